What follows belongs to an exercise in optimizing a design on an open flow for a short achievable clock period and few clock cycles; a production flow would make more cautious choices. Only simulation tests tie the RTL to the original design; equivalence was not proved. The runs stand in the order in which they began. Some may have run side by side, so a run need not build on the results above it, and the first need not be the original design. Not every run is shown, and edits may drop behaviour that the tests do not exercise. Power figures rest on the tool's default switching activity, not on a simulated workload.

==> design.v <==
module micro68k
(
  input clk,
  input reset_n,
  output reg [15:0] mem_address,
  output reg [15:0] mem_write,
  output reg [1:0] mem_write_mask,
  output reg mem_write_enable,
  input [15:0] mem_read,
  output halted,
  output error
);
reg mem_bus_enable;
reg [31:0] data [7:0];
reg [31:0] address [7:0];
reg [15:0] pc;
reg [15:0] pc_current;
reg [15:0] instruction;
reg [31:0] arg1;
reg [2:0] arg1_reg;
reg [31:0] temp;
reg [5:0] ea_code;
wire [2:0] op_reg;
wire [2:0] op_mode;
wire [2:0] ea_mode;
wire [2:0] ea_reg;
assign op_reg = instruction[11:9];
assign op_mode = instruction[8:6];
assign ea_mode = ea_code[5:3];
assign ea_reg  = ea_code[2:0];
reg is_address;
reg is_immediate;
reg [2:0] size;
reg direction;
reg is_lea;
reg do_branch;
reg [5:0] shift_count;
reg [2:0] shift_type;
wire[1:0] shift_size;
assign shift_size = instruction[7:6];
wire xn_type;
wire [3:0] xn_reg;
wire xn_size;
wire [2:0] xn_scale;
wire signed [7:0] xn_disp;
assign xn_type = temp[15];
assign xn_reg = temp[14:12];
assign xn_size = temp[11];
assign xn_scale = temp[10:9];
assign xn_disp = temp[7:0];
reg [2:0] dest_reg;
reg [3:0] alu_op;
reg [31:0] dest_value;
reg [32:0] result;
reg [31:0] alu_mask;
reg alu_reverse_sign;
reg [5:0] state;
reg [5:0] state_after_fetch_data;
reg [5:0] state_after_ea;
reg mem_count;
reg mem_last;
reg [31:0] ea;
reg [31:0] ea_value;
reg [31:0] ea_wb;
reg [15:0]flags;
parameter FLAG_EXTEND   = 4;
parameter FLAG_NEGATIVE = 3;
parameter FLAG_ZERO     = 2;
parameter FLAG_OVERFLOW = 1;
parameter FLAG_CARRY    = 0;
parameter STATE_RESET =        0;
parameter STATE_DELAY_LOOP =   1;
parameter STATE_FETCH_OP_0 =   2;
parameter STATE_FETCH_OP_1 =   3;
parameter STATE_START_DECODE = 4;
parameter STATE_FETCH_DATA_0 = 5;
parameter STATE_FETCH_DATA_1 = 6;
parameter STATE_FETCH_EA_0 =   7;
parameter STATE_FETCH_EA_1 =   8;
parameter STATE_WRITE_EA_0 =   9;
parameter STATE_WRITE_EA_1 =   10;
parameter STATE_COMPUTE_EA_0 = 11;
parameter STATE_COMPUTE_EA_1 = 12;
parameter STATE_COMPUTE_EA_2 = 13;
parameter STATE_ALU_IMM_0 =    14;
parameter STATE_ALU_IMM_1 =    15;
parameter STATE_ALU_CCR =      16;
parameter STATE_ALU_0 =        17;
parameter STATE_ALU_1 =        18;
parameter STATE_ALU_2 =        19;
parameter STATE_ALU_3 =        20;
parameter STATE_ALU_4 =        21;
parameter STATE_ALU_WB =       22;
parameter STATE_ALU_WB_MEM =   23;
parameter STATE_MOVE_0 =       24;
parameter STATE_MOVE_1 =       25;
parameter STATE_EXT =          26;
parameter STATE_SHIFT_0 =      27;
parameter STATE_SHIFT_1 =      28;
parameter STATE_SHIFT_2 =      29;
parameter STATE_BRANCH_0 =     30;
parameter STATE_BRANCH_1 =     31;
parameter STATE_PUSH_TEMP_0 =  32;
parameter STATE_PUSH_TEMP_1 =  33;
parameter STATE_POP_PC_0 =     34;
parameter STATE_POP_PC_1 =     35;
parameter STATE_SWAP =         36;
parameter STATE_BIT_UPDATE   = 37;
parameter STATE_ALU_QUICK_0  = 38;
parameter STATE_DEBUG_0 =      50;
parameter STATE_DEBUG_1 =      51;
parameter STATE_HALTED =       57;  
parameter STATE_ERROR =        58;  
parameter STATE_EEPROM_START = 59;
parameter STATE_EEPROM_READ =  60;
parameter STATE_EEPROM_WAIT =  61;
parameter STATE_EEPROM_WRITE = 62;
parameter STATE_EEPROM_DONE =  63;
parameter ALU_OR  = 0;
parameter ALU_AND = 1;
parameter ALU_SUB = 2;
parameter ALU_ADD = 3;
parameter ALU_BIT = 4;
parameter ALU_EOR = 5;
parameter ALU_CMP = 6;
parameter ALU_MOV = 7;
parameter ALU_JMP = 8;
parameter ALU_JSR = 9;
parameter ALU_LEA = 10;
parameter ALU_CLR = 11;
parameter ALU_NEG = 12;
parameter ALU_SR  = 13;
task set_flags8_nocf(input [8:0] value);
  begin
    flags[FLAG_NEGATIVE] <= value[7];
    flags[FLAG_ZERO]     <= value[7:0] == 0;
    flags[FLAG_OVERFLOW] <= 0;
    flags[FLAG_CARRY]    <= 0;
  end
endtask
task set_flags16_nocf(input [16:0] value);
  begin
    flags[FLAG_NEGATIVE] <= value[15];
    flags[FLAG_ZERO]     <= value[15:0] == 0;
    flags[FLAG_OVERFLOW] <= 0;
    flags[FLAG_CARRY]    <= 0;
  end
endtask
task set_flags32_nocf(input [32:0] value);
  begin
    flags[FLAG_NEGATIVE] <= value[31];
    flags[FLAG_ZERO]     <= value[31:0] == 0;
    flags[FLAG_OVERFLOW] <= 0;
    flags[FLAG_CARRY]    <= 0;
  end
endtask
task set_flags8(input [8:0] value, input [7:0] old, input [31:0] src, input alu_reverse_sign);
  begin
    flags[FLAG_NEGATIVE] <= value[7];
    flags[FLAG_ZERO]     <= value[7:0] == 0;
    flags[FLAG_OVERFLOW] <= old[7] == (src[7] ^ alu_reverse_sign) && value[7] != old[7];
    flags[FLAG_CARRY]    <= value[8];
  end
endtask
task set_flags16(input [16:0] value, input [15:0] old, input [31:0] src, input alu_reverse_sign);
  begin
    flags[FLAG_NEGATIVE] <= value[15];
    flags[FLAG_ZERO]     <= value[15:0] == 0;
    flags[FLAG_OVERFLOW] <= old[15] == (src[15] ^ alu_reverse_sign) && value[15] != old[15];
    flags[FLAG_CARRY]    <= value[16];
  end
endtask
task set_flags32(input [32:0] value, input [31:0] old, input [31:0] src, input alu_reverse_sign);
  begin
    flags[FLAG_NEGATIVE] <= value[31];
    flags[FLAG_ZERO]     <= value[31:0] == 0;
    flags[FLAG_OVERFLOW] <= old[31] == (src[31] ^ alu_reverse_sign) && value[31] != old[31];
    flags[FLAG_CARRY]    <= value[32];
  end
endtask
always @(posedge clk) begin
  if (!reset_n) begin
    state <= STATE_RESET;
    mem_address <= 0;
    mem_write <= 0;
    mem_write_mask <= 0;
    mem_bus_enable <= 0;
    mem_write_enable <= 0;
    pc <= 0;
    pc_current <= 0;
    is_address <= 0;
    is_immediate <= 0;
    size <= 0;
    direction <= 0;
    alu_op <= 0;
    state_after_fetch_data <= 0;
    state_after_ea <= 0;
    mem_count <= 0;
    mem_last <= 0;
  end else
    case (state)
      STATE_RESET:
        begin
          mem_address <= 0;
          mem_write_enable <= 0;
          mem_write <= 0;
          instruction <= 0;
          flags <= 0;
          arg1 <= 0;
          arg1_reg <= 0;
          pc <= 16'h4000;
          state <= STATE_FETCH_OP_0;
          address[7] <= 16'h1000;
        end
      STATE_FETCH_OP_0:
        begin
          is_lea <= 0;
          is_address <= 0;
          is_immediate <= 0;
          alu_mask <= 32'hffffffff;
          do_branch <= 0;
          direction <= 0;
          mem_count <= 0;
          mem_bus_enable <= 1;
          mem_address <= pc;
          pc <= pc + 2;
          state <= STATE_FETCH_OP_1;
        end
      STATE_FETCH_OP_1:
        begin
          pc_current <= pc;
          mem_bus_enable <= 0;
          instruction <= mem_read;
          state <= STATE_START_DECODE;
        end
      STATE_START_DECODE:
        case (instruction[15:14])
          2'b00:
            case (instruction[13:12])
              2'b00:
                if (instruction[8] == 0) begin
                  alu_op <= instruction[11:9];
                  state <= STATE_ALU_IMM_0;
                end else begin
                  alu_op <= ALU_BIT;
                  state <= STATE_ALU_0;
                end
              default:
                begin
                  alu_op <= ALU_MOV;
                  state <= STATE_ALU_0;
                end
            endcase
          2'b01:
            case (instruction[13:12])
              2'b00:
                if (instruction[8] == 1) begin
                  is_lea <= 1;
                  alu_op <= ALU_LEA;
                  state <= STATE_ALU_0;
                end else begin
                  case (instruction[11:9])
                    3'b000:
                      begin
                        alu_op <= ALU_SR;
                        state <= STATE_ALU_0;
                      end
                    3'b001:
                      begin
                        if (instruction[7:6] == 2'b11)
                          alu_op <= ALU_SR;
                        else
                          alu_op <= ALU_CLR;
                        state <= STATE_ALU_0;
                      end
                    3'b010:
                      begin
                        if (instruction[7:6] == 2'b11)
                          alu_op <= ALU_SR;
                        else
                          alu_op <= ALU_NEG;
                        state <= STATE_ALU_0;
                      end
                    3'b011:
                      begin
                        alu_op <= ALU_SR;
                        state <= STATE_ALU_0;
                      end
                    3'b100:
                      begin
                        arg1 <= data[instruction[2:0]];
                        if (instruction[7:6] == 2'b01)
                          state <= STATE_SWAP;
                        else
                          state <= STATE_EXT;
                      end
                    3'b111:
                      case (instruction[7:6])
                        2'b01:
                          if (instruction[5:4] == 2'b00)
                            if (instruction[3:0] == 1)
                              state <= STATE_ERROR;
                            else
                              state <= STATE_HALTED;
                          else
                            case (instruction[3:0])
                              4'b0101: state <= STATE_POP_PC_0;
                              default: state <= STATE_FETCH_OP_0;
                            endcase
                        2'b10:
                          begin
                            is_lea <= 1;
                            alu_op <= ALU_JSR;
                            state <= STATE_ALU_0;
                          end
                        2'b11:
                          begin
                            is_lea <= 1;
                            alu_op <= ALU_JMP;
                            state <= STATE_ALU_0;
                          end
                      endcase
                  endcase
                end
              2'b01:
                begin
                  if (instruction[8] == 0)
                    alu_op <= ALU_ADD;
                  else
                    alu_op <= ALU_SUB;
                  state <= STATE_ALU_QUICK_0;
                end
              2'b10:
                begin
                  state <= STATE_BRANCH_0;
                end
              2'b11:
                begin
                  data[op_reg] <= {{24{instruction[7]}}, instruction[7:0]};
                  state <= STATE_FETCH_OP_0;
                end
              default: state <= STATE_ERROR;
            endcase
          2'b10:
            case (instruction[13:12])
              2'b00:
                begin
                  alu_op <= ALU_OR;
                  state <= STATE_ALU_0;
                end
              2'b01:
                begin
                  alu_op <= ALU_SUB;
                  state <= STATE_ALU_0;
                end
              2'b11:
                begin
                  if (op_mode[2] == 1) begin
                    alu_op <= ALU_EOR;
                  end else begin
                    alu_op <= ALU_CMP;
                  end
                  state <= STATE_ALU_0;
                end
              default: state <= STATE_HALTED;
            endcase
          2'b11:
            case (instruction[13:12])
              4'b00:
                begin
                  alu_op <= ALU_AND;
                  state <= STATE_ALU_0;
                end
              2'b01:
                begin
                  alu_op <= ALU_ADD;
                  state <= STATE_ALU_0;
                end
              4'b10:
                begin
                  state <= STATE_SHIFT_0;
                end
            endcase
        endcase
      STATE_FETCH_DATA_0:
        begin
          mem_bus_enable <= 1;
          mem_address <= pc;
          state <= STATE_FETCH_DATA_1;
        end
      STATE_FETCH_DATA_1:
        begin
          mem_bus_enable <= 0;
          mem_count <= mem_count + 1;
          pc <= pc + 2;
          if (mem_last == 1)
            case (mem_count)
              0: temp[31:16] <= mem_read;
              1: temp[15:0]  <= mem_read;
            endcase
          else
            begin
              temp[31:0] <= 0;
              temp[15:0] <= mem_read;
            end
          if (mem_count == mem_last)
            state <= state_after_fetch_data;
          else
            state <= STATE_FETCH_DATA_0;
        end
      STATE_FETCH_EA_0:
        begin
          mem_bus_enable <= 1;
          mem_address <= { ea[15:1], 1'b0 };
          state <= STATE_FETCH_EA_1;
        end
      STATE_FETCH_EA_1:
        begin
          mem_bus_enable <= 0;
          mem_count <= mem_count + 1;
          ea <= ea + 2;
          if (mem_last == 1)
            case (mem_count)
              0: temp[31:16] <= mem_read;
              1: temp[15:0]  <= mem_read;
            endcase
          else
            begin
              temp[31:16] <= 0;
              if (size == 2) begin
                temp[15:0] <= mem_read;
              end else begin
                temp[15:8] <= 0;
                if (ea[0] == 0)
                  temp[7:0] <= mem_read[7:0];
                else
                  temp[7:0] <= mem_read[15:8];
              end
            end
          if (mem_count == mem_last)
            state <= state_after_ea;
          else
            state <= STATE_FETCH_EA_0;
        end
      STATE_WRITE_EA_0:
        begin
          mem_bus_enable <= 1;
          mem_write_enable <= 1;
          mem_address <= { ea_wb[15:1], 1'b0 };
          if (mem_last == 1) begin
            mem_write_mask <= 2'b00;
            case (mem_count)
              0: mem_write <= temp[31:16];
              1: mem_write <= temp[15:0];
            endcase
          end else begin
            if (size == 2) begin
              mem_write_mask <= 2'b00;
              mem_write <= temp[15:0];
            end else begin
              if (ea_wb[0] == 0) begin
                mem_write_mask <= 2'b01;
                mem_write[7:0] <= temp[7:0];
              end else begin
                mem_write_mask <= 2'b10;
                mem_write[15:8] <= temp[7:0];
              end
            end
          end
          state <= STATE_WRITE_EA_1;
        end
      STATE_WRITE_EA_1:
        begin
          mem_bus_enable <= 0;
          mem_write_enable <= 0;
          ea_wb <= ea_wb + 2;
          if (mem_count == mem_last)
            state <= state_after_ea;
          else
            state <= STATE_WRITE_EA_0;
          mem_count <= mem_count + 1;
        end
      STATE_COMPUTE_EA_0:
        begin
          mem_count <= 0;
          case (ea_mode)
            3'b010:
              begin
                ea <= address[ea_reg];
                state <= state_after_ea;
              end
            3'b011:
              begin
                ea <= address[ea_reg];
                address[ea_reg] <= address[ea_reg] + size;
                state <= state_after_ea;
              end
            3'b100:
              begin
                ea <= address[ea_reg] - size;
                address[ea_reg] <= address[ea_reg] - size;
                state <= state_after_ea;
              end
            3'b101:
              begin
                mem_last <= 0;
                state_after_fetch_data <= STATE_COMPUTE_EA_1;
                state <= STATE_FETCH_DATA_0;
              end
            3'b110:
              begin
                mem_last <= 0;
                state_after_fetch_data <= STATE_COMPUTE_EA_1;
                state <= STATE_FETCH_DATA_0;
              end
            3'b111:
              begin
                mem_last <= ea_reg == 3'b001 ? 1 : 0;
                state_after_fetch_data <= STATE_COMPUTE_EA_1;
                state <= STATE_FETCH_DATA_0;
              end
            default:
              state <= STATE_ERROR;
          endcase
        end
      STATE_COMPUTE_EA_1:
        begin
          case (ea_mode)
            3'b101:
              begin
                ea <= address[ea_reg] + $signed(temp[15:0]);
              end
            3'b110:
              begin
                if (xn_size == 0)
                  if (xn_type == 0)
                    ea <= address[ea_reg] + xn_disp + (data[xn_reg][15:0] << xn_scale);
                  else
                    ea <= address[ea_reg] + xn_disp + (address[xn_reg][15:0] << xn_scale);
                else
                  if (xn_type == 0)
                    ea <= address[ea_reg] + xn_disp + (data[xn_reg] << xn_scale);
                  else
                    ea <= address[ea_reg] + xn_disp + (address[xn_reg] << xn_scale);
              end
            3'b111:
              begin
                mem_count <= 0;
                case (ea_reg)
                  3'b000:
                    begin
                      ea <= temp;
                    end
                  3'b001:
                    begin
                      ea <= temp;
                    end
                  3'b010:
                    begin
                      ea <= pc_current + $signed(temp[15:0]);
                    end
                  3'b011:
                    begin
                      if (xn_size == 0)
                        if (xn_type == 0)
                          ea <= pc_current + xn_disp + (data[xn_reg][15:0] << xn_scale);
                        else
                          ea <= pc_current + xn_disp + (address[xn_reg][15:0] << xn_scale);
                      else
                        if (xn_type == 0)
                          ea <= pc_current + xn_disp + (data[xn_reg] << xn_scale);
                        else
                          ea <= pc_current + xn_disp + (address[xn_reg] << xn_scale);
                    end
                endcase
              end
          endcase
          state <= state_after_ea;
        end
      STATE_ALU_IMM_0:
        begin
          mem_count <= 0;
          is_immediate <= 1;
          direction <= 1;
          if (alu_op == ALU_BIT) begin
            mem_last <= 0;
            size <= ea_mode == 0 ? 4 : 1;
          end else begin
            mem_last <= instruction[7:6] == 2 ? 1 : 0;
            case (instruction[7:6])
              2'b00: size <= 1;
              2'b01: size <= 2;
              2'b10: size <= 4;
            endcase
          end
          state_after_fetch_data <= STATE_ALU_IMM_1;
          state <= STATE_FETCH_DATA_0;
        end
      STATE_ALU_IMM_1:
        begin
          arg1 <= temp;
          ea_code <= instruction[5:0];
          if (instruction[5:0] == 6'b111100)
            state <= STATE_ALU_CCR;
          else
            state <= STATE_ALU_1;
        end
      STATE_ALU_QUICK_0:
        begin
          is_immediate <= 1;
          direction <= 1;
          arg1 <= op_reg == 0 ? 8 : op_reg;
          ea_code <= instruction[5:0];
          mem_count <= 0;
          mem_last <= instruction[7:6] == 2 ? 1 : 0;
          case (instruction[7:6])
            2'b00: size <= 1;
            2'b01: size <= 2;
            2'b10: size <= 4;
          endcase
          state <= STATE_ALU_1;
        end
      STATE_ALU_CCR:
        begin
          case (alu_op)
            ALU_OR:  flags[4:0] <= arg1 | flags[4:0];
            ALU_AND: flags[4:0] <= arg1 & flags[4:0];
            ALU_ADD: flags[4:0] <= arg1 + flags[4:0];
            ALU_EOR: flags[4:0] <= arg1 ^ flags[4:0];
          endcase
          state <= STATE_FETCH_OP_0;
        end
      STATE_ALU_0:
        begin
          if (alu_op == ALU_MOV) begin
            direction <= 0;
            mem_last <= instruction[13:12] == 2'b10 ? 1 : 0;
            case (instruction[13:12])
              2'b01: size <= 1;
              2'b11: size <= 2;
              2'b10: size <= 4;
            endcase
          end else if (alu_op == ALU_BIT) begin
            direction <= 1;
            size <= ea_mode == 0 ? 4 : 1;
            is_immediate <= 1;
            mem_last <= 0;
          end else if (alu_op == ALU_SR) begin
            direction <= ~instruction[10];
            size <= 2;
          end else if (op_mode[1:0] == 2'b11) begin
            direction <= 0;
            mem_last <= op_mode[2];
            is_address <= 1;
            size <= op_mode[2] == 0 ? 2 : 4;
          end else begin
            direction <= op_mode[2];
            mem_last <= op_mode[1];
            case (op_mode[1:0])
              0: size <= 1;
              1: size <= 2;
              2: size <= 4;
            endcase
          end
          arg1 <= data[op_reg];
          arg1_reg <= op_reg;
          ea_code <= instruction[5:0];
          state_after_ea <= STATE_ALU_2;
          state <= STATE_ALU_1;
        end
      STATE_ALU_1:
        begin
          case (ea_mode)
            3'b000:
              begin
                temp <= data[ea_reg];
                state <= STATE_ALU_3;
              end
            3'b001:
              begin
                temp <= address[ea_reg];
                state <= STATE_ALU_3;
              end
            3'b111:
              begin
                if (ea_reg == 3'b100) begin
                  mem_count <= 0;
                  mem_last <= size == 4 ? 1 : 0;
                  state_after_fetch_data <= STATE_ALU_3;
                  state <= STATE_FETCH_DATA_0;
                end else begin
                  state_after_ea <= STATE_ALU_2;
                  state <= STATE_COMPUTE_EA_0;
                end
              end
            default:
              begin
                state_after_ea <= STATE_ALU_2;
                state <= STATE_COMPUTE_EA_0;
              end
          endcase
          case (size)
            1: alu_mask <= 8'hff;
            2: alu_mask <= 16'hffff;
            4: alu_mask <= 32'hffffffff;
          endcase
        end
      STATE_ALU_2:
        begin
          mem_count <= 0;
          mem_last <= size == 4 ? 1 : 0;
          ea_wb <= ea;
          if (is_lea == 1) begin
            if (alu_op == ALU_JMP || alu_op == ALU_JSR)
              pc <= ea;
            else
              address[op_reg] <= ea;
            if (alu_op == ALU_JSR) begin
              temp <= pc;
              state <= STATE_PUSH_TEMP_0;
            end else begin
              state <= STATE_FETCH_OP_0;
            end
          end else begin
            state <= STATE_FETCH_EA_0;
          end
          if (alu_op == ALU_MOV) begin
            ea_code[2:0] <= instruction[11:9];
            ea_code[5:3] <= instruction[8:6];
            state_after_ea <= STATE_MOVE_0;
          end else begin
            state_after_ea <= STATE_ALU_3;
          end
        end
      STATE_ALU_3:
        begin
          if (is_immediate) begin
            dest_value <= temp & alu_mask;
            dest_reg = ea_reg;
          end else if (direction == 0) begin
            if (alu_op != ALU_BIT) arg1 <= temp;
            dest_reg = op_reg;
            dest_value <= data[op_reg] & alu_mask;
          end else begin
            dest_value <= temp & alu_mask;
            temp <= data[op_reg];
          end
          if (alu_op == ALU_MOV) begin
            ea_code[2:0] <= instruction[11:9];
            ea_code[5:3] <= instruction[8:6];
            state <= STATE_MOVE_0;
          end else begin
            state <= STATE_ALU_4;
          end
        end
      STATE_ALU_4:
        begin
          case (alu_op)
            ALU_OR:  result <= dest_value | arg1;
            ALU_AND: result <= dest_value & arg1;
            ALU_SUB: result <= dest_value - arg1;
            ALU_CMP: result <= dest_value - arg1;
            ALU_ADD: result <= dest_value + arg1;
            ALU_EOR: result <= dest_value ^ arg1;
            ALU_CLR: result <= 0;
            ALU_NEG: result <= 0 - arg1;
            ALU_SR:  result <= flags;
            ALU_BIT: begin flags[FLAG_ZERO] <= ~dest_value[arg1]; result <= dest_value; end
          endcase
          alu_reverse_sign <= alu_op == ALU_SUB || alu_op == ALU_CMP;
          if (alu_op == ALU_BIT) begin
            state <= STATE_BIT_UPDATE;
          end else if (alu_op == ALU_NEG) begin
            dest_reg = ea_reg;
            direction <= 1;
            state <= STATE_ALU_WB;
          end else if (alu_op == ALU_SR && direction == 0) begin
            flags <= temp;
            state <= STATE_FETCH_OP_0;
          end else begin
            state <= STATE_ALU_WB;
          end
        end
      STATE_ALU_WB:
        begin
          if (alu_op != ALU_BIT && alu_op != ALU_SR)
            case (size)
              1:
                begin
                  set_flags8(result, dest_value, arg1, alu_reverse_sign);
                  temp[7:0] <= result[7:0];
                end
              2:
                begin
                  set_flags16(result, dest_value, arg1, alu_reverse_sign);
                  temp[15:0] <= result[15:0];
                end
              4:
                begin
                  set_flags32(result, dest_value, arg1, alu_reverse_sign);
                  temp[31:0] <= result[31:0];
                end
            endcase
          if (alu_op == ALU_CMP) begin
            state <= STATE_FETCH_OP_0;
          end else if (is_address == 1) begin
            if (size == 2)
              address[op_reg][15:0] <= result[15:0];
            else
              address[op_reg] <= result;
            state <= STATE_FETCH_OP_0;
          end else if (direction == 0) begin
            case (size)
              1: data[op_reg][7:0] <= result[7:0];
              2: data[op_reg][15:0] <= result[15:0];
              4: data[op_reg] <= result;
            endcase
            state <= STATE_FETCH_OP_0;
          end else begin
            case (ea_mode)
              3'b000:
                begin
                  case (size)
                    1: data[ea_reg][7:0] <= result[7:0];
                    2: data[ea_reg][15:0] <= result[15:0];
                    4: data[ea_reg] <= result;
                  endcase
                  state <= STATE_FETCH_OP_0;
                end
              3'b001:
                begin
                  case (size)
                    1: address[ea_reg][7:0] <= result[7:0];
                    2: address[ea_reg][15:0] <= result[15:0];
                    4: address[ea_reg] <= result;
                  endcase
                  state <= STATE_FETCH_OP_0;
                end
              default:
                begin
                  state <= STATE_ALU_WB_MEM;
                end
            endcase
          end
        end
      STATE_ALU_WB_MEM:
        begin
          mem_count <= 0;
          mem_last <= size == 4 ? 1 : 0;
          temp <= result;
          state_after_ea <= STATE_FETCH_OP_0;
          state <= STATE_WRITE_EA_0;
        end
      STATE_MOVE_0:
        begin
          arg1 <= temp;
          case (ea_mode)
            3'b000:
              begin
                case (size)
                  1:
                    begin
                      data[ea_reg][7:0] <= temp[7:0];
                      flags[FLAG_NEGATIVE] <= temp[7];
                      flags[FLAG_ZERO] <= temp[7:0] == 0 ? 1 : 0;
                    end
                  2:
                    begin
                      data[ea_reg][15:0] <= temp[15:0];
                      flags[FLAG_NEGATIVE] <= temp[15];
                      flags[FLAG_ZERO] <= temp[15:0] == 0 ? 1 : 0;
                    end
                  4:
                    begin
                      data[ea_reg] <= temp;
                      flags[FLAG_NEGATIVE] <= temp[31];
                      flags[FLAG_ZERO] <= temp[31:0] == 0 ? 1 : 0;
                    end
                endcase
                flags[FLAG_OVERFLOW] <= 0;
                flags[FLAG_CARRY] <= 0;
                state <= STATE_FETCH_OP_0;
              end
            3'b001:
              begin
                case (size)
                  2: address[ea_reg] <= {{16{temp[15]}}, temp[15:0]};
                  4: address[ea_reg] <= temp;
                endcase
                state <= STATE_FETCH_OP_0;
              end
            default:
              begin
                state_after_ea <= STATE_MOVE_1;
                state <= STATE_COMPUTE_EA_0;
              end
          endcase
        end
      STATE_MOVE_1:
        begin
          ea_wb <= ea;
          case (instruction[13:12])
            2'b01:
              begin
                set_flags8_nocf(arg1);
                temp[7:0] <= arg1[7:0];
              end
            2'b11:
              begin
                set_flags16_nocf(arg1);
                temp[15:0] <= arg1[15:0];
              end
            2'b10:
              begin
                set_flags32_nocf(arg1);
                temp[31:0] <= arg1[31:0];
              end
          endcase
          mem_count <= 0;
          mem_last <= size == 4 ? 1 : 0;
          state_after_ea <= STATE_FETCH_OP_0;
          state <= STATE_WRITE_EA_0;
        end
      STATE_EXT:
        begin
          if (op_mode == 2) begin
            data[instruction[2:0]][15:0] <= {{8{arg1[7]}}, arg1[7:0]};
            flags[FLAG_NEGATIVE] <= arg1[7];
            flags[FLAG_ZERO]     <= arg1[7:0] == 0;
          end else begin
            data[instruction[2:0]] <= {{16{arg1[15]}}, arg1[15:0]};
            flags[FLAG_NEGATIVE] <= arg1[15];
            flags[FLAG_ZERO]     <= arg1[15:0] == 0;
          end
          flags[FLAG_OVERFLOW] <= 0;
          flags[FLAG_CARRY] <= 0;
          state <= STATE_FETCH_OP_0;
        end
      STATE_SHIFT_0:
        begin
          if (instruction[5] == 0)
            shift_count <= instruction[11:9] == 0 ? 8 : instruction[11:9];
          else
            shift_count <= data[instruction[11:9]];
          shift_type = { instruction[8], instruction[4:3] };
          state <= STATE_SHIFT_1;
        end
      STATE_SHIFT_1:
        begin
          case (shift_type)
            3'b000: result <= $signed(data[instruction[2:0]]) >> shift_count;
            3'b001: result <= data[instruction[2:0]] >> shift_count;
            3'b011:
              case (shift_size)
                2'b00:
                  begin
                    result <=
                      (data[instruction[2:0]][7:0] >> shift_count) |
                      (data[instruction[2:0]][7:0] << (8 - shift_count));
                  end
                2'b01:
                  begin
                    result <=
                      (data[instruction[2:0]][15:0] >> shift_count) |
                      (data[instruction[2:0]][15:0] << (16 - shift_count));
                  end
                2'b10:
                  begin
                    result <=
                      (data[instruction[2:0]] >> shift_count) |
                      (data[instruction[2:0]] << (32 - shift_count));
                  end
              endcase
            3'b100: result <= $signed(data[instruction[2:0]]) << shift_count;
            3'b101: result <= data[instruction[2:0]] << shift_count;
            3'b111:
              case (shift_size)
                2'b00:
                  begin
                    result <=
                      (data[instruction[2:0]][7:0] << shift_count) |
                      (data[instruction[2:0]][7:0] >> (8 - shift_count));
                  end
                2'b01:
                  begin
                    result <=
                      (data[instruction[2:0]][15:0] << shift_count) |
                      (data[instruction[2:0]][15:0] >> (16 - shift_count));
                  end
                2'b10:
                  begin
                    result <=
                      (data[instruction[2:0]] << shift_count) |
                      (data[instruction[2:0]] >> (32 - shift_count));
                  end
              endcase
          endcase
          state <= STATE_SHIFT_2;
        end
      STATE_SHIFT_2:
        begin
          case (shift_size)
            2'b00:
              begin
                data[instruction[2:0]][7:0] <= result[7:0];
                flags[FLAG_ZERO] <= result[7:0] == 0;
                flags[FLAG_NEGATIVE] <= result[7];
                if (shift_type[2] == 0)
                  flags[FLAG_CARRY] <= data[instruction[2:0]][shift_count - 1];
                else
                  flags[FLAG_CARRY] <= data[instruction[2:0]][8 - shift_count];
              end
            2'b01:
              begin
                data[instruction[2:0]][15:0] <= result[15:0];
                flags[FLAG_ZERO] <= result[15:0] == 0;
                flags[FLAG_NEGATIVE] <= result[15];
                if (shift_type[2] == 0)
                  flags[FLAG_CARRY] <= data[instruction[2:0]][shift_count - 1];
                else
                  flags[FLAG_CARRY] <= data[instruction[2:0]][16 - shift_count];
              end
            2'b10:
              begin
                data[instruction[2:0]] <= result;
                flags[FLAG_ZERO] <= result == 0;
                flags[FLAG_NEGATIVE] <= result[31];
                if (shift_type[2] == 0)
                  flags[FLAG_CARRY] <= data[instruction[2:0]][shift_count - 1];
                else
                  flags[FLAG_CARRY] <= data[instruction[2:0]][32 - shift_count];
              end
          endcase
          flags[FLAG_OVERFLOW] <= 0;
          state <= STATE_FETCH_OP_0;
        end
      STATE_BRANCH_0:
        begin
          if (instruction[7:0] == 0) begin
            mem_count <= 0;
            mem_last <= 0;
            state_after_fetch_data <= STATE_BRANCH_1;
            state <= STATE_FETCH_DATA_0;
          end else begin
            temp <= { {8{instruction[7]}}, instruction[7:0] };
            state <= STATE_BRANCH_1;
          end
          case (instruction[11:9])
            3'b000:
              begin
                do_branch <= 1;
              end
            3'b001:
              begin
                if ((~flags[FLAG_CARRY] && ~flags[FLAG_ZERO]) ^ instruction[8])
                  do_branch <= 1;
              end
            3'b010:
              begin
                if (~flags[FLAG_CARRY] ^ instruction[8])
                  do_branch <= 1;
              end
            3'b011:
              begin
                if (~flags[FLAG_ZERO] ^ instruction[8])
                  do_branch <= 1;
              end
            3'b100:
              begin
                if (~flags[FLAG_OVERFLOW] ^ instruction[8])
                  do_branch <= 1;
              end
            3'b101:
              begin
                if (~flags[FLAG_NEGATIVE] ^ instruction[8])
                  do_branch <= 1;
              end
            3'b110:
              begin
                if (((flags[FLAG_NEGATIVE] &&  flags[FLAG_OVERFLOW]) ||
                    (~flags[FLAG_NEGATIVE] && ~flags[FLAG_OVERFLOW]))
                     ^ instruction[8])
                  do_branch <= 1;
              end
            3'b111:
              begin
                if (((flags[FLAG_NEGATIVE] &&
                      flags[FLAG_OVERFLOW] &&
                     ~flags[FLAG_ZERO]) ||
                    (~flags[FLAG_NEGATIVE] &&
                     ~flags[FLAG_OVERFLOW] &&
                     ~flags[FLAG_ZERO])) ^ instruction[8])
                  do_branch <= 1;
              end
          endcase
          arg1 <= pc;
        end
      STATE_BRANCH_1:
        begin
          if (do_branch)
            pc <= $signed(arg1[15:0]) + $signed(temp[15:0]);
          temp <= pc;
          if (instruction[11:8] == 4'b0001) begin
            mem_count <= 0;
            state <= STATE_PUSH_TEMP_0;
          end else begin
            state <= STATE_FETCH_OP_0;
          end
        end
      STATE_PUSH_TEMP_0:
        begin
          mem_bus_enable <= 1;
          mem_write_enable <= 1;
          mem_address <= address[7] - 2;
          mem_write_mask <= 2'b00;
          case (mem_count)
            0: mem_write <= temp[15:0];
            1: mem_write <= temp[31:16];
          endcase
          state <= STATE_PUSH_TEMP_1;
        end
      STATE_PUSH_TEMP_1:
        begin
          mem_bus_enable <= 0;
          mem_write_enable <= 0;
          if (mem_count == 1)
            state <= STATE_FETCH_OP_0;
          else
            state <= STATE_PUSH_TEMP_0;
          address[7] <= mem_address;
          mem_count <= mem_count + 1;
        end
      STATE_POP_PC_0:
        begin
          mem_bus_enable <= 1;
          mem_address <= address[7];
          state <= STATE_POP_PC_1;
        end
      STATE_POP_PC_1:
        begin
          case (mem_count)
            1: pc[15:0]  <= mem_read;
          endcase
          address[7] <= mem_address + 2;
          mem_count <= mem_count + 1;
          mem_bus_enable <= 0;
          if (mem_count == 1)
            state <= STATE_FETCH_OP_0;
          else
            state <= STATE_POP_PC_0;
        end
      STATE_SWAP:
        begin
          data[instruction[2:0]][31:16] <= arg1[15:0];
          data[instruction[2:0]][15:0]  <= arg1[31:16];
          state <= STATE_FETCH_OP_0;
        end
      STATE_BIT_UPDATE:
        begin
          case (instruction[7:6])
            2'b01: result[arg1] <= result[arg1] ^ 1;
            2'b10: result[arg1] <= 0;
            2'b11: result[arg1] <= 1;
          endcase
          if (instruction[7:6] == 0)
            state <= STATE_FETCH_OP_0;
          else
            state <= STATE_ALU_WB;
        end
      STATE_HALTED:
        begin
          state <= STATE_HALTED;
        end
      STATE_ERROR:
        begin
          state <= STATE_ERROR;
        end
    endcase
end
assign halted = state == STATE_HALTED;
assign error  = state == STATE_ERROR;
endmodule
==> run.sh <==
#!/bin/bash
# synth_recipe.tcl (not shown) runs the flow's synth.tcl, then flattens the netlist and writes it again
# the make line also repeats each setting of config.mk as NAME=value (left out here)
make -C /OpenROAD-flow-scripts/flow DESIGN_CONFIG=/design/flow/config.mk WORK_HOME=/design/flow/orfs CLKGATE_MAP_FILE= SYNTH_SCRIPT=/design/flow/synth_recipe.tcl finish
==> config.mk <==
export PLATFORM = sky130hd
export DESIGN_NAME = micro68k
export DESIGN_NICKNAME = micro68k
export VERILOG_FILES = /design/flow/design.v
export SDC_FILE = /design/flow/constraint.sdc
export NUM_CORES = 4
export LEC_CHECK = 0
export CAP_MARGIN = 20
export CELL_PAD_IN_SITES_DETAIL_PLACEMENT = 1
export CORE_MARGIN = 2
export CORE_UTILIZATION = 35
export SLEW_MARGIN = 20
==> constraint.sdc <==
create_clock -name core_clock -period 12.0 [get_ports {clk}]
set_input_delay 2.4000 -clock core_clock [delete_from_list [all_inputs] [get_ports {clk}]]
set_output_delay 2.4000 -clock core_clock [all_outputs]
set_load 0.01 [all_outputs]
==> summary.log, run 1 <==
qor: worst_setup_path.cp-start-kind flip-flop
qor: routing.post_detailed_route_via_to_cell_ratio 7.51
qor: status.outcome timing/DRC/antenna clean
qor: yosys.postSynthRegisterBits 847
qor: floorplanning.design.die.area 0.241 mm2
qor: yosys.synthesis.area 0.0831 mm2
qor: sta.post-route-min-period 7.89 ns
qor: clocking.cts_root_buffer clkbuf_16
qor: yosys.ranking_of_synthesized_cells_by_instance_count 973 x nand2_1, 836 x nor2_1, 741 x edfxtp_1, 662 x a21oi_1, 651 x o21ai_0
qor: routing.wl_met1 201000 um
qor: worst_setup_path.worst_path_max_delay_cell o41ai_1
qor: sta.timing_worst_slew_pin_value 1.43 ns
qor: floorplanning.number_of_core_rows 178
qor: global_route.antenna_found_initial 44
qor: power_and_ir_drop.power.share.switching 54.4%
qor: finish.syn2layout_area_growth 10.9%
qor: clocking.clkTransAtPathRegs 0.07 ns
qor: sta.relSlewSlack 4.22%
qor: sta.finalSetupTns 0 ns
qor: routing.ant_nets 0
qor: sta.number_of_max_slew_violations_in_the_final_report 0
qor: yosys.synth-warning-count 1
qor: placement.dpl_cell_area 0.0885 mm2
qor: global_route.grt.overflow.total 0
qor: clocking.cts_hold_buf 0
qor: clocking.post-cts-setup-buffers 0
qor: routing.routed-wl-met2 217000 um
qor: power_and_ir_drop.power_report.internal_total 9.21 mW
qor: clocking.clock_tree.buffer_depth 3
qor: yosys.mappedNetlistNets 9531
qor: worst_setup_path.critical_path.max_fanout 44
qor: finish.multiInputGateArea 0.0557 mm2
qor: yosys.post_synth_inst_count 9238
qor: routing.wl_per_cell 44.2 um
qor: worst_setup_path.critPathRequiredTime 12.52 ns
qor: floorplanning.die-height 491 um
qor: worst_setup_path.cp_top_family compound AO/OA/AOI/OAI gates
qor: yosys.synth_enable_flop_cells 741
qor: floorplanning.floorplan.core_area 0.236 mm2
qor: worst_setup_path.critPathArrivalTime 8.41 ns
qor: yosys.leading_cell_type_by_number_of_instances_after_synthesis nand2_1
qor: routing.firstDrtPassIters 14
qor: clocking.numClockSinks 847
qor: yosys.synth.area.top_cells edfxtp_1 27%, mux4_2 12%, mux2i_1 5.0%
qor: placement.buffer_ports.inserted 54
qor: clocking.htree_num_levels 3
qor: worst_setup_path.crit_type reg -> reg
qor: sta.setup_viol 0
qor: yosys.netlist.top_cell.by_area edfxtp_1
qor: yosys.ys_seq_area_share 29.3%
qor: power_and_ir_drop.combPwrFrac 62.6%
qor: global_route.global_route_wire_length_before_repair 744000 um
qor: yosys.postSynthAreaPerCell 9.00 um2
qor: finish.drive_gt1_share 14.7%
qor: clocking.insertion_delay 0.83 ns
qor: power_and_ir_drop.power_frac_seq 21.1%
qor: yosys.top_cell_type_s_share_of_synthesized_area 26.8%
qor: power_and_ir_drop.peakVddDrop 0.000154 V
qor: global_route.globalRouteTotalUtil 43.5%
qor: finish.finalInstanceArea 0.0921 mm2
qor: sta.clock-skew-final 0.0918 ns
qor: routing.routed_wl 547000 um
qor: power_and_ir_drop.switchingPower 11.0 mW
qor: yosys.async_reset_ff_share 0%
qor: floorplanning.dieWidth 491 um
qor: global_route.maximum_number_of_pins_on_one_net_before_global_route_repair 107
qor: routing.routed.top_layer met5
qor: floorplanning.io-pin-count 55
qor: placement.place.detailed.hpwl 412000 um
qor: global_route.grt_pass1_vias 88800
qor: finish.biggestRegsByFlops address (256), data (256), result (33)
qor: clocking.tritoncts_clock_tree yes
qor: routing.dr_total_vias 92800
qor: finish.fill_cells 27000
qor: yosys.synthDistinctLibCells 103
qor: routing.drt_iter0_markers 17500
qor: worst_setup_path.max_stage_delay 0.74 ns
qor: clocking.cts_made_buffers 102
qor: sta.final_hold_violation_count 0
qor: finish.final_util 39.1%
qor: sta.max_freq 127 MHz
qor: placement.gp_routability_congestion 1.12
qor: yosys.ys_dominant_reg_cell edfxtp_1
qor: power_and_ir_drop.portion_of_total_power_attributed_to_the_clock_network 16.3%
qor: sta.rsz0062_at_grt no
qor: floorplanning.floorplan.initialDensity 35.3%
qor: clocking.post_cts_resized 0
qor: sta.post-route-period-util 65.8%
qor: routing.drc 0
qor: worst_setup_path.endpoint_kind flip-flop
qor: worst_setup_path.path_buf_inv 3
qor: min_path.worstHoldPathType reg -> reg
qor: routing.routed_wire_length_on_met3 82300 um
qor: power_and_ir_drop.power.static_leakage 32.1 nW
qor: finish.regArea 0.0244 mm2
qor: run.drv_cap 0
qor: power_and_ir_drop.power-per-cell-area 220 mW/mm2
qor: finish.finalNetCount 9397
==> worst paths after layout <==
path,startpoint,to,slack [ns],depth (start not counted)
setup reg to reg,flip-flop,ea[30],4.11,28
setup / recovery,flip-flop,ea[30],4.11,28
hold reg to reg,pc_current[0],pc_current[0],0.50,2
hold / removal,pc_current[0],pc_current[0],0.50,2
==> power groups by stage <==
| stage | registers, mW | logic, mW | clock network [mW] |
|---|---|---|---|
| 2_1_floorplan | 3.84 | 6.98 | 0 |
| 3_3_place_gp | 4.25 | 11.6 | 0 |
| 3_5_place_dp | 4.27 | 11.7 | 0 |
| 4_1_cts | 4.21 | 11.8 | 3.29 |
| 5_1_grt | 4.26 | 12.7 | 3.38 |
| 6_report | 4.27 | 12.7 | 3.30 |
==> layout make-up <==
class	instances	share of cell area (%)
clock buffers	129	2.98
inverters	181	0.739
flip-flops and latches	847	26.5
multi-input cells	7476	60.4
well taps	3150	4.28
clock inverters	58	0.723
diodes	25	0.0679
repair buffers	496	4.27
==> placed cells by master, fill, tap and decap left out, drive strengths merged, types with 37 or more instances in the layout <==
cell type,instances
nand2,973
nor2,838
edfxtp,741
o21ai,665
a21oi,662
buf,441
mux4,436
mux2i,413
ha,263
nand3,262
xnor2,232
nor3,201
inv,179
a22oi,168
o211ai,146
xor2,143
o22ai,135
clkbuf,131
a211oi,128
a31oi,117
mux2,114
a222oi,107
nand4,106
dfxtp,106
o221ai,105
a21o,98
and3,96
and2,87
a221oi,84
nand2b,74
nor4,62
nor2b,60
clkdlybuf4s50,53
or3,51
o31ai,51
clkinv,50
o21a,39
o211a,39
or2,39
o2111ai,37
==> through the flow <==
step / cells / hold WS [ns] / power (mW) / setup WS, ns
3_5_place_dp: 12100 / 0.483 / 16.0 / 4.30
2_1_floorplan: 9238 / 0.435 / 10.8 / 5.04
5_1_grt: 12300 / 0.521 / 20.4 / 3.63
3_3_place_gp: 12100 / 0.454 / 15.8 / 4.18
6_report: 12400 / 0.498 / 20.2 / 4.11
4_1_cts: 12300 / 0.496 / 19.3 / 4.22
==> cells by family after synthesis <==
family	count (synthesis)	share of synthesized area [%]
AOI/OAI and AO/OA	2941	23.6
xor gates and xnor gates	375	3.95
adders and majority gates	275	4.25
buffers and inverters	915	4.39
DFF	847	29.3
muxes	963	18.3
and+or+nand+nor	2922	16.1
==> worst min-delay path, cell delays in order (launching register included) <==
cell and delay (ns):
dfxtp_1 0.32, nand2_1 0.06, a21oi_1 0.07
==> routing by layer <==
layer	vias to the layer above	track usage, %
li1	35800	-
met1	46600	55.1
met2	8184	60.4
met3	2150	17.4
met4	46	29.0
met5	-	0.317
Testbench counts, summed over its fixed seeds: cycles 526,006.
==> run 2, diff against run 1 <==
==> design.v (replaced) <==
module micro68k
(
  input clk,
  input reset_n,
  output reg [15:0] mem_address,
  output reg [15:0] mem_write,
  output reg [1:0] mem_write_mask,
  output reg mem_write_enable,
  input [15:0] mem_read,
  output halted,
  output error
);
localparam S_FETCH  = 4'd0;
localparam S_DEC    = 4'd1;
localparam S_FD     = 4'd2;    
localparam S_RD     = 4'd3;    
localparam S_WR     = 4'd4;    
localparam S_CE0    = 4'd5;
localparam S_CE1    = 4'd6;
localparam S_EX     = 4'd7;    
localparam S_MOVE0  = 4'd8;
localparam S_SHIFT2 = 4'd9;
localparam S_BR1    = 4'd10;
localparam S_PUSH   = 4'd11;
localparam S_HALT   = 4'd12;
localparam S_ERR    = 4'd13;
localparam FD_ALU3 = 2'd0;
localparam FD_IMM1 = 2'd1;
localparam FD_CE1  = 2'd2;
localparam FD_BR1  = 2'd3;
localparam EA_ALU2  = 3'd0;
localparam EA_MOVE0 = 3'd1;
localparam EA_MOVE1 = 3'd2;
localparam EA_ALU3  = 3'd3;
localparam EA_FETCH = 3'd4;
localparam ALU_OR  = 0;
localparam ALU_AND = 1;
localparam ALU_SUB = 2;
localparam ALU_ADD = 3;
localparam ALU_BIT = 4;
localparam ALU_EOR = 5;
localparam ALU_CMP = 6;
localparam ALU_MOV = 7;
localparam ALU_JMP = 8;
localparam ALU_JSR = 9;
localparam ALU_LEA = 10;
localparam ALU_CLR = 11;
localparam ALU_NEG = 12;
localparam ALU_SR  = 13;
localparam FLAG_EXTEND   = 4;
localparam FLAG_NEGATIVE = 3;
localparam FLAG_ZERO     = 2;
localparam FLAG_OVERFLOW = 1;
localparam FLAG_CARRY    = 0;
reg [255:0] dregs, dregs_n;      
reg [255:0] aregs, aregs_n;      
reg [15:0] pc, pc_n;
reg [15:0] pc_current, pc_current_n;
reg [15:0] instruction, instruction_n;
reg [15:0] flags, flags_n;
reg [31:0] temp, temp_n;
reg [31:0] arg1, arg1_n;
reg [31:0] dest_value, dest_value_n;
reg [32:0] result, result_n;
reg [31:0] alu_mask, alu_mask_n;
reg [3:0] alu_op, alu_op_n;
reg [2:0] size, size_n;
reg direction, direction_n;
reg is_address, is_address_n;
reg is_immediate, is_immediate_n;
reg is_lea, is_lea_n;
reg do_branch, do_branch_n;
reg alu_reverse_sign, alu_reverse_sign_n;
reg [31:0] ea, ea_n;
reg [31:0] ea_wb, ea_wb_n;
reg [5:0] ea_code, ea_code_n;
reg [5:0] shift_count, shift_count_n;
reg [2:0] shift_type, shift_type_n;
reg mem_count, mem_count_n;
reg mem_last, mem_last_n;
reg [1:0] sa_fd, sa_fd_n;
reg [2:0] sa_ea, sa_ea_n;
reg [3:0] state, state_n;
wire [2:0] op_reg  = instruction[11:9];
wire [2:0] op_mode = instruction[8:6];
wire [1:0] shift_size = instruction[7:6];
function [31:0] rsel(input [255:0] f, input [2:0] i);
  rsel = f[i * 32 +: 32];
endfunction
task wr_d(input [2:0] i, input [2:0] sz, input [31:0] v);
  integer k;
  begin
    for (k = 0; k < 8; k = k + 1)
      if (i == k)
        case (sz)
          1: dregs_n[k * 32 +: 8]  = v[7:0];
          2: dregs_n[k * 32 +: 16] = v[15:0];
          4: dregs_n[k * 32 +: 32] = v;
        endcase
  end
endtask
task wr_a(input [2:0] i, input [2:0] sz, input [31:0] v);
  integer k;
  begin
    for (k = 0; k < 8; k = k + 1)
      if (i == k)
        case (sz)
          1: aregs_n[k * 32 +: 8]  = v[7:0];
          2: aregs_n[k * 32 +: 16] = v[15:0];
          4: aregs_n[k * 32 +: 32] = v;
        endcase
  end
endtask
task set_flags8_nocf(input [8:0] value);
  begin
    flags_n[FLAG_NEGATIVE] = value[7];
    flags_n[FLAG_ZERO]     = value[7:0] == 0;
    flags_n[FLAG_OVERFLOW] = 0;
    flags_n[FLAG_CARRY]    = 0;
  end
endtask
task set_flags16_nocf(input [16:0] value);
  begin
    flags_n[FLAG_NEGATIVE] = value[15];
    flags_n[FLAG_ZERO]     = value[15:0] == 0;
    flags_n[FLAG_OVERFLOW] = 0;
    flags_n[FLAG_CARRY]    = 0;
  end
endtask
task set_flags32_nocf(input [32:0] value);
  begin
    flags_n[FLAG_NEGATIVE] = value[31];
    flags_n[FLAG_ZERO]     = value[31:0] == 0;
    flags_n[FLAG_OVERFLOW] = 0;
    flags_n[FLAG_CARRY]    = 0;
  end
endtask
task set_flags8(input [8:0] value, input [7:0] old, input [31:0] src, input rev);
  begin
    flags_n[FLAG_NEGATIVE] = value[7];
    flags_n[FLAG_ZERO]     = value[7:0] == 0;
    flags_n[FLAG_OVERFLOW] = old[7] == (src[7] ^ rev) && value[7] != old[7];
    flags_n[FLAG_CARRY]    = value[8];
  end
endtask
task set_flags16(input [16:0] value, input [15:0] old, input [31:0] src, input rev);
  begin
    flags_n[FLAG_NEGATIVE] = value[15];
    flags_n[FLAG_ZERO]     = value[15:0] == 0;
    flags_n[FLAG_OVERFLOW] = old[15] == (src[15] ^ rev) && value[15] != old[15];
    flags_n[FLAG_CARRY]    = value[16];
  end
endtask
task set_flags32(input [32:0] value, input [31:0] old, input [31:0] src, input rev);
  begin
    flags_n[FLAG_NEGATIVE] = value[31];
    flags_n[FLAG_ZERO]     = value[31:0] == 0;
    flags_n[FLAG_OVERFLOW] = old[31] == (src[31] ^ rev) && value[31] != old[31];
    flags_n[FLAG_CARRY]    = value[32];
  end
endtask
task do_fetch(input [15:0] addr);
  begin
    mem_address    = addr;
    is_lea_n       = 0;
    is_address_n   = 0;
    is_immediate_n = 0;
    alu_mask_n     = 32'hffffffff;
    do_branch_n    = 0;
    direction_n    = 0;
    mem_count_n    = 0;
    pc_n           = addr + 2;
    pc_current_n   = addr + 2;
    instruction_n  = mem_read;
    state_n        = S_DEC;
  end
endtask
reg fd_done;
task fd_word;
  reg mc;
  begin
    mc = mem_count_n;
    mem_address = pc_n;
    mem_count_n = mc + 1;
    pc_n = pc_n + 2;
    if (mem_last_n == 1) begin
      if (mc == 0) temp_n[31:16] = mem_read;
      else         temp_n[15:0]  = mem_read;
    end else
      temp_n = {16'd0, mem_read};
    fd_done = (mc == mem_last_n);
    state_n = S_FD;
  end
endtask
reg rd_done;
task rd_word;
  reg mc;
  reg e0;
  begin
    mc = mem_count_n;
    e0 = ea_n[0];
    mem_address = {ea_n[15:1], 1'b0};
    mem_count_n = mc + 1;
    ea_n = ea_n + 2;
    if (mem_last_n == 1) begin
      if (mc == 0) temp_n[31:16] = mem_read;
      else         temp_n[15:0]  = mem_read;
    end else begin
      temp_n[31:16] = 0;
      if (size_n == 2)
        temp_n[15:0] = mem_read;
      else begin
        temp_n[15:8] = 0;
        temp_n[7:0] = e0 ? mem_read[15:8] : mem_read[7:0];
      end
    end
    rd_done = (mc == mem_last_n);
    state_n = S_RD;
  end
endtask
reg wr_done;
task wr_word;
  reg mc;
  begin
    mc = mem_count_n;
    mem_write_enable = 1;
    mem_address = {ea_wb_n[15:1], 1'b0};
    if (mem_last_n == 1) begin
      mem_write_mask = 2'b00;
      mem_write = (mc == 0) ? temp_n[31:16] : temp_n[15:0];
    end else if (size_n == 2) begin
      mem_write_mask = 2'b00;
      mem_write = temp_n[15:0];
    end else begin
      mem_write = {temp_n[7:0], temp_n[7:0]};
      mem_write_mask = ea_wb_n[0] ? 2'b10 : 2'b01;
    end
    ea_wb_n = ea_wb_n + 2;
    mem_count_n = mc + 1;
    wr_done = (mc == mem_last_n);
    state_n = wr_done ? S_FETCH : S_WR;
  end
endtask
task push_word;
  reg mc;
  reg [31:0] a;
  begin
    mc = mem_count_n;
    a = rsel(aregs, 7) - 2;
    mem_write_enable = 1;
    mem_address = a[15:0];
    mem_write_mask = 2'b00;
    mem_write = (mc == 0) ? temp_n[15:0] : temp_n[31:16];
    aregs_n[7 * 32 +: 32] = {16'd0, a[15:0]};
    mem_count_n = mc + 1;
    state_n = (mc == 1) ? S_FETCH : S_PUSH;
  end
endtask
localparam D_FETCH = 4'd0, D_HALT = 4'd1, D_ERR = 4'd2, D_STUCK = 4'd3,
           D_POP = 4'd4, D_EXT = 4'd5, D_SWAP = 4'd6, D_SHIFT = 4'd7,
           D_BRANCH = 4'd8, D_IMM = 4'd9, D_QUICK = 4'd10, D_ALU0 = 4'd11;
reg [3:0] dpath;
task start_decode;
  begin
    dpath = D_STUCK;
    case (instruction[15:14])
      2'b00:
        case (instruction[13:12])
          2'b00:
            if (instruction[8] == 0) begin
              alu_op_n = instruction[11:9];
              dpath = D_IMM;
            end else begin
              alu_op_n = ALU_BIT;
              dpath = D_ALU0;
            end
          default:
            begin
              alu_op_n = ALU_MOV;
              dpath = D_ALU0;
            end
        endcase
      2'b01:
        case (instruction[13:12])
          2'b00:
            if (instruction[8] == 1) begin
              is_lea_n = 1;
              alu_op_n = ALU_LEA;
              dpath = D_ALU0;
            end else begin
              case (instruction[11:9])
                3'b000: begin alu_op_n = ALU_SR; dpath = D_ALU0; end
                3'b001:
                  begin
                    if (instruction[7:6] == 2'b11) alu_op_n = ALU_SR;
                    else alu_op_n = ALU_CLR;
                    dpath = D_ALU0;
                  end
                3'b010:
                  begin
                    if (instruction[7:6] == 2'b11) alu_op_n = ALU_SR;
                    else alu_op_n = ALU_NEG;
                    dpath = D_ALU0;
                  end
                3'b011: begin alu_op_n = ALU_SR; dpath = D_ALU0; end
                3'b100:
                  begin
                    arg1_n = rsel(dregs, instruction[2:0]);
                    if (instruction[7:6] == 2'b01) dpath = D_SWAP;
                    else dpath = D_EXT;
                  end
                3'b111:
                  case (instruction[7:6])
                    2'b01:
                      if (instruction[5:4] == 2'b00)
                        if (instruction[3:0] == 1) dpath = D_ERR;
                        else dpath = D_HALT;
                      else
                        case (instruction[3:0])
                          4'b0101: dpath = D_POP;
                          default: dpath = D_FETCH;
                        endcase
                    2'b10: begin is_lea_n = 1; alu_op_n = ALU_JSR; dpath = D_ALU0; end
                    2'b11: begin is_lea_n = 1; alu_op_n = ALU_JMP; dpath = D_ALU0; end
                    default: dpath = D_STUCK;
                  endcase
                default: dpath = D_STUCK;
              endcase
            end
          2'b01:
            begin
              if (instruction[8] == 0) alu_op_n = ALU_ADD;
              else alu_op_n = ALU_SUB;
              dpath = D_QUICK;
            end
          2'b10: dpath = D_BRANCH;
          2'b11:
            begin
              wr_d(op_reg, 4, {{24{instruction[7]}}, instruction[7:0]});
              dpath = D_FETCH;
            end
        endcase
      2'b10:
        case (instruction[13:12])
          2'b00: begin alu_op_n = ALU_OR;  dpath = D_ALU0; end
          2'b01: begin alu_op_n = ALU_SUB; dpath = D_ALU0; end
          2'b11:
            begin
              if (op_mode[2] == 1) alu_op_n = ALU_EOR;
              else alu_op_n = ALU_CMP;
              dpath = D_ALU0;
            end
          default: dpath = D_HALT;
        endcase
      2'b11:
        case (instruction[13:12])
          2'b00: begin alu_op_n = ALU_AND; dpath = D_ALU0; end
          2'b01: begin alu_op_n = ALU_ADD; dpath = D_ALU0; end
          2'b10: dpath = D_SHIFT;
          default: dpath = D_STUCK;
        endcase
    endcase
  end
endtask
task alu0;
  begin
    if (alu_op_n == ALU_MOV) begin
      direction_n = 0;
      mem_last_n = instruction[13:12] == 2'b10 ? 1 : 0;
      case (instruction[13:12])
        2'b01: size_n = 1;
        2'b11: size_n = 2;
        2'b10: size_n = 4;
      endcase
    end else if (alu_op_n == ALU_BIT) begin
      direction_n = 1;
      size_n = ea_code_n[5:3] == 0 ? 4 : 1;
      is_immediate_n = 1;
      mem_last_n = 0;
    end else if (alu_op_n == ALU_SR) begin
      direction_n = ~instruction[10];
      size_n = 2;
    end else if (op_mode[1:0] == 2'b11) begin
      direction_n = 0;
      mem_last_n = op_mode[2];
      is_address_n = 1;
      size_n = op_mode[2] == 0 ? 2 : 4;
    end else begin
      direction_n = op_mode[2];
      mem_last_n = op_mode[1];
      case (op_mode[1:0])
        0: size_n = 1;
        1: size_n = 2;
        2: size_n = 4;
      endcase
    end
    arg1_n = rsel(dregs, op_reg);
    ea_code_n = instruction[5:0];
    sa_ea_n = EA_ALU2;
  end
endtask
reg [1:0] a1_next;
task alu1;
  begin
    case (ea_code_n[5:3])
      3'b000: begin temp_n = rsel(dregs, ea_code_n[2:0]); a1_next = 0; end
      3'b001: begin temp_n = rsel(aregs, ea_code_n[2:0]); a1_next = 0; end
      3'b111:
        if (ea_code_n[2:0] == 3'b100) begin
          mem_count_n = 0;
          mem_last_n = size_n == 4 ? 1 : 0;
          sa_fd_n = FD_ALU3;
          a1_next = 1;
        end else begin
          sa_ea_n = EA_ALU2;
          a1_next = 2;
        end
      default:
        begin
          sa_ea_n = EA_ALU2;
          a1_next = 2;
        end
    endcase
    case (size_n)
      1: alu_mask_n = 32'h000000ff;
      2: alu_mask_n = 32'h0000ffff;
      4: alu_mask_n = 32'hffffffff;
    endcase
  end
endtask
task alu3;
  reg [31:0] t;
  begin
    t = temp_n;
    if (is_immediate_n) begin
      dest_value_n = t & alu_mask_n;
    end else if (direction_n == 0) begin
      if (alu_op_n != ALU_BIT) arg1_n = t;
      dest_value_n = rsel(dregs, op_reg) & alu_mask_n;
    end else begin
      dest_value_n = t & alu_mask_n;
      temp_n = rsel(dregs, op_reg);
    end
    if (alu_op_n == ALU_MOV) begin
      ea_code_n[2:0] = instruction[11:9];
      ea_code_n[5:3] = instruction[8:6];
      state_n = S_MOVE0;
    end else
      state_n = S_EX;
  end
endtask
task imm0;
  begin
    mem_count_n = 0;
    is_immediate_n = 1;
    direction_n = 1;
    if (alu_op_n == ALU_BIT) begin
      mem_last_n = 0;
      size_n = ea_code_n[5:3] == 0 ? 4 : 1;
    end else begin
      mem_last_n = instruction[7:6] == 2 ? 1 : 0;
      case (instruction[7:6])
        2'b00: size_n = 1;
        2'b01: size_n = 2;
        2'b10: size_n = 4;
      endcase
    end
    sa_fd_n = FD_IMM1;
  end
endtask
task quick0;
  begin
    is_immediate_n = 1;
    direction_n = 1;
    arg1_n = op_reg == 0 ? 8 : op_reg;
    ea_code_n = instruction[5:0];
    mem_count_n = 0;
    mem_last_n = instruction[7:6] == 2 ? 1 : 0;
    case (instruction[7:6])
      2'b00: size_n = 1;
      2'b01: size_n = 2;
      2'b10: size_n = 4;
    endcase
  end
endtask
task alu_ccr;
  begin
    case (alu_op_n)
      ALU_OR:  flags_n[4:0] = arg1_n[4:0] | flags_n[4:0];
      ALU_AND: flags_n[4:0] = arg1_n[4:0] & flags_n[4:0];
      ALU_ADD: flags_n[4:0] = arg1_n[4:0] + flags_n[4:0];
      ALU_EOR: flags_n[4:0] = arg1_n[4:0] ^ flags_n[4:0];
    endcase
  end
endtask
reg [1:0] ce0_next;
task ce0;
  reg [31:0] an;
  begin
    an = rsel(aregs, ea_code_n[2:0]);
    mem_count_n = 0;
    ce0_next = 0;
    case (ea_code_n[5:3])
      3'b010: ea_n = an;
      3'b011:
        begin
          ea_n = an;
          wr_a(ea_code_n[2:0], 4, an + size_n);
        end
      3'b100:
        begin
          ea_n = an - size_n;
          wr_a(ea_code_n[2:0], 4, an - size_n);
        end
      3'b101, 3'b110:
        begin
          mem_last_n = 0;
          sa_fd_n = FD_CE1;
          ce0_next = 1;
        end
      3'b111:
        begin
          mem_last_n = ea_code_n[2:0] == 3'b001 ? 1 : 0;
          sa_fd_n = FD_CE1;
          ce0_next = 1;
        end
      default: ce0_next = 2;
    endcase
  end
endtask
task ce1;
  reg [31:0] an;
  reg [31:0] xn;
  reg [31:0] xs;
  begin
    an = rsel(aregs, ea_code_n[2:0]);
    xn = temp_n[15] ? rsel(aregs, temp_n[14:12]) : rsel(dregs, temp_n[14:12]);
    if (temp_n[11] == 0)
      xs = {16'd0, xn[15:0]} << temp_n[10:9];
    else
      xs = xn << temp_n[10:9];
    case (ea_code_n[5:3])
      3'b101: ea_n = an + {16'd0, temp_n[15:0]};
      3'b110: ea_n = an + {24'd0, temp_n[7:0]} + xs;
      3'b111:
        begin
          mem_count_n = 0;
          case (ea_code_n[2:0])
            3'b000: ea_n = temp_n;
            3'b001: ea_n = temp_n;
            3'b010: ea_n = {16'd0, pc_current_n} + {16'd0, temp_n[15:0]};
            3'b011: ea_n = {16'd0, pc_current_n} + {24'd0, temp_n[7:0]} + xs;
          endcase
        end
    endcase
  end
endtask
reg [1:0] a2_next;
task alu2;
  reg [15:0] opc;
  begin
    opc = pc_n;
    mem_count_n = 0;
    mem_last_n = size_n == 4 ? 1 : 0;
    ea_wb_n = ea_n;
    a2_next = 0;
    if (is_lea_n == 1) begin
      if (alu_op_n == ALU_JMP || alu_op_n == ALU_JSR)
        pc_n = ea_n[15:0];
      else
        wr_a(op_reg, 4, ea_n);
      if (alu_op_n == ALU_JSR) begin
        temp_n = {16'd0, opc};
        a2_next = 2;
      end else
        a2_next = 1;
    end
    if (alu_op_n == ALU_MOV) begin
      ea_code_n[2:0] = instruction[11:9];
      ea_code_n[5:3] = instruction[8:6];
      sa_ea_n = EA_MOVE0;
    end else
      sa_ea_n = EA_ALU3;
  end
endtask
reg mv0_mem;
task move0;
  reg [31:0] t;
  begin
    t = temp_n;
    arg1_n = t;
    mv0_mem = 0;
    case (ea_code_n[5:3])
      3'b000:
        begin
          case (size_n)
            1:
              begin
                wr_d(ea_code_n[2:0], 1, t);
                flags_n[FLAG_NEGATIVE] = t[7];
                flags_n[FLAG_ZERO] = t[7:0] == 0;
              end
            2:
              begin
                wr_d(ea_code_n[2:0], 2, t);
                flags_n[FLAG_NEGATIVE] = t[15];
                flags_n[FLAG_ZERO] = t[15:0] == 0;
              end
            4:
              begin
                wr_d(ea_code_n[2:0], 4, t);
                flags_n[FLAG_NEGATIVE] = t[31];
                flags_n[FLAG_ZERO] = t[31:0] == 0;
              end
          endcase
          flags_n[FLAG_OVERFLOW] = 0;
          flags_n[FLAG_CARRY] = 0;
        end
      3'b001:
        case (size_n)
          2: wr_a(ea_code_n[2:0], 4, {{16{t[15]}}, t[15:0]});
          4: wr_a(ea_code_n[2:0], 4, t);
        endcase
      default:
        begin
          sa_ea_n = EA_MOVE1;
          mv0_mem = 1;
        end
    endcase
  end
endtask
task move1;
  begin
    ea_wb_n = ea_n;
    case (instruction[13:12])
      2'b01: begin set_flags8_nocf(arg1_n[8:0]); temp_n[7:0] = arg1_n[7:0]; end
      2'b11: begin set_flags16_nocf(arg1_n[16:0]); temp_n[15:0] = arg1_n[15:0]; end
      2'b10: begin set_flags32_nocf({1'b0, arg1_n}); temp_n[31:0] = arg1_n[31:0]; end
    endcase
    mem_count_n = 0;
    mem_last_n = size_n == 4 ? 1 : 0;
    sa_ea_n = EA_FETCH;
  end
endtask
reg ex_next;
task alu_execute;
  reg wb;
  reg [32:0] r;
  begin
    ex_next = 0;
    r = result;
    case (alu_op)
      ALU_OR:  r = dest_value | arg1;
      ALU_AND: r = dest_value & arg1;
      ALU_SUB: r = dest_value - arg1;
      ALU_CMP: r = dest_value - arg1;
      ALU_ADD: r = dest_value + arg1;
      ALU_EOR: r = dest_value ^ arg1;
      ALU_CLR: r = 0;
      ALU_NEG: r = 0 - arg1;
      ALU_SR:  r = flags;
      ALU_BIT: begin flags_n[FLAG_ZERO] = ~dest_value[arg1]; r = dest_value; end
    endcase
    alu_reverse_sign_n = alu_op == ALU_SUB || alu_op == ALU_CMP;
    wb = 1;
    if (alu_op == ALU_BIT) begin
      case (instruction[7:6])
        2'b01: r[arg1] = r[arg1] ^ 1;
        2'b10: r[arg1] = 0;
        2'b11: r[arg1] = 1;
      endcase
      if (instruction[7:6] == 0) wb = 0;
    end else if (alu_op == ALU_NEG) begin
      direction_n = 1;
    end else if (alu_op == ALU_SR && direction == 0) begin
      flags_n = temp;
      wb = 0;
    end
    result_n = r;
    if (wb) begin
      if (alu_op != ALU_BIT && alu_op != ALU_SR)
        case (size)
          1:
            begin
              set_flags8(r[8:0], dest_value[7:0], arg1, alu_reverse_sign_n);
              temp_n[7:0] = r[7:0];
            end
          2:
            begin
              set_flags16(r[16:0], dest_value[15:0], arg1, alu_reverse_sign_n);
              temp_n[15:0] = r[15:0];
            end
          4:
            begin
              set_flags32(r, dest_value, arg1, alu_reverse_sign_n);
              temp_n[31:0] = r[31:0];
            end
        endcase
      if (alu_op == ALU_CMP) begin
        ex_next = 0;
      end else if (is_address == 1) begin
        if (size == 2) wr_a(op_reg, 2, r[31:0]);
        else wr_a(op_reg, 4, r[31:0]);
      end else if (direction_n == 0) begin
        wr_d(op_reg, size, r[31:0]);
      end else begin
        case (ea_code[5:3])
          3'b000: wr_d(ea_code[2:0], size, r[31:0]);
          3'b001: wr_a(ea_code[2:0], size, r[31:0]);
          default:
            begin
              mem_count_n = 0;
              mem_last_n = size == 4 ? 1 : 0;
              temp_n = r[31:0];
              sa_ea_n = EA_FETCH;
              ex_next = 1;
            end
        endcase
      end
    end
  end
endtask
wire [31:0] sdata = rsel(dregs, instruction[2:0]);
task shift01;
  begin
    if (instruction[5] == 0)
      shift_count_n = instruction[11:9] == 0 ? 8 : instruction[11:9];
    else
      shift_count_n = rsel(dregs, instruction[11:9]);
    shift_type_n = { instruction[8], instruction[4:3] };
    case (shift_type_n)
      3'b000: result_n = $signed(sdata) >> shift_count_n;
      3'b001: result_n = sdata >> shift_count_n;
      3'b011:
        case (shift_size)
          2'b00: result_n = (sdata[7:0] >> shift_count_n) | (sdata[7:0] << (8 - shift_count_n));
          2'b01: result_n = (sdata[15:0] >> shift_count_n) | (sdata[15:0] << (16 - shift_count_n));
          2'b10: result_n = (sdata >> shift_count_n) | (sdata << (32 - shift_count_n));
        endcase
      3'b100: result_n = $signed(sdata) << shift_count_n;
      3'b101: result_n = sdata << shift_count_n;
      3'b111:
        case (shift_size)
          2'b00: result_n = (sdata[7:0] << shift_count_n) | (sdata[7:0] >> (8 - shift_count_n));
          2'b01: result_n = (sdata[15:0] << shift_count_n) | (sdata[15:0] >> (16 - shift_count_n));
          2'b10: result_n = (sdata << shift_count_n) | (sdata >> (32 - shift_count_n));
        endcase
    endcase
  end
endtask
task shift2;
  begin
    case (shift_size)
      2'b00:
        begin
          wr_d(instruction[2:0], 1, result[31:0]);
          flags_n[FLAG_ZERO] = result[7:0] == 0;
          flags_n[FLAG_NEGATIVE] = result[7];
          if (shift_type[2] == 0)
            flags_n[FLAG_CARRY] = sdata[shift_count - 1];
          else
            flags_n[FLAG_CARRY] = sdata[8 - shift_count];
        end
      2'b01:
        begin
          wr_d(instruction[2:0], 2, result[31:0]);
          flags_n[FLAG_ZERO] = result[15:0] == 0;
          flags_n[FLAG_NEGATIVE] = result[15];
          if (shift_type[2] == 0)
            flags_n[FLAG_CARRY] = sdata[shift_count - 1];
          else
            flags_n[FLAG_CARRY] = sdata[16 - shift_count];
        end
      2'b10:
        begin
          wr_d(instruction[2:0], 4, result[31:0]);
          flags_n[FLAG_ZERO] = result == 0;
          flags_n[FLAG_NEGATIVE] = result[31];
          if (shift_type[2] == 0)
            flags_n[FLAG_CARRY] = sdata[shift_count - 1];
          else
            flags_n[FLAG_CARRY] = sdata[32 - shift_count];
        end
    endcase
    flags_n[FLAG_OVERFLOW] = 0;
  end
endtask
reg br_fetch;
task branch0;
  begin
    br_fetch = 0;
    if (instruction[7:0] == 0) begin
      mem_count_n = 0;
      mem_last_n = 0;
      sa_fd_n = FD_BR1;
      br_fetch = 1;
    end else
      temp_n = { 16'd0, {8{instruction[7]}}, instruction[7:0] };
    case (instruction[11:9])
      3'b000: do_branch_n = 1;
      3'b001: if ((~flags[FLAG_CARRY] && ~flags[FLAG_ZERO]) ^ instruction[8]) do_branch_n = 1;
      3'b010: if (~flags[FLAG_CARRY] ^ instruction[8]) do_branch_n = 1;
      3'b011: if (~flags[FLAG_ZERO] ^ instruction[8]) do_branch_n = 1;
      3'b100: if (~flags[FLAG_OVERFLOW] ^ instruction[8]) do_branch_n = 1;
      3'b101: if (~flags[FLAG_NEGATIVE] ^ instruction[8]) do_branch_n = 1;
      3'b110:
        if (((flags[FLAG_NEGATIVE] &&  flags[FLAG_OVERFLOW]) ||
             (~flags[FLAG_NEGATIVE] && ~flags[FLAG_OVERFLOW])) ^ instruction[8])
          do_branch_n = 1;
      3'b111:
        if (((flags[FLAG_NEGATIVE] && flags[FLAG_OVERFLOW] && ~flags[FLAG_ZERO]) ||
             (~flags[FLAG_NEGATIVE] && ~flags[FLAG_OVERFLOW] && ~flags[FLAG_ZERO]))
             ^ instruction[8])
          do_branch_n = 1;
    endcase
    arg1_n = {16'd0, pc_n};
  end
endtask
reg br_push;
task branch1;
  reg [15:0] opc;
  begin
    opc = pc_n;
    if (do_branch_n)
      pc_n = arg1_n[15:0] + temp_n[15:0];
    temp_n = {16'd0, opc};
    br_push = 0;
    if (instruction[11:8] == 4'b0001) begin
      mem_count_n = 0;
      br_push = 1;
    end
  end
endtask
task ce0_chain;
  begin
    ce0;
    if (ce0_next == 2)
      state_n = S_ERR;
    else if (ce0_next == 1) begin
      fd_word;
      state_n = fd_done ? S_CE1 : S_FD;
    end else
      after_ea;
  end
endtask
task after_ea;
  begin
    if (sa_ea_n == EA_MOVE1) begin
      move1;
      wr_word;
    end else begin
      alu2;
      if (a2_next == 2) begin
        state_n = S_PUSH;
      end else if (a2_next == 1) begin
        do_fetch(pc_n);
      end else begin
        rd_word;
        if (rd_done) begin
          if (sa_ea_n == EA_ALU3) alu3;
          else state_n = S_MOVE0;
        end
      end
    end
  end
endtask
task alu1_chain;
  begin
    alu1;
    if (a1_next == 0) begin
      alu3;
      if (state_n == S_MOVE0) begin
        move0;
        if (mv0_mem) ce0_chain;
        else do_fetch(pc_n);
      end
    end else if (a1_next == 1) begin
      fd_word;
      if (fd_done) alu3;
    end else
      ce0_chain;
  end
endtask
always @* begin
  dregs_n = dregs;
  aregs_n = aregs;
  pc_n = pc;
  pc_current_n = pc_current;
  instruction_n = instruction;
  flags_n = flags;
  temp_n = temp;
  arg1_n = arg1;
  dest_value_n = dest_value;
  result_n = result;
  alu_mask_n = alu_mask;
  alu_op_n = alu_op;
  size_n = size;
  direction_n = direction;
  is_address_n = is_address;
  is_immediate_n = is_immediate;
  is_lea_n = is_lea;
  do_branch_n = do_branch;
  alu_reverse_sign_n = alu_reverse_sign;
  ea_n = ea;
  ea_wb_n = ea_wb;
  ea_code_n = ea_code;
  shift_count_n = shift_count;
  shift_type_n = shift_type;
  mem_count_n = mem_count;
  mem_last_n = mem_last;
  sa_fd_n = sa_fd;
  sa_ea_n = sa_ea;
  state_n = state;
  mem_address = pc;
  mem_write = 16'd0;
  mem_write_mask = 2'b00;
  mem_write_enable = 0;
  fd_done = 0;
  rd_done = 0;
  wr_done = 0;
  dpath = 0;
  a1_next = 0;
  ce0_next = 0;
  a2_next = 0;
  mv0_mem = 0;
  ex_next = 0;
  br_fetch = 0;
  br_push = 0;
  case (state)
    S_FETCH: do_fetch(pc);
    S_DEC:
      begin
        start_decode;
        case (dpath)
          D_FETCH: do_fetch(pc_n);
          D_HALT:  state_n = S_HALT;
          D_ERR:   state_n = S_ERR;
          D_STUCK: state_n = S_DEC;
          D_POP:
            begin : pop
              reg [31:0] a1;
              a1 = {16'd0, aregs[7 * 32 +: 16]} + 2;
              mem_address = a1[15:0];
              pc_n = mem_read;
              aregs_n[7 * 32 +: 32] = {16'd0, a1[15:0]} + 2;
              mem_count_n = 0;
              state_n = S_FETCH;
            end
          D_EXT:
            begin
              if (op_mode == 2) begin
                wr_d(instruction[2:0], 2, {16'd0, {8{arg1_n[7]}}, arg1_n[7:0]});
                flags_n[FLAG_NEGATIVE] = arg1_n[7];
                flags_n[FLAG_ZERO]     = arg1_n[7:0] == 0;
              end else begin
                wr_d(instruction[2:0], 4, {{16{arg1_n[15]}}, arg1_n[15:0]});
                flags_n[FLAG_NEGATIVE] = arg1_n[15];
                flags_n[FLAG_ZERO]     = arg1_n[15:0] == 0;
              end
              flags_n[FLAG_OVERFLOW] = 0;
              flags_n[FLAG_CARRY] = 0;
              do_fetch(pc_n);
            end
          D_SWAP:
            begin
              wr_d(instruction[2:0], 4, {arg1_n[15:0], arg1_n[31:16]});
              do_fetch(pc_n);
            end
          D_SHIFT:
            begin
              shift01;
              state_n = S_SHIFT2;
            end
          D_BRANCH:
            begin
              branch0;
              if (br_fetch) begin
                fd_word;
                state_n = S_BR1;
              end else begin
                branch1;
                if (br_push) push_word;
                else do_fetch(pc_n);
              end
            end
          D_IMM:
            begin
              imm0;
              fd_word;
              if (fd_done) begin
                arg1_n = temp_n;
                ea_code_n = instruction[5:0];
                if (instruction[5:0] == 6'b111100) begin
                  alu_ccr;
                  state_n = S_FETCH;
                end else begin
                  alu1;
                  if (a1_next == 0) alu3;
                  else if (a1_next == 1) state_n = S_FD;
                  else state_n = S_CE0;
                end
              end
            end
          D_QUICK:
            begin
              quick0;
              alu1_chain;
            end
          D_ALU0:
            begin
              alu0;
              alu1_chain;
            end
        endcase
      end
    S_FD:
      begin
        fd_word;
        if (fd_done)
          case (sa_fd)
            FD_ALU3: alu3;
            FD_IMM1:
              begin
                arg1_n = temp_n;
                ea_code_n = instruction[5:0];
                if (instruction[5:0] == 6'b111100) begin
                  alu_ccr;
                  state_n = S_FETCH;
                end else begin
                  alu1;
                  if (a1_next == 0) alu3;
                  else if (a1_next == 1) state_n = S_FD;
                  else state_n = S_CE0;
                end
              end
            FD_CE1: state_n = S_CE1;
            FD_BR1: state_n = S_BR1;
          endcase
      end
    S_RD:
      begin
        rd_word;
        if (rd_done) begin
          if (sa_ea == EA_ALU3) alu3;
          else state_n = S_MOVE0;
        end
      end
    S_WR: wr_word;
    S_CE0: ce0_chain;
    S_CE1:
      begin
        ce1;
        after_ea;
      end
    S_MOVE0:
      begin
        move0;
        if (mv0_mem) ce0_chain;
        else do_fetch(pc_n);
      end
    S_EX:
      begin
        alu_execute;
        if (ex_next) state_n = S_WR;
        else do_fetch(pc_n);
      end
    S_SHIFT2:
      begin
        shift2;
        do_fetch(pc_n);
      end
    S_BR1:
      begin
        branch1;
        if (br_push) push_word;
        else do_fetch(pc_n);
      end
    S_PUSH: push_word;
    default: ;
  endcase
end
always @(posedge clk) begin
  if (!reset_n) begin
    state <= S_FETCH;
    pc <= 16'h4000;
    pc_current <= 0;
    flags <= 0;
    instruction <= 0;
    arg1 <= 0;
    is_address <= 0;
    is_immediate <= 0;
    size <= 0;
    direction <= 0;
    alu_op <= 0;
    sa_fd <= 0;
    sa_ea <= 0;
    mem_count <= 0;
    mem_last <= 0;
    aregs[7 * 32 +: 32] <= 32'h00001000;
  end else begin
    state <= state_n;
    pc <= pc_n;
    pc_current <= pc_current_n;
    flags <= flags_n;
    instruction <= instruction_n;
    arg1 <= arg1_n;
    is_address <= is_address_n;
    is_immediate <= is_immediate_n;
    size <= size_n;
    direction <= direction_n;
    alu_op <= alu_op_n;
    sa_fd <= sa_fd_n;
    sa_ea <= sa_ea_n;
    mem_count <= mem_count_n;
    mem_last <= mem_last_n;
    dregs <= dregs_n;
    aregs <= aregs_n;
    temp <= temp_n;
    dest_value <= dest_value_n;
    result <= result_n;
    alu_mask <= alu_mask_n;
    is_lea <= is_lea_n;
    do_branch <= do_branch_n;
    alu_reverse_sign <= alu_reverse_sign_n;
    ea <= ea_n;
    ea_wb <= ea_wb_n;
    ea_code <= ea_code_n;
    shift_count <= shift_count_n;
    shift_type <= shift_type_n;
  end
end
assign halted = state == S_HALT;
assign error  = state == S_ERR;
endmodule
==> run 2 against run 1 <==
The run now fails in 5_1_grt. Area after synthesis grew 130%. Synthesized cell count increased to 3.2 times the previous value.
==> summary.log, run 2 <==
qor: status.halt_stage 5_1_grt
qor: global_route.global_route_wire_length_before_repair 3830000 um
qor: yosys.postSynthAreaPerCell 6.45 um2 [was 9.00 um2]
qor: yosys.ys_seq_area_share 12.3% [was 29.3%]
qor: yosys.ys_dominant_reg_cell edfxtp_1 [unchanged]
qor: placement.gp_routability_congestion 1.44 [was 1.12]
qor: floorplanning.die-height 737 um [was 491 um]
qor: global_route.grt_pass1_vias 360000
qor: global_route.maximum_number_of_pins_on_one_net_before_global_route_repair 112
qor: yosys.top_cell_type_s_share_of_synthesized_area 10.7% [was 26.8%]
qor: yosys.synth.area.top_cells edfxtp_1 11%, a21oi_1 10%, o21ai_0 8.4% [was edfxtp_1 27%, mux4_2 12%, mux2i_1 5.0%]
qor: placement.place.detailed.hpwl 1960000 um [was 412000 um]
qor: yosys.netlist.top_cell.by_area edfxtp_1 [unchanged]
qor: floorplanning.io-pin-count 55 [unchanged]
qor: clocking.numClockSinks 821 [was 847]
qor: yosys.post_synth_inst_count 29200 [was 9238]
qor: yosys.mappedNetlistNets 29600 [was 9531]
qor: floorplanning.floorplan.initialDensity 35.1% [was 35.3%]
qor: status.outcome aborted with a tool error [was timing/DRC/antenna clean]
qor: yosys.leading_cell_type_by_number_of_instances_after_synthesis nand2_1 [unchanged]
qor: clocking.htree_num_levels 4 [was 3]
qor: yosys.postSynthRegisterBits 821 [was 847]
qor: yosys.synth-warning-count 1 [unchanged]
qor: clocking.cts_made_buffers 147 [was 102]
qor: clocking.clock_tree.buffer_depth 4 [was 3]
qor: yosys.ranking_of_synthesized_cells_by_instance_count 3885 x nand2_1, 3772 x a21oi_1, 3299 x nor2_1, 3170 x o21ai_0, 2704 x clkbuf_1 [was 973 x nand2_1, 836 x nor2_1, 741 x edfxtp_1, 662 x a21oi_1, 651 x o21ai_0]
qor: global_route.globalRouteTotalUtil 100%
qor: floorplanning.number_of_core_rows 269 [was 178]
qor: global_route.grt.overflow.total 26000
qor: yosys.synthesis.area 0.188 mm2 [was 0.0831 mm2]
qor: clocking.cts_root_buffer clkbuf_16 [unchanged]
qor: yosys.synth_enable_flop_cells 672 [was 741]
qor: status.firstError [ERROR GRT-0116] Global routing finished with congestion. Check the congestion regions in the DRC Viewer.
qor: yosys.async_reset_ff_share 0% [unchanged]
qor: placement.buffer_ports.inserted 54 [unchanged]
qor: yosys.synthDistinctLibCells 130 [was 103]
qor: floorplanning.dieWidth 737 um [was 491 um]
qor: placement.dpl_cell_area 0.210 mm2 [was 0.0885 mm2]
run 2: changes by cell type after synthesis, sizes merged, moves of 321 or more:
cell	before	now
a21oi	662	3775
nand2	973	3886
o21ai	665	3267
nor2	838	3305
clkbuf	552	2711
o221ai	105	764
o22ai	135	718
a211oi	128	681
a221oi	84	610
nor3	201	652
o211ai	146	544
nand3	262	624
xnor2	232	553
run 2: how the worst max path moves through the flow:
stage                          from              end  cells past startpoint  slack (ns)
floorplan                  temp[15]  mem_address[14]                     33        0.66
global placement           temp[12]  mem_address[14]                     26        0.63
detailed placement  instruction[12]  mem_address[12]                     27        0.74
CTS                        temp[12]  mem_address[14]                     26        0.06
run 2: layer usage:
metal / track usage (%) / GRT overflow
met2: 109 / 13200
met5: 88.9 / 434
met3: 95.8 / 3198
met1: 97.7 / 3582
met4: 100 / 5656
run 2: cell families after synthesis:
family                     after synthesis  synth area share, %
AOI/OAI and AO/OA                    12900                 43.4
and+or+nand+nor                       9652                 22.0
buffers and inverters                 3540                 7.19
muxes                                 1110                 8.73
xor gates and xnor gates               830                 3.87
DFF                                    821                 12.3
adders and majority gates              360                 2.54
run 2: power groups by stage:
| stage | Sequential (mW) | Clock [mW] | Combinational (mW) |
|---|---|---|---|
| 4_1_cts | 7.99 | 4.87 | 133 |
| 3_5_place_dp | 8.03 | 0 | 132 |
| 3_3_place_gp | 7.99 | 0 | 131 |
| 2_1_floorplan | 6.19 | 0 | 59.4 |
run 2: timing repair:
action / in CTS
pin swaps: 0
resized for setup: 5
hold buffers: 0
setup endpoints to repair: 3
buffers inserted: 0
run 2: metrics by stage:
stage / cells / hold slack (ns) / worst slack (ns)
2_1_floorplan: 29200 / 0.418 / 0.660
3_3_place_gp: 35800 / 0.448 / 0.634
3_5_place_dp: 35800 / 0.455 / 0.742
4_1_cts: 36100 / 0.464 / 0.0584
Testbench counts for the RTL of run 2, summed over its fixed seeds: cycles 139,570.
==> run 3, diff against run 2 <==
--- a/design.v
+++ b/design.v
@@ -4,6 +4,6 @@
   input reset_n,
-  output reg [15:0] mem_address,
-  output reg [15:0] mem_write,
-  output reg [1:0] mem_write_mask,
-  output reg mem_write_enable,
+  output [15:0] mem_address,
+  output [15:0] mem_write,
+  output [1:0] mem_write_mask,
+  output mem_write_enable,
   input [15:0] mem_read,
@@ -26,2 +26,3 @@
 localparam S_ERR    = 4'd13;
+localparam S_A2     = 4'd14;    
 localparam FD_ALU3 = 2'd0;
@@ -57,2 +58,3 @@
 reg [15:0] pc, pc_n;
+reg [15:0] pc_p2;      
 reg [15:0] pc_current, pc_current_n;
@@ -74,2 +76,3 @@
 reg [31:0] ea, ea_n;
+reg [31:0] ea_p2;      
 reg [31:0] ea_wb, ea_wb_n;
@@ -83,2 +86,6 @@
 reg [3:0] state, state_n;
+reg [31:0] cea;    
+wire [31:0] cea_n;
+reg [31:0] xs_r;   
+wire [31:0] xs_n;
 wire [2:0] op_reg  = instruction[11:9];
@@ -89,12 +96,60 @@
 endfunction
+wire [31:0] rd_ir = rsel(dregs, instruction[2:0]);
+wire [31:0] ra_ir = rsel(aregs, instruction[2:0]);
+wire [31:0] b_an;      
+wire [2:0] b_size;
+wire [32:0] cea_s;
+wire [16:0] s_pc2;  ksadd #(16) u_pc2 (.a(pc), .b(16'd2), .cin(1'b0), .s(s_pc2));
+wire [15:0] w_pc2 = s_pc2[15:0];
+wire [32:0] s_ea2;  ksadd #(32) u_ea2 (.a(ea), .b(32'd2), .cin(1'b0), .s(s_ea2));
+wire [31:0] w_ea2 = s_ea2[31:0];
+wire [32:0] s_eawb2; ksadd #(32) u_eawb2 (.a(ea_wb), .b(32'd2), .cin(1'b0), .s(s_eawb2));
+wire [31:0] w_eawb2 = s_eawb2[31:0];
+wire [32:0] s_cea2; ksadd #(32) u_cea2 (.a(cea), .b(32'd2), .cin(1'b0), .s(s_cea2));
+wire [31:0] w_cea2 = s_cea2[31:0];
+wire [32:0] s_a7m2; ksadd #(32) u_a7m2 (.a(aregs[7 * 32 +: 32]), .b(~32'd2), .cin(1'b1), .s(s_a7m2));
+wire [31:0] w_a7m2 = s_a7m2[31:0];
+wire [32:0] s_pop1; ksadd #(32) u_pop1 (.a({16'd0, aregs[7 * 32 +: 16]}), .b(32'd2), .cin(1'b0), .s(s_pop1));
+wire [31:0] w_pop1 = s_pop1[31:0];
+wire [32:0] s_pop2; ksadd #(32) u_pop2 (.a({16'd0, s_pop1[15:0]}), .b(32'd2), .cin(1'b0), .s(s_pop2));
+wire [31:0] w_pop2 = s_pop2[31:0];
+wire [32:0] s_an2;  ksadd #(32) u_an2 (.a(b_an), .b(32'd2), .cin(1'b0), .s(s_an2));
+wire [31:0] w_an2 = s_an2[31:0];
+wire [32:0] s_anps; ksadd #(32) u_anps (.a(b_an), .b({29'd0, b_size}), .cin(1'b0), .s(s_anps));
+wire [31:0] w_anps = s_anps[31:0];
+wire [32:0] s_anms; ksadd #(32) u_anms (.a(b_an), .b(~{29'd0, b_size}), .cin(1'b1), .s(s_anms));
+wire [31:0] w_anms = s_anms[31:0];
+wire [32:0] s_anp2ms; ksadd #(32) u_anp2ms (.a(b_an), .b(32'd2 - {29'd0, b_size}), .cin(1'b0), .s(s_anp2ms));
+wire [31:0] w_anp2ms = s_anp2ms[31:0];
+wire [31:0] ix_a = ea_code[5:3] == 3'b111 ? {16'd0, pc_current} : b_an;
+wire [31:0] ix_b = {24'd0, temp[7:0]};
+wire [31:0] ix_x = ix_a ^ ix_b ^ xs_r;
+wire [31:0] ix_c = {(ix_a[30:0] & ix_b[30:0]) | (ix_a[30:0] & xs_r[30:0]) | (ix_b[30:0] & xs_r[30:0]), 1'b0};
+wire [32:0] s_idx;  ksadd #(32) u_idx (.a(ix_x), .b(ix_c), .cin(1'b0), .s(s_idx));
+wire [31:0] w_idx = s_idx[31:0];
+wire [15:0] bt_a = state == S_DEC ? pc : arg1[15:0];
+wire [15:0] bt_b = state == S_DEC ? {{8{instruction[7]}}, instruction[7:0]} : temp[15:0];
+wire [16:0] s_bt;   ksadd #(16) u_bt (.a(bt_a), .b(bt_b), .cin(1'b0), .s(s_bt));
+wire [15:0] w_bt = s_bt[15:0];
+wire [15:0] bt2_x = bt_a ^ bt_b ^ 16'd2;
+wire [15:0] bt2_c = {(bt_a[14:0] & bt_b[14:0]) | (bt_a[14:0] & 15'd2) | (bt_b[14:0] & 15'd2), 1'b0};
+wire [16:0] s_bt2;  ksadd #(16) u_bt2 (.a(bt2_x), .b(bt2_c), .cin(1'b0), .s(s_bt2));
+wire [15:0] w_bt2 = s_bt2[15:0];
+reg [15:0] c_addr;
+reg [15:0] c_wdata;
+reg [1:0] c_mask;
+reg c_we;
+reg c_rd;
+reg fetch_now;
+reg dw_en;  reg [2:0] dw_i;  reg [2:0] dw_sz;  reg [31:0] dw_v;
+reg aw0_en; reg [2:0] aw0_i; reg [31:0] aw0_v;
+reg aw1_en; reg [2:0] aw1_i; reg [2:0] aw1_sz; reg [31:0] aw1_v;
 task wr_d(input [2:0] i, input [2:0] sz, input [31:0] v);
-  integer k;
   begin
-    for (k = 0; k < 8; k = k + 1)
-      if (i == k)
-        case (sz)
-          1: dregs_n[k * 32 +: 8]  = v[7:0];
-          2: dregs_n[k * 32 +: 16] = v[15:0];
-          4: dregs_n[k * 32 +: 32] = v;
-        endcase
+    dw_en = 1; dw_i = i; dw_sz = sz; dw_v = v;
+  end
+endtask
+task wr_a0(input [2:0] i, input [31:0] v);
+  begin
+    aw0_en = 1; aw0_i = i; aw0_v = v;
   end
@@ -102,11 +157,4 @@
 task wr_a(input [2:0] i, input [2:0] sz, input [31:0] v);
-  integer k;
   begin
-    for (k = 0; k < 8; k = k + 1)
-      if (i == k)
-        case (sz)
-          1: aregs_n[k * 32 +: 8]  = v[7:0];
-          2: aregs_n[k * 32 +: 16] = v[15:0];
-          4: aregs_n[k * 32 +: 32] = v;
-        endcase
+    aw1_en = 1; aw1_i = i; aw1_sz = sz; aw1_v = v;
   end
@@ -163,3 +211,5 @@
   begin
-    mem_address    = addr;
+    c_addr    = addr;
+    c_rd = 1;
+    fetch_now = 1;
     is_lea_n       = 0;
@@ -171,4 +221,4 @@
     mem_count_n    = 0;
-    pc_n           = addr + 2;
-    pc_current_n   = addr + 2;
+    pc_n           = pc_p2;
+    pc_current_n   = pc_p2;
     instruction_n  = mem_read;
@@ -182,5 +232,6 @@
     mc = mem_count_n;
-    mem_address = pc_n;
+    c_addr = pc_n;
+    c_rd = 1;
     mem_count_n = mc + 1;
-    pc_n = pc_n + 2;
+    pc_n = w_pc2;    
     if (mem_last_n == 1) begin
@@ -201,5 +252,6 @@
     e0 = ea_n[0];
-    mem_address = {ea_n[15:1], 1'b0};
+    c_addr = {ea_n[15:1], 1'b0};
+    c_rd = 1;
     mem_count_n = mc + 1;
-    ea_n = ea_n + 2;
+    ea_n = ea_p2;
     if (mem_last_n == 1) begin
@@ -225,15 +277,15 @@
     mc = mem_count_n;
-    mem_write_enable = 1;
-    mem_address = {ea_wb_n[15:1], 1'b0};
+    c_we = 1;
+    c_addr = {ea_wb_n[15:1], 1'b0};
     if (mem_last_n == 1) begin
-      mem_write_mask = 2'b00;
-      mem_write = (mc == 0) ? temp_n[31:16] : temp_n[15:0];
+      c_mask = 2'b00;
+      c_wdata = (mc == 0) ? temp_n[31:16] : temp_n[15:0];
     end else if (size_n == 2) begin
-      mem_write_mask = 2'b00;
-      mem_write = temp_n[15:0];
+      c_mask = 2'b00;
+      c_wdata = temp_n[15:0];
     end else begin
-      mem_write = {temp_n[7:0], temp_n[7:0]};
-      mem_write_mask = ea_wb_n[0] ? 2'b10 : 2'b01;
+      c_wdata = {temp_n[7:0], temp_n[7:0]};
+      c_mask = ea_wb_n[0] ? 2'b10 : 2'b01;
     end
-    ea_wb_n = ea_wb_n + 2;
+    ea_wb_n = state == S_WR ? w_eawb2 : ea_p2;    
     mem_count_n = mc + 1;
@@ -248,8 +300,8 @@
     mc = mem_count_n;
-    a = rsel(aregs, 7) - 2;
-    mem_write_enable = 1;
-    mem_address = a[15:0];
-    mem_write_mask = 2'b00;
-    mem_write = (mc == 0) ? temp_n[15:0] : temp_n[31:16];
-    aregs_n[7 * 32 +: 32] = {16'd0, a[15:0]};
+    a = w_a7m2;
+    c_we = 1;
+    c_addr = a[15:0];
+    c_mask = 2'b00;
+    c_wdata = (mc == 0) ? temp_n[15:0] : temp_n[31:16];
+    wr_a0(7, {16'd0, a[15:0]});
     mem_count_n = mc + 1;
@@ -307,3 +359,3 @@
                   begin
-                    arg1_n = rsel(dregs, instruction[2:0]);
+                    arg1_n = rd_ir;
                     if (instruction[7:6] == 2'b01) dpath = D_SWAP;
@@ -396,2 +448,3 @@
     end
+    size_n = dsize;
     arg1_n = rsel(dregs, op_reg);
@@ -405,4 +458,4 @@
     case (ea_code_n[5:3])
-      3'b000: begin temp_n = rsel(dregs, ea_code_n[2:0]); a1_next = 0; end
-      3'b001: begin temp_n = rsel(aregs, ea_code_n[2:0]); a1_next = 0; end
+      3'b000: begin temp_n = rd_ir; a1_next = 0; end
+      3'b001: begin temp_n = ra_ir; a1_next = 0; end
       3'b111:
@@ -483,2 +536,3 @@
     endcase
+    size_n = dsize;
   end
@@ -499,3 +553,3 @@
   begin
-    an = rsel(aregs, ea_code_n[2:0]);
+    an = b_an;     
     mem_count_n = 0;
@@ -503,3 +557,3 @@
     case (ea_code_n[5:3])
-      3'b010: ea_n = an;
+      3'b010: begin ea_n = an; ea_p2 = w_an2; end
       3'b011:
@@ -507,3 +561,4 @@
           ea_n = an;
-          wr_a(ea_code_n[2:0], 4, an + size_n);
+          ea_p2 = w_an2;
+          wr_a0(ea_code_n[2:0], w_anps);
         end
@@ -511,4 +566,5 @@
         begin
-          ea_n = an - size_n;
-          wr_a(ea_code_n[2:0], 4, an - size_n);
+          ea_n = w_anms;
+          ea_p2 = w_anp2ms;
+          wr_a0(ea_code_n[2:0], ea_n);
         end
@@ -531,26 +587,7 @@
 task ce1;
-  reg [31:0] an;
-  reg [31:0] xn;
-  reg [31:0] xs;
+  reg [31:0] base;
   begin
-    an = rsel(aregs, ea_code_n[2:0]);
-    xn = temp_n[15] ? rsel(aregs, temp_n[14:12]) : rsel(dregs, temp_n[14:12]);
-    if (temp_n[11] == 0)
-      xs = {16'd0, xn[15:0]} << temp_n[10:9];
-    else
-      xs = xn << temp_n[10:9];
-    case (ea_code_n[5:3])
-      3'b101: ea_n = an + {16'd0, temp_n[15:0]};
-      3'b110: ea_n = an + {24'd0, temp_n[7:0]} + xs;
-      3'b111:
-        begin
-          mem_count_n = 0;
-          case (ea_code_n[2:0])
-            3'b000: ea_n = temp_n;
-            3'b001: ea_n = temp_n;
-            3'b010: ea_n = {16'd0, pc_current_n} + {16'd0, temp_n[15:0]};
-            3'b011: ea_n = {16'd0, pc_current_n} + {24'd0, temp_n[7:0]} + xs;
-          endcase
-        end
-    endcase
+    base = ea_code[5:3] == 3'b111 ? {16'd0, pc_current} : b_an;
+    ea_n = w_idx;
+    if (ea_code[5:3] == 3'b111) mem_count_n = 0;
   end
@@ -568,3 +605,6 @@
       if (alu_op_n == ALU_JMP || alu_op_n == ALU_JSR)
-        pc_n = ea_n[15:0];
+        begin
+          pc_n = ea_n[15:0];
+          pc_p2 = ea_p2[15:0];
+        end
       else
@@ -644,2 +684,6 @@
 endtask
+wire alu_sub = alu_op == ALU_SUB || alu_op == ALU_CMP || alu_op == ALU_NEG;
+wire [32:0] addsum;
+ksadd #(32) u_addsum(.a((alu_op == ALU_NEG) ? 32'd0 : dest_value), .b(alu_sub ? ~arg1 : arg1), .cin(alu_sub), .s(addsum));
+wire [32:0] addsub = {addsum[32] ^ alu_sub, addsum[31:0]};
 reg ex_next;
@@ -648,2 +692,3 @@
   reg [32:0] r;
+  reg [32:0] ra;
   begin
@@ -654,8 +699,8 @@
       ALU_AND: r = dest_value & arg1;
-      ALU_SUB: r = dest_value - arg1;
-      ALU_CMP: r = dest_value - arg1;
-      ALU_ADD: r = dest_value + arg1;
+      ALU_SUB: r = addsub;
+      ALU_CMP: r = addsub;
+      ALU_ADD: r = addsub;
       ALU_EOR: r = dest_value ^ arg1;
       ALU_CLR: r = 0;
-      ALU_NEG: r = 0 - arg1;
+      ALU_NEG: r = addsub;
       ALU_SR:  r = flags;
@@ -664,2 +709,3 @@
     alu_reverse_sign_n = alu_op == ALU_SUB || alu_op == ALU_CMP;
+    ra = r;
     wb = 1;
@@ -679,2 +725,3 @@
     result_n = r;
+    temp_n = r[31:0];
     if (wb) begin
@@ -684,4 +731,3 @@
             begin
-              set_flags8(r[8:0], dest_value[7:0], arg1, alu_reverse_sign_n);
-              temp_n[7:0] = r[7:0];
+              set_flags8(ra[8:0], dest_value[7:0], arg1, alu_reverse_sign_n);
             end
@@ -689,4 +735,3 @@
             begin
-              set_flags16(r[16:0], dest_value[15:0], arg1, alu_reverse_sign_n);
-              temp_n[15:0] = r[15:0];
+              set_flags16(ra[16:0], dest_value[15:0], arg1, alu_reverse_sign_n);
             end
@@ -694,4 +739,3 @@
             begin
-              set_flags32(r, dest_value, arg1, alu_reverse_sign_n);
-              temp_n[31:0] = r[31:0];
+              set_flags32(ra, dest_value, arg1, alu_reverse_sign_n);
             end
@@ -713,3 +757,2 @@
               mem_last_n = size == 4 ? 1 : 0;
-              temp_n = r[31:0];
               sa_ea_n = EA_FETCH;
@@ -722,3 +765,3 @@
 endtask
-wire [31:0] sdata = rsel(dregs, instruction[2:0]);
+wire [31:0] sdata = rd_ir;
 task shift01;
@@ -824,3 +867,6 @@
     if (do_branch_n)
-      pc_n = arg1_n[15:0] + temp_n[15:0];
+      begin
+        pc_n = w_bt;
+        pc_p2 = w_bt2;
+      end
     temp_n = {16'd0, opc};
@@ -841,3 +887,6 @@
       state_n = fd_done ? S_CE1 : S_FD;
-    end else
+    end else if (sa_ea_n == EA_ALU2 && is_lea_n &&
+                 (alu_op_n == ALU_JMP || alu_op_n == ALU_JSR))
+      state_n = S_A2;    
+    else
       after_ea;
@@ -884,5 +933,7 @@
 always @* begin
-  dregs_n = dregs;
-  aregs_n = aregs;
+  dw_en = 0;  dw_i = 0;  dw_sz = 0;  dw_v = 0;
+  aw0_en = 0; aw0_i = 0; aw0_v = 0;
+  aw1_en = 0; aw1_i = 0; aw1_sz = 0; aw1_v = 0;
   pc_n = pc;
+  pc_p2 = w_pc2;
   pc_current_n = pc_current;
@@ -904,2 +955,3 @@
   ea_n = ea;
+  ea_p2 = w_ea2;
   ea_wb_n = ea_wb;
@@ -913,6 +965,8 @@
   state_n = state;
-  mem_address = pc;
-  mem_write = 16'd0;
-  mem_write_mask = 2'b00;
-  mem_write_enable = 0;
+  c_addr = pc;
+  c_wdata = 16'd0;
+  c_mask = 2'b00;
+  c_we = 0;
+  c_rd = 0;
+  fetch_now = 0;
   fd_done = 0;
@@ -933,2 +987,3 @@
         start_decode;
+        dpath = pd_path;
         case (dpath)
@@ -941,6 +996,7 @@
               reg [31:0] a1;
-              a1 = {16'd0, aregs[7 * 32 +: 16]} + 2;
-              mem_address = a1[15:0];
+              a1 = w_pop1;
+              c_addr = a1[15:0];
+              c_rd = 1;
               pc_n = mem_read;
-              aregs_n[7 * 32 +: 32] = {16'd0, a1[15:0]} + 2;
+              wr_a0(7, w_pop2);
               mem_count_n = 0;
@@ -1050,6 +1106,14 @@
     S_CE1:
-      begin
+      if (ea_code[5:3] == 3'b110 || ea_code[5:0] == 6'b111011) begin
         ce1;
+        state_n = S_A2;
+      end else begin
+        if (ea_code[5:3] == 3'b111) mem_count_n = 0;
+        if (ea_code[5:3] == 3'b101 || ea_code[5:1] == 5'b11100 || ea_code[5:0] == 6'b111010) begin
+          ea_n = cea;
+          ea_p2 = w_cea2;
+        end
         after_ea;
       end
+    S_A2: after_ea;
     S_MOVE0:
@@ -1081,2 +1145,23 @@
 end
+always @* begin : regfile_write
+  integer k;
+  dregs_n = dregs;
+  aregs_n = aregs;
+  for (k = 0; k < 8; k = k + 1) begin
+    if (dw_en && dw_i == k)
+      case (dw_sz)
+        1: dregs_n[k * 32 +: 8]  = dw_v[7:0];
+        2: dregs_n[k * 32 +: 16] = dw_v[15:0];
+        4: dregs_n[k * 32 +: 32] = dw_v;
+      endcase
+    if (aw0_en && aw0_i == k)
+      aregs_n[k * 32 +: 32] = aw0_v;
+    if (aw1_en && aw1_i == k)
+      case (aw1_sz)
+        1: aregs_n[k * 32 +: 8]  = aw1_v[7:0];
+        2: aregs_n[k * 32 +: 16] = aw1_v[15:0];
+        4: aregs_n[k * 32 +: 32] = aw1_v;
+      endcase
+  end
+end
 always @(posedge clk) begin
@@ -1099,3 +1184,5 @@
     aregs[7 * 32 +: 32] <= 32'h00001000;
+    pd <= pdec(16'd0);
   end else begin
+    if (fetch_now) pd <= pdec(mem_read);
     state <= state_n;
@@ -1127,2 +1214,4 @@
     ea_code <= ea_code_n;
+    cea <= cea_n;
+    xs_r <= xs_n;
     shift_count <= shift_count_n;
@@ -1131,2 +1220,241 @@
 end
+wire [31:0] cea_base =
+  b_mode == 3'b101 ? b_an :
+  b_mode == 3'b111 && b_reg == 3'b010 ? {16'd0, pc_current} :
+  b_mode == 3'b111 && b_reg == 3'b001 ? {temp[31:16], 16'd0} : 32'd0;
+ksadd #(32) u_cea(.a(cea_base), .b({16'd0, mem_read}), .cin(1'b0), .s(cea_s));
+assign cea_n = cea_s[31:0];
+wire [31:0] xs_reg = mem_read[15] ? rsel(aregs, mem_read[14:12]) : rsel(dregs, mem_read[14:12]);
+assign xs_n = mem_read[11] ? xs_reg << mem_read[10:9] : {16'd0, xs_reg[15:0]} << mem_read[10:9];
+function branch_cond(input [15:0] ir, input [15:0] f);
+  begin
+    case (ir[11:9])
+      3'b000: branch_cond = 1;
+      3'b001: branch_cond = (~f[FLAG_CARRY] && ~f[FLAG_ZERO]) ^ ir[8];
+      3'b010: branch_cond = ~f[FLAG_CARRY] ^ ir[8];
+      3'b011: branch_cond = ~f[FLAG_ZERO] ^ ir[8];
+      3'b100: branch_cond = ~f[FLAG_OVERFLOW] ^ ir[8];
+      3'b101: branch_cond = ~f[FLAG_NEGATIVE] ^ ir[8];
+      3'b110: branch_cond = ((f[FLAG_NEGATIVE] && f[FLAG_OVERFLOW]) ||
+                             (~f[FLAG_NEGATIVE] && ~f[FLAG_OVERFLOW])) ^ ir[8];
+      default: branch_cond = ((f[FLAG_NEGATIVE] && f[FLAG_OVERFLOW] && ~f[FLAG_ZERO]) ||
+                              (~f[FLAG_NEGATIVE] && ~f[FLAG_OVERFLOW] && ~f[FLAG_ZERO])) ^ ir[8];
+    endcase
+  end
+endfunction
+localparam PD_W = 25;
+function [PD_W-1:0] pdec(input [15:0] x);
+  reg move, bitdyn, imm, i4, lea, sr, clrneg, extswp, i4e, jsr, jmp, nop, rts;
+  reg quick, branch, moveq, alu, alu0, mdst;
+  reg [2:0] dsz;
+  reg [3:0] dp;
+  begin
+    move   = x[15:14] == 2'b00 && x[13:12] != 2'b00;
+    bitdyn = x[15:12] == 4'b0000 && x[8];
+    imm    = x[15:12] == 4'b0000 && !x[8];
+    i4     = x[15:12] == 4'b0100;
+    lea    = i4 && x[8];
+    sr     = i4 && !x[8] && (x[11:9] == 3'b000 || x[11:9] == 3'b011 ||
+             ((x[11:9] == 3'b001 || x[11:9] == 3'b010) && x[7:6] == 2'b11));
+    clrneg = i4 && !x[8] && (x[11:9] == 3'b001 || x[11:9] == 3'b010) && x[7:6] != 2'b11;
+    extswp = i4 && !x[8] && x[11:9] == 3'b100;
+    i4e    = i4 && !x[8] && x[11:9] == 3'b111;
+    jsr    = i4e && x[7:6] == 2'b10;
+    jmp    = i4e && x[7:6] == 2'b11;
+    nop    = i4e && x[7:6] == 2'b01 && x[5:4] != 2'b00 && x[3:0] != 4'b0101;
+    rts    = i4e && x[7:6] == 2'b01 && x[5:4] != 2'b00 && x[3:0] == 4'b0101;
+    quick  = x[15:12] == 4'b0101;
+    branch = x[15:12] == 4'b0110;
+    moveq  = x[15:12] == 4'b0111;
+    alu    = (x[15:14] == 2'b10 && x[13:12] != 2'b10) || (x[15:14] == 2'b11 && x[13] == 1'b0);
+    alu0   = move || bitdyn || lea || sr || clrneg || jsr || jmp || alu;
+    mdst   = move && x[5:4] == 2'b00;
+    dsz = 0;
+    if (quick)
+      case (x[7:6])
+        2'b00: dsz = 1;
+        2'b01: dsz = 2;
+        2'b10: dsz = 4;
+      endcase
+    else if (move)
+      case (x[13:12])
+        2'b01: dsz = 1;
+        2'b11: dsz = 2;
+        default: dsz = 4;
+      endcase
+    else if (bitdyn)
+      dsz = 0;
+    else if (sr)
+      dsz = 2;
+    else if (x[7:6] == 2'b11)
+      dsz = x[8] ? 4 : 2;
+    else
+      case (x[7:6])
+        2'b00: dsz = 1;
+        2'b01: dsz = 2;
+        2'b10: dsz = 4;
+      endcase
+    dp = D_STUCK;
+    if (imm) dp = D_IMM;
+    else if (alu0) dp = D_ALU0;
+    else if (quick) dp = D_QUICK;
+    else if (branch) dp = D_BRANCH;
+    else if (moveq || nop) dp = D_FETCH;
+    else if (rts) dp = D_POP;
+    else if (extswp) dp = x[7:6] == 2'b01 ? D_SWAP : D_EXT;
+    else if (i4e && x[7:6] == 2'b01 && x[5:4] == 2'b00) dp = x[3:0] == 1 ? D_ERR : D_HALT;
+    else if (x[15:12] == 4'b1010) dp = D_HALT;
+    else if (x[15:12] == 4'b1110) dp = D_SHIFT;
+    pdec = {dp, dsz, mdst, alu0, alu, moveq, branch, quick, rts, nop, jmp, jsr, i4e,
+            extswp, clrneg, sr, lea, imm, bitdyn, move};
+  end
+endfunction
+reg [PD_W-1:0] pd;
+wire [15:0] ir = instruction;
+wire i_move   = pd[0];
+wire i_bitdyn = pd[1];
+wire i_imm    = pd[2];
+wire i_lea    = pd[3];
+wire i_sr     = pd[4];
+wire i_clrneg = pd[5];
+wire i_extswp = pd[6];
+wire i_4e     = pd[7];
+wire i_jsr    = pd[8];
+wire i_jmp    = pd[9];
+wire i_nop    = pd[10];
+wire i_rts    = pd[11];
+wire i_quick  = pd[12];
+wire i_branch = pd[13];
+wire i_moveq  = pd[14];
+wire i_alu    = pd[15];
+wire i_alu0   = pd[16];
+wire dec_mdst = pd[17];      
+wire [2:0] pd_size = pd[20:18];
+wire [3:0] pd_path = pd[24:21];
+wire [2:0] dsize = i_bitdyn ? (ea_code[5:3] == 0 ? 3'd4 : 3'd1) :
+                   pd_size != 0 ? pd_size : size;
+wire [2:0] b_mode_c = state == S_DEC ? (dec_mdst ? ir[8:6] : ir[5:3]) : ea_code[5:3];
+wire [2:0] b_reg_c  = state == S_DEC ? (dec_mdst ? ir[11:9] : ir[2:0]) : ea_code[2:0];
+wire [2:0] b_size_c = state == S_DEC ? dsize : size;
+wire [PD_W-1:0] pd_n = fetch_now ? pdec(mem_read) : pd;
+wire dec_n = state_n == S_DEC;
+wire [2:0] dsize_n = pd_n[1] ? (ea_code_n[5:3] == 0 ? 3'd4 : 3'd1) :
+                     pd_n[20:18] != 0 ? pd_n[20:18] : size_n;
+wire [2:0] b_mode_n = dec_n ? (pd_n[17] ? instruction_n[8:6] : instruction_n[5:3]) : ea_code_n[5:3];
+wire [2:0] b_reg_n  = dec_n ? (pd_n[17] ? instruction_n[11:9] : instruction_n[2:0]) : ea_code_n[2:0];
+wire [2:0] b_size_n = dec_n ? dsize_n : size_n;
+reg [2:0] b_mode_r, b_reg_r, b_size_r;
+always @(posedge clk) begin
+  b_mode_r <= b_mode_n;
+  b_reg_r <= b_reg_n;
+  b_size_r <= b_size_n;
+end
+wire [2:0] b_mode = b_mode_r;
+wire [2:0] b_reg  = b_reg_r;
+assign b_size = b_size_r;
+assign b_an = rsel(aregs, b_reg);
+wire [15:0] b_ean = b_mode == 3'b100 ? w_anms[15:0] : b_an[15:0];
+wire [31:0] a7    = rsel(aregs, 7);
+wire [15:0] a7m2  = w_a7m2[15:0];
+wire [31:0] srcv  = ir[3] ? ra_ir : rd_ir;
+reg [15:0] f_addr;
+reg [15:0] f_wdata;
+reg [1:0] f_mask;
+reg f_we;
+reg [31:0] f_wv;         
+reg f_mv;                
+always @* begin
+  f_addr = pc;
+  f_we = 0;
+  f_wdata = 16'd0;
+  f_mask = 2'b00;
+  f_mv = 0;
+  f_wv = arg1;
+  case (state)
+    S_RD: f_addr = {ea[15:1], 1'b0};
+    S_WR:
+      begin
+        f_we = 1;
+        f_addr = {ea_wb[15:1], 1'b0};
+        if (mem_last) begin
+          f_wdata = mem_count ? temp[15:0] : temp[31:16];
+        end else if (size == 2) begin
+          f_wdata = temp[15:0];
+        end else begin
+          f_wdata = {temp[7:0], temp[7:0]};
+          f_mask = ea_wb[0] ? 2'b10 : 2'b01;
+        end
+      end
+    S_PUSH:
+      begin
+        f_we = 1;
+        f_addr = a7m2;
+        f_wdata = mem_count ? temp[31:16] : temp[15:0];
+      end
+    S_BR1:
+      if (ir[11:8] == 4'b0001) begin
+        f_we = 1;
+        f_addr = a7m2;
+        f_wdata = pc;
+      end else if (do_branch)
+        f_addr = w_bt;
+    S_MOVE0:
+      if (ea_code[5:3] == 3'b010 || ea_code[5:3] == 3'b011 || ea_code[5:3] == 3'b100) begin
+        f_mv = 1;
+        f_wv = temp;
+        f_addr = b_ean;
+      end
+    S_CE0:
+      if (ea_code[5:3] == 3'b010 || ea_code[5:3] == 3'b011 || ea_code[5:3] == 3'b100) begin
+        f_addr = b_ean;
+        if (sa_ea == EA_MOVE1) f_mv = 1;
+        else if (is_lea && alu_op != ALU_JMP) f_addr = pc;
+      end
+    S_CE1, S_A2:
+      if (state == S_A2 || !(ea_code[5:3] == 3'b110 || ea_code[5:0] == 6'b111011)) begin
+        f_addr = (state == S_A2 || ea_code[5:2] == 4'b1111) ? ea[15:0] : cea[15:0];
+        if (sa_ea == EA_MOVE1) f_mv = 1;
+        else if (is_lea && alu_op != ALU_JMP) f_addr = pc;
+      end
+    S_DEC:
+      if (i_rts)
+        f_addr = w_pop1[15:0];
+      else if (i_branch) begin
+        if (ir[7:0] != 0) begin
+          if (ir[11:8] == 4'b0001) begin
+            f_we = 1;
+            f_addr = a7m2;
+            f_wdata = pc;
+          end else if (branch_cond(ir, flags))
+            f_addr = w_bt;
+        end
+      end else if (i_alu0 || i_quick) begin
+        if (dec_mdst) begin
+          if (b_mode == 3'b010 || b_mode == 3'b011 || b_mode == 3'b100) begin
+            f_mv = 1;
+            f_wv = srcv;
+            f_addr = b_ean;
+          end
+        end else if (b_mode == 3'b010 || b_mode == 3'b011 || b_mode == 3'b100) begin
+          if (!(i_lea || i_jsr)) f_addr = b_ean;
+        end
+      end
+    default: ;
+  endcase
+  if (f_mv) begin
+    f_we = 1;
+    if (b_size == 4)
+      f_wdata = f_wv[31:16];
+    else if (b_size == 2)
+      f_wdata = f_wv[15:0];
+    else begin
+      f_wdata = {f_wv[7:0], f_wv[7:0]};
+      f_mask = f_addr[0] ? 2'b10 : 2'b01;
+    end
+  end
+end
+assign mem_address = f_we ? {f_addr[15:1], f_addr[0] & ~f_mv} : f_addr;
+assign mem_write = f_wdata;
+assign mem_write_mask = f_mask;
+assign mem_write_enable = f_we;
 assign halted = state == S_HALT;
@@ -1134 +1462,29 @@
 endmodule
+module ksadd #(parameter W = 32) (
+  input [W-1:0] a,
+  input [W-1:0] b,
+  input cin,
+  output [W:0] s
+);
+  localparam L = W > 16 ? 5 : (W > 8 ? 4 : 3);
+  wire [W-1:0] g [0:L];
+  wire [W-1:0] p [0:L];
+  assign g[0] = a & b;
+  assign p[0] = a ^ b;
+  genvar i, k;
+  generate
+    for (k = 0; k < L; k = k + 1) begin : lvl
+      for (i = 0; i < W; i = i + 1) begin : bt
+        if (i >= (1 << k)) begin : m
+          assign g[k + 1][i] = g[k][i] | (p[k][i] & g[k][i - (1 << k)]);
+          assign p[k + 1][i] = p[k][i] & p[k][i - (1 << k)];
+        end else begin : pass
+          assign g[k + 1][i] = g[k][i];
+          assign p[k + 1][i] = p[k][i];
+        end
+      end
+    end
+  endgenerate
+  wire [W:0] c = {g[L] | (p[L] & {W{cin}}), cin};
+  assign s = {c[W], p[0] ^ c[W-1:0]};
+endmodule
--- a/config.mk
+++ b/config.mk
@@ -10,3 +10,5 @@
 export CORE_MARGIN = 2
-export CORE_UTILIZATION = 35
+export CORE_UTILIZATION = 12
+export GPL_ROUTABILITY_DRIVEN = 1
+export SETUP_SLACK_MARGIN = 5
 export SLEW_MARGIN = 20
==> run 3 against run 2 <==
The run fails in 3_3_place_gp. Area after synthesis is 30% lower. Synthesized cell count fell by 39%.
==> summary.log, run 3 <==
qor: status.outcome aborted with a tool error [unchanged]
qor: status.halt_stage 3_3_place_gp [was 5_1_grt]
qor: status.firstError [ERROR GPL-0305] RePlAce diverged during gradient descent calculation, resulting in an invalid step length (Inf or NaN). This is often caused by numerical instability ... [was [ERROR GRT-0116] Global routing finished with congestion. Check the congestion regions in the DRC Viewer.]
qor: floorplanning.number_of_core_rows 384 [was 269]
qor: floorplanning.die-height 1050 um [was 737 um]
qor: floorplanning.dieWidth 1050 um [was 737 um]
qor: yosys.ranking_of_synthesized_cells_by_instance_count 2212 x nand2_1, 1882 x nor2_1, 1855 x a21oi_1, 1760 x o21ai_0, 1450 x clkbuf_1 [was 3885 x nand2_1, 3772 x a21oi_1, 3299 x nor2_1, 3170 x o21ai_0, 2704 x clkbuf_1]
qor: floorplanning.floorplan.initialDensity 12.0% [was 35.1%]
qor: yosys.synth.area.top_cells edfxtp_1 17%, mux4_2 8.3%, a21oi_1 7.1% [was edfxtp_1 11%, a21oi_1 10%, o21ai_0 8.4%]
qor: yosys.mappedNetlistNets 18100 [was 29600]
qor: yosys.ys_dominant_reg_cell edfxtp_1 [unchanged]
qor: yosys.postSynthRegisterBits 909 [was 821]
qor: yosys.postSynthAreaPerCell 7.37 um2 [was 6.45 um2]
qor: yosys.post_synth_inst_count 17800 [was 29200]
qor: yosys.netlist.top_cell.by_area edfxtp_1 [unchanged]
qor: yosys.synthesis.area 0.131 mm2 [was 0.188 mm2]
qor: yosys.leading_cell_type_by_number_of_instances_after_synthesis nand2_1 [unchanged]
qor: yosys.synth_enable_flop_cells 736 [was 672]
qor: yosys.async_reset_ff_share 0% [unchanged]
qor: yosys.top_cell_type_s_share_of_synthesized_area 16.8% [was 10.7%]
qor: yosys.synth-warning-count 3 [was 1]
qor: yosys.ys_seq_area_share 19.5% [was 12.3%]
qor: floorplanning.io-pin-count 55 [unchanged]
qor: placement.buffer_ports.inserted 54 [unchanged]
qor: yosys.synthDistinctLibCells 122 [was 130]
run 3: cell count changes after synthesis, moves of 263 or more:
cell,before,now
a211oi_1,677,254
a21oi_1,3772,1855
a221oi_1,608,345
clkbuf_1,2704,1450
nand2_1,3885,2212
nor2_1,3299,1882
o21ai_0,3170,1760
o221ai_1,764,292
o22ai_1,713,331
xnor2_1,553,277
run 3: kinds of logic after synthesis:
| family | Yosys count | share of synthesized area [%] |
|---|---|---|
| flip-flops | 909 | 19.5 |
| XOR/XNOR | 413 | 2.77 |
| AO/OA/AOI/OAI | 7002 | 34.4 |
| buffers and inverters | 2022 | 5.95 |
| multiplexers | 1314 | 14.8 |
| AND/OR/NAND/NOR | 5857 | 19.5 |
| adder cells (fa/ha/maj) | 303 | 3.04 |
Testbench counts for the RTL of run 3, summed over its fixed seeds: cycles 140,390.
==> run 4, diff against run 3 <==
--- a/config.mk
+++ b/config.mk
@@ -7,3 +7,3 @@
 export LEC_CHECK = 0
-export CAP_MARGIN = 20
+export CAP_MARGIN = 40
 export CELL_PAD_IN_SITES_DETAIL_PLACEMENT = 1
@@ -13,2 +13,2 @@
 export SETUP_SLACK_MARGIN = 5
-export SLEW_MARGIN = 20
+export SLEW_MARGIN = 40
==> run 4 against run 3 <==
Area after synthesis unchanged. The flow again stops in 3_3_place_gp. Synthesized cell count did not move.
==> summary.log, run 4 <==
qor: status.outcome aborted with a tool error [unchanged]
qor: status.halt_stage 3_3_place_gp [unchanged]
qor: status.firstError [ERROR GPL-0305] RePlAce diverged during gradient descent calculation, resulting in an invalid step length (Inf or NaN). This is often caused by numerical instability ... [unchanged]
qor: yosys.synth-warning-count 3 [unchanged]
qor: yosys.post_synth_inst_count 17800 [unchanged]
qor: yosys.leading_cell_type_by_number_of_instances_after_synthesis nand2_1 [unchanged]
qor: yosys.synth.mux.area_fraction 14.8% [unchanged]
qor: yosys.synth.area.top_cells edfxtp_1 17%, mux4_2 8.3%, a21oi_1 7.1% [unchanged]
qor: yosys.post_synth_xor_area_fraction 2.77% [unchanged]
qor: yosys.postSynthRegisterBits 909 [unchanged]
qor: yosys.mappedNetlistNets 18100 [unchanged]
qor: yosys.async_reset_ff_share 0% [unchanged]
qor: yosys.top_cell_type_s_share_of_synthesized_area 16.8% [unchanged]
qor: floorplanning.io-pin-count 55 [unchanged]
qor: floorplanning.dieWidth 1050 um [unchanged]
qor: yosys.ys_seq_area_share 19.5% [unchanged]
qor: floorplanning.floorplan.initialDensity 12.0% [unchanged]
qor: yosys.postSynthAreaPerCell 7.37 um2 [unchanged]
qor: yosys.synth_top_family_by_area compound AO/OA/AOI/OAI gates [unchanged]
qor: floorplanning.die-height 1050 um [unchanged]
qor: yosys.synthDistinctLibCells 122 [unchanged]
qor: yosys.synth-compound-area-share 34.4% [unchanged]
qor: yosys.synth_enable_flop_cells 736 [unchanged]
qor: yosys.synth-adder-area-share 3.04% [unchanged]
qor: yosys.ranking_of_synthesized_cells_by_instance_count 2212 x nand2_1, 1882 x nor2_1, 1855 x a21oi_1, 1760 x o21ai_0, 1450 x clkbuf_1 [unchanged]
qor: yosys.yosys.area_share.simple 19.5% [unchanged]
qor: yosys.synthesis.area 0.131 mm2 [unchanged]
qor: placement.buffer_ports.inserted 54 [unchanged]
qor: yosys.netlist.top_cell.by_area edfxtp_1 [unchanged]
qor: yosys.ys_dominant_reg_cell edfxtp_1 [unchanged]
qor: floorplanning.number_of_core_rows 384 [unchanged]
-- run 4: cell counts after synthesis --
No cell type changed its count.
-- run 4: cells by family after synthesis --
group	after synthesis
buffers and inverters	2022
XOR/XNOR	413
adder cells (fa/ha/maj)	303
AND/OR/NAND/NOR	5857
flip-flops	909
AO/OA/AOI/OAI	7002
multiplexers	1314

separate check: timing with driven ports:
How much do the figures lean on ideal ports? The routed layout below was timed once more, with nothing changed but the port constraints.
Step 1 sets driving cells, clkbuf_16 on the clock port and buf_2 on the other inputs (assumed; they add their load-dependent delay and slew).
Step 2 moves the port delays by t, midway between the first and last clock arrival at a register: inputs arrive t later, outputs are due t later. That takes back most of the time a late clock gives input paths.
Slacks: ideal ports / drivers / drivers and shift; pairs: ideal ports / drivers.
run: run 1
t (ns): 0.878
slack for setup (ns): 4.108 / 4.108 / 4.108
worst hold slack (ns): 0.498 / 0.498 / 0.498
worst slew at a driven data input, ns: 0.04
pins driven straight from the clock port: 1
After both steps setup and hold are still met in run 1. The setup slack of run 1 moves by 0.000 ns with the drivers and by 0.000 ns with both steps.
